This design comes from an exercise in tuning for a short achievable clock period and few clock cycles on the open sky130 flow, not from production work. Only simulation tests tie the RTL to the original design; equivalence was not proved. The runs stand in the order in which they began. Some may have run side by side, so a run need not build on the results above it, and the first need not be the original design. Not every run is shown, and edits may drop behaviour that the tests do not exercise. Power figures rest on the tool's default switching activity, not on a simulated workload.

--- flow/design.v ---
module ALU #(parameter WIDTH = 32) (
    input logic [3:0] control,
    input logic signed [WIDTH - 1: 0] src_a, src_b,
    output logic zero,
    output logic signed [WIDTH - 1: 0] out
);
    always_comb begin
        case (control)
            4'b0000:out = src_a & src_b;             
            4'b0001:out = src_a | src_b;             
            4'b0011:out = src_a ^ src_b;             
            4'b0010:out = src_a + src_b;             
            4'b0110:out = src_a - src_b;             
            4'b1000:out = src_a << src_b[4:0];       
            4'b1001:out = src_a >> src_b[4:0];       
            4'b1011:out = src_a >>> src_b[4:0];      
            4'b1111:out = (src_a < src_b) ? 32'd1 : 32'd0;            
            4'b1110:out = ($unsigned(src_a) < $unsigned(src_b)) ? 32'd1 : 32'd0;  
            4'b1010:out = $unsigned(src_a) * $unsigned(src_b);        
            default: begin
                out = 32'd0;
            end
        endcase
    end
    assign zero = (out == 32'd0) ? 1'b1 : 1'b0;
endmodule
module PC #(parameter WIDTH = 32) (
    input logic clk, rst,en,
    input logic [WIDTH - 1: 0] in,
    output logic [WIDTH - 1: 0] out
);
    always_ff @(posedge clk ) begin
        if (rst) begin
            out <= 'd0;
        end else if (en) begin
            out <= in;
        end
    end
endmodule
module Registry #(parameter WIDTH = 32, DEPTH = 32) (
    input logic clk, write_en,
    input logic [$clog2(DEPTH) -1:0] rs1,
    input logic [$clog2(DEPTH) -1:0] rs2,
    input logic [$clog2(DEPTH) -1:0] rd,
    input logic [WIDTH - 1 : 0]  write_data,
    output logic [WIDTH - 1 : 0] data_1, data_2
);
    logic [WIDTH - 1 : 0] registry [1: DEPTH - 1];
    always_comb begin
        data_1 = (rs1 == 0) ? {WIDTH{1'b0}} : registry[rs1];
        data_2 = (rs2 == 0) ? {WIDTH{1'b0}} : registry[rs2];
    end
    always_ff @(posedge clk ) begin
        if (write_en && rd != 0) begin
            registry[rd] <= write_data;
        end
    end
endmodule
module Extender #(parameter WIDTH = 32) (
    input logic [2 : 0] selector,
    input logic [WIDTH - 1 : 7] in,
    output logic [WIDTH - 1 : 0] out
);
    always_comb begin
        case (selector)
            3'd0 : out = {{21{in[31]}}, in[30:20]};                                  
            3'd1 : out = {{21{in[31]}},in[30:25],in[11:7]};                          
            3'd2 : out = {{20{in[31]}},in[7],in[30:25],in[11:8],1'b0};               
            3'd3 : out = {in[31:12],12'b0};                                          
            3'd4 : out = {{12{in[31]}},in[19:12],in[20],in[30:21],1'b0};             
            default: begin
                out = 32'd0;
            end
        endcase
    end
endmodule
module LS_extender #(parameter WIDTH = 32) (
    input logic [2:0] selector,
    input logic [WIDTH - 1 : 0] load_in, store_in,
    output logic [WIDTH - 1 : 0] load_out, store_out
);
    always_comb begin
        case (selector)
            3'd0 :begin
                load_out  = load_in;
                store_out = store_in;
            end
            3'd1 :begin
                load_out  = {{16{load_in[15]}},load_in[15:0]};
                store_out = {load_in[31:16],store_in[15:0]};
            end
            3'd2 :begin
                load_out  = {{24{load_in[7]}},load_in[7:0]};
                store_out = {load_in[31:8],store_in[7:0]};
            end
            3'd3 :begin
                load_out  = {{16{1'b0}},load_in[15:0]};
                store_out = store_in;
            end
            3'd4 :begin
                load_out = {{24{1'b0}},load_in[7:0]};
                store_out = store_in;
            end
            default: begin
                load_out = load_in;
                store_out = store_in;
            end
        endcase
    end
endmodule
module Adder_PC #(parameter WIDTH = 32) (
    input logic [WIDTH - 1 : 0] in,
    output logic [WIDTH - 1 : 0] out
);
    always_comb begin
        out = in + 32'd4;
    end
endmodule
module Adder_Branch #(parameter WIDTH = 32) (
    input logic [WIDTH - 1 : 0] pc_in,
    input logic [WIDTH - 1 : 0] branch,
    output logic [WIDTH - 1 : 0] out
);
    always_comb begin
        out = pc_in + branch;
    end
endmodule
module Controller #(parameter WIDTH = 32) (
    input logic zero, last,
    input logic [1:0] state,
    input logic [WIDTH - 1 : 0] instr,
    output logic alu_src_2, alu_src_1, data_write_en, reg_write_en, multi_cy, pc_en, data_en,
    output logic [1:0] pc_src, result_src,
    output logic [2:0] ls_src, imm_src,
    output logic [3:0] alu_control
);
    localparam FETCH   = 2'd0;
    localparam EXEC    = 2'd1;
    localparam LOAD_W  = 2'd2;
    localparam STORE_W = 2'd3;
    logic [6:0] opcode;
    logic [2:0] funct3;
    logic       taken;
    assign opcode = instr[6:0];
    assign funct3 = instr[14:12];
    always_comb begin
        case (funct3)
            3'b000 : taken =  zero;                  
            3'b001 : taken = ~zero;                  
            3'b100 : taken = ~zero;                  
            3'b101 : taken =  zero;                  
            3'b110 : taken = ~zero;                  
            3'b111 : taken =  zero;                  
            default: taken = 1'b0;
        endcase
    end
    always_comb begin
        multi_cy      = 1'b0;
        data_en       = 1'b0;
        ls_src        = 3'd0;
        reg_write_en  = 1'b0;
        alu_src_1     = 1'b0;
        alu_src_2     = 1'b0;
        alu_control   = 4'b0010;
        data_write_en = 1'b0;
        result_src    = 2'b00;
        pc_src        = 2'b00;
        pc_en         = 1'b0;
        imm_src       = 3'd0;
        case (state)
            FETCH : begin
            end
            EXEC : begin
                pc_en = 1'b1;
                case (opcode)
                    7'b0110111 : begin                           
                        reg_write_en = 1'b1; result_src = 2'b11; imm_src = 3'd3;
                    end
                    7'b0010111 : begin                           
                        reg_write_en = 1'b1; alu_src_1 = 1'b1; alu_src_2 = 1'b1; imm_src = 3'd3;
                    end
                    7'b1101111 : begin                           
                        reg_write_en = 1'b1; result_src = 2'b10; pc_src = 2'b01; imm_src = 3'd4;
                    end
                    7'b1100111 : begin                           
                        reg_write_en = 1'b1; result_src = 2'b10; pc_src = 2'b10;
                        alu_src_2 = 1'b1; imm_src = 3'd0;
                    end
                    7'b1100011 : begin                           
                        imm_src = 3'd2;
                        case (funct3[2:1])
                            2'b00  : alu_control = 4'b0110;      
                            2'b10  : alu_control = 4'b1111;      
                            default: alu_control = 4'b1110;      
                        endcase
                        pc_src = taken ? 2'b01 : 2'b00;
                    end
                    7'b0000011 : begin                           
                        reg_write_en = 1'b1; result_src = 2'b01; alu_src_2 = 1'b1; imm_src = 3'd0;
                        data_en = 1'b1;
                        case (funct3)
                            3'b000 : ls_src = 3'd2;              
                            3'b001 : ls_src = 3'd1;              
                            3'b100 : ls_src = 3'd4;              
                            3'b101 : ls_src = 3'd3;              
                            default: ls_src = 3'd0;              
                        endcase
                    end
                    7'b0100011 : begin                           
                        data_write_en = 1'b1; result_src = 2'b01; alu_src_2 = 1'b1; imm_src = 3'd1;
                        data_en = 1'b1;
                        case (funct3)
                            3'b000 : ls_src = 3'd2;              
                            3'b001 : ls_src = 3'd1;              
                            default: ls_src = 3'd0;              
                        endcase
                    end
                    7'b0010011 : begin                           
                        reg_write_en = 1'b1; alu_src_2 = 1'b1; imm_src = 3'd0;
                        case (funct3)
                            3'b000 : alu_control = 4'b0010;      
                            3'b001 : alu_control = 4'b1000;      
                            3'b010 : alu_control = 4'b1111;      
                            3'b011 : alu_control = 4'b1110;      
                            3'b100 : alu_control = 4'b0011;      
                            3'b101 : alu_control = instr[30] ? 4'b1011 : 4'b1001;  
                            3'b110 : alu_control = 4'b0001;      
                            default: alu_control = 4'b0000;      
                        endcase
                    end
                    7'b0110011 : begin                           
                        reg_write_en = 1'b1;
                        case (funct3)
                            3'b000 : alu_control = instr[30] ? 4'b0110 : 4'b0010;  
                            3'b001 : alu_control = 4'b1000;      
                            3'b010 : alu_control = 4'b1111;      
                            3'b011 : alu_control = 4'b1110;      
                            3'b100 : alu_control = 4'b0011;      
                            3'b101 : alu_control = instr[30] ? 4'b1011 : 4'b1001;  
                            3'b110 : alu_control = 4'b0001;      
                            default: alu_control = 4'b0000;      
                        endcase
                    end
                    7'b0110000 : begin                           
                        reg_write_en = 1'b1; alu_control = 4'b1010;
                    end
                    7'b0000000 : begin                           
                        multi_cy = 1'b1; pc_en = 1'b0;
                    end
                    default : begin                              
                    end
                endcase
            end
            LOAD_W : begin
                reg_write_en = 1'b1; result_src = 2'b01; data_en = 1'b1;
            end
            default : begin
                data_write_en = 1'b1; result_src = 2'b01; data_en = 1'b1;
                pc_en = last;
            end
        endcase
    end
endmodule
module MI_dec #(parameter WIDTH = 32) (
    input logic clk, rst, en,
    input logic [WIDTH - 1 : 0] instr_in,
    output logic last,
    output logic [11:0] count,
    output logic [WIDTH - 1 : 0] instr_out,
    output logic [1:0] state
);
    localparam FETCH   = 2'd0;
    localparam EXEC    = 2'd1;
    localparam LOAD_W  = 2'd2;
    localparam STORE_W = 2'd3;
    assign last = (count == instr_out[31:20]);
    always_ff @(posedge clk) begin
        if (rst) begin
            state <= FETCH;
        end else begin
            case (state)
                FETCH : begin
                    instr_out <= instr_in;
                    count     <= 12'd0;
                    state     <= EXEC;
                end
                EXEC : begin
                    state <= (en) ? LOAD_W : FETCH;
                end
                LOAD_W : begin
                    state <= STORE_W;
                end
                default : begin
                    state <= (last) ? FETCH : LOAD_W;
                    count <= count + 12'd1;
                end
            endcase
        end
    end
endmodule
module Datapath #(parameter WIDTH = 32) (
    input logic clk, rst,
    input logic alu_src_2, alu_src_1,reg_write_en,pc_en,
    input logic [1:0] result_src, pc_src, state,
    input logic [2:0] ls_src, imm_src,
    input logic [3:0] alu_control,
    input logic [11:0] count,
    output logic zero,
    input logic [WIDTH - 1 : 7] instr,
    input logic [WIDTH - 1 : 0] data_in,
    output logic [WIDTH - 1: 0] pc_out, alu_out, write_data_mod
    );
    logic [WIDTH - 1 : 0] pc_target_out, branch_pc_out, adder_pc_out;
    logic [WIDTH - 1 : 0] reg_1_out, alu_mux_out_2, alu_mux_out_1, result_out, ext_out;
    logic [WIDTH - 1 : 0] reg_2_out, result_out_mod;
    logic [4:0] rs1, rs2, rd;
    logic memc;
    assign memc = state[1];
    assign rs1  = (state == 2'd3) ? instr[11:7] : instr[19:15];
    assign rs2  = (state == 2'd3) ? 5'd9        : instr[24:20];
    assign rd   = memc            ? 5'd9        : instr[11:7];
    assign alu_mux_out_1 = (alu_src_1)  ? pc_out   : reg_1_out;
    assign alu_mux_out_2 = memc ? {18'd0, count, 2'b00} :
                           (alu_src_2)  ? ext_out  : reg_2_out;
    always_comb begin
        case (pc_src)
            2'b00 : pc_target_out = adder_pc_out;
            2'b01 : pc_target_out = branch_pc_out;
            2'b10 : pc_target_out = {alu_out[WIDTH - 1 : 1], 1'b0};
            default:pc_target_out = adder_pc_out;
        endcase
    end
    always_comb begin
        case (result_src)
            2'b00 : result_out = alu_out;
            2'b01 : result_out = data_in;
            2'b10 : result_out = adder_pc_out;
            default:result_out = ext_out;
        endcase
    end
    PC              pc(.clk(clk), .rst(rst), .en(pc_en), .in(pc_target_out), .out(pc_out));
    Adder_PC        pcplus_4(.in(pc_out),    .out(adder_pc_out));
    Adder_Branch    pcbranch(.pc_in(pc_out), .branch(ext_out),
                            .out(branch_pc_out));
    Extender extender(.in(instr), .selector(imm_src), .out(ext_out));
    LS_extender ls_extender(.selector(ls_src), .load_in(result_out), .store_in(reg_2_out),
                            .load_out(result_out_mod), .store_out(write_data_mod));
    Registry registry (.clk(clk), .write_en(reg_write_en), .rs1(rs1),
                        .rs2(rs2), .rd(rd),
                       .write_data(result_out_mod), .data_1(reg_1_out), .data_2(reg_2_out));
    ALU alu (.control(alu_control), .src_a(alu_mux_out_1), .src_b(alu_mux_out_2), .zero(zero),
             .out(alu_out));
endmodule
module RISC #(parameter WIDTH = 32) (
    input logic clk, rst,
    input logic [WIDTH - 1 : 0] instr_in, data_in,
    output logic data_write_en,
    output logic [WIDTH - 1 : 0] instr_addr, data_addr, data_out
);
    logic multi_cy, last, zero, pc_en, data_en;
    logic alu_src_1, alu_src_2, reg_write_en;
    logic [1:0] pc_src, result_src, state;
    logic [2:0] ls_src, imm_src;
    logic [3:0] alu_control;
    logic [11:0] count;
    logic [WIDTH - 1 : 0] instr_mod, alu_out;
    Datapath Datapath_1 (.clk(clk), .rst(rst), .pc_en(pc_en), .instr(instr_mod[31:7]), .data_in(data_in),
     .pc_out(instr_addr), .alu_out(alu_out), .write_data_mod(data_out), .pc_src(pc_src),
     .alu_src_1(alu_src_1), .alu_src_2(alu_src_2), .result_src(result_src), .ls_src(ls_src) , .reg_write_en(reg_write_en),
     .imm_src(imm_src), .alu_control(alu_control), .zero(zero), .state(state), .count(count));
    Controller CPU (.zero(zero), .last(last), .state(state), .instr(instr_mod), .alu_src_1(alu_src_1), .alu_src_2(alu_src_2),
     .pc_src(pc_src), .pc_en(pc_en),
     .result_src(result_src), .ls_src(ls_src), .data_write_en(data_write_en), .reg_write_en(reg_write_en),
      .imm_src(imm_src), .alu_control(alu_control), .multi_cy(multi_cy), .data_en(data_en));
    assign data_addr = data_en ? alu_out : {WIDTH{1'b0}};
    MI_dec mi_decorder (.clk(clk) , .rst(rst), .en(multi_cy), .instr_in(instr_in), .instr_out(instr_mod),
     .last(last), .count(count), .state(state));
endmodule
--- flow/run.sh ---
#!/bin/bash
# synth_recipe.tcl (not shown) runs the flow's synth.tcl, then flattens the netlist and writes it again
# the make line also repeats each setting of config.mk as NAME=value (left out here)
make -C /OpenROAD-flow-scripts/flow DESIGN_CONFIG=/design/flow/config.mk WORK_HOME=/design/flow/orfs CLKGATE_MAP_FILE= SYNTH_SCRIPT=/design/flow/synth_recipe.tcl finish
--- flow/config.mk ---
export PLATFORM = sky130hd
export DESIGN_NAME = RISC
export DESIGN_NICKNAME = RISC
export VERILOG_FILES = /design/flow/design.v
export SDC_FILE = /design/flow/constraint.sdc
export NUM_CORES = 4
export LEC_CHECK = 0
export CAP_MARGIN = 20
export CORE_MARGIN = 2
export CORE_UTILIZATION = 35
export PLACE_DENSITY = 0.55
export SETUP_SLACK_MARGIN = 1.0
export SLEW_MARGIN = 20
--- flow/constraint.sdc ---
create_clock -name core_clock -period 20.0 [get_ports {clk}]
set_input_delay 4.0000 -clock core_clock [delete_from_list [all_inputs] [get_ports {clk}]]
set_output_delay 4.0000 -clock core_clock [all_outputs]
set_load 0.01 [all_outputs]
==> impl_results.md, run 1 <==
- Syn-to-layout area delta: 13.0%
- Mapped Avg Cell Area: between 10 and 15 µm²
- First-pass GRT wire length: around 570 mm
- Status: timing/DRC/antenna clean
- Die width: 485 µm
- Synth Area in Compound Gates: between 15 and 20%
- Post-Syn Area: 80,900 µm²
- Post-Route WL: 417 mm
- Period utilisation layout: between 90% and 100%
- Starting Density: 35.2%
- Total CTS buffers: about 110
- Fin Hold WS: 654 ps
- H-tree depth: 3
- Layout cells sized above 1: 12.8%
- Area of the core: ~230,000 µm²
- Largest net degree at the start of global routing: a little over 90
- Crit path kind: flip-flop to output pin
- Finish-stage setup viols: 0
- Dominant synthesized flop cell: edfxtp_1
- Req. time, crit path: around 16,000 ps
- Worst r2r src: mi_decorder.instr_out[22]
- Crit-path max cell delay: slightly above 700 ps
- Drt wl/cell: between 30 and 40 µm
- First DRT Iteration DRCs: between 10,000 and 15,000
- Post-synth ARST share: 0%
- Count of pins over their slew limit: 0
- Vias in the first global route: 70,025
- Die footprint: approximately 230,000 µm²
- Worst slew pin tran: approximately 1300 ps
- Die Ht: approximately 480 µm
- Max transition margin: approximately a tenth
- CP endpoint kind: output pin
- Fin Setup TNS: 0 ps
- CTS tree: yes
- Final Instance Area: roughly 90,000 µm²
- Clock Tree Buf Depth: 3
- CTS root buf: clkbuf_16
- Antenna violations before repair: 25
- Hold path start: Datapath_1.pc.out[21]
- Placer Congestion: approximately 1.1
- Syn Inst Count: just under 8,000
- Clock skew: around 89 ps
- Fill cells: between 20,000 and 25,000
- Crit path max-delay cell type: clkdlybuf4s50_1
- Synth unique cells: 110
- I/O Buffers: between 150 and 200
- All-Layer GR Usage: about 34%
- Synth Warn #: 10
- Data arrival time of the critical path: roughly 15,000 ps
- # rows: 176
- Placed cell area: about 87,000 µm²
- Tmin final: between 15,000 and 20,000 ps
- Pre-antenna DRT Iters: 9
- Setup crit start: mi_decorder.state[0]
- Largest family of logic cells by synthesized area: compound AO/OA/AOI/OAI gates
- Post-synthesis sequential area ratio: 39.3%
- Number of flops mapped to enable cells by yosys: between 1,000 and 1,500
- Grt total ovfl: 0
- Clock slew at reported path FFs: 60 ps
- Via count: around 73,000
- Post-Synth Simple-Gate Area: a little over an eighth
- Detailed Place HPWL: 292 mm
- FMAX: roughly 53 MHz
- Boundary Pins: roughly 160
- Yosys reg bits: between 1,000 and 1,500
- Clk Latency, worst-skew pair: 810 ps
- Final ANT Viol Nets: 0
- CP dominant cell by count: fa_1
- DRC viols: 0
- CP Launch Type: flip-flop
- Count of nets after finishing: 8,729
- HP Class: flip-flop to flip-flop
- Clk sinks: 1,070
- Final hold viol count: 0
- Synth Area in Adders: approximately 14%
- Post-Synth XOR/XNOR Area: approximately 1.9%
- Post-synthesis mux area share: under 10%
- Crit path max fanout: 27
- Vias/cell: ~6.6
- Unrepaired setup endpoints after global routing: no
- Maxcap violations: 0
==> routing by layer <==
metal | up-vias | GRT usage [%] | share of wire [%]
met4 | 20 | 25.0 | 9.2
met3 | 1425 | 11.0 | 14
met1 | 36662 | 43.6 | 36
met5 | - | 0.204 | 0.048
met2 | 6148 | 48.9 | 41
li1 | 29057 | - | -
==> metrics by stage <==
stage / util (%) / worst slack [ps] / std cells
4_1_cts: 39.6 / 953 / 11087
6_report: 39.8 / 966 / 11129
2_1_floorplan: - / 4510 / 7900
3_3_place_gp: 37.8 / 1210 / 10870
3_5_place_dp: 37.9 / 1230 / 10874
5_1_grt: 39.8 / 1010 / 11119
==> worst max-delay path, delay by kind of cell (launching register included) <==
| family | cells | cell delay (ps) |
|---|---|---|
| multiplexers | 3 | 1550 |
| flip-flops | 1 | 400 |
| buffers and inverters | 7 | 2430 |
| adder cells (fa/ha/maj) | 9 | 4380 |
| XOR/XNOR | 11 | 3200 |
| AO/OA/AOI/OAI | 5 | 1530 |
| AND/OR/NAND/NOR | 2 | 620 |
==> final timing paths <==
check,to,slack (ps),cells past startpoint
worst min-delay path,Datapath_1.pc.out[21],650,3
worst max-delay path,data_out[31],970,37
worst max register to register,Datapath_1.pc.out[31],3470,45
worst min register to register,Datapath_1.pc.out[21],650,3
==> registers in the layout (all words and copies together), names as in the netlist <==
name                          flops
mi_decorder.state                 2
Datapath_1.pc.out                32
mi_decorder.instr_out            32
mi_decorder.count                12
Datapath_1.registry.registry    992
==> final cells by class <==
type	instances	area (µm²)	area share, %
flip-flops and latches	1070	31800	34.8
clock inverters	81	906	0.991
repair buffers	546	4690	5.14
multi-input cells	5688	45200	49.4
diodes	15	37.5	0.0411
well taps	3026	3790	4.14
clock buffers	128	2880	3.15
inverters	575	2160	2.37
==> synth_stat cells (all sizes together), types with 34 or more instances <==
cell	n	area (µm²)
xnor2	109	955
o211ai	96	721
nor3	115	581
mux2	41	469
nor2	619	2330
a221oi	73	669
ha	259	3240
nand2	1107	4160
or2	60	375
and3	34	213
a21oi	421	2110
o21ai	323	1620
inv	567	2130
a2111oi	36	418
a21o	39	293
a22oi	66	495
or3	36	225
nand3	275	1380
nor2b	54	338
o22ai	80	500
a211oi	89	683
o221ai	64	604
o31ai	52	404
edfxtp	1036	31100
nand4	40	250
a221o	39	390
buf	288	1660
a31oi	84	526
a32oi	42	368
fa	411	8230
o21a	35	263
mux2i	359	3610
xor2	42	368
dfxtp	34	681
mux4	169	3810
clkbuf	284	1070
==> timing repair <==
item	4_1_cts	5_1_grt
gates resized for setup	5	27
cloned	0	5
endpoints found under the setup margin	4	5
pin swaps	2	5
buffers inserted	4	20
hold buffers	0	0
==> cells in the final DEF (no fill, tap or decap), types with 82 or more instances in the layout <==
cell type / netlist / routed
ha_1: 259 / 257
inv_1: 560 / 556
mux4_2: 169 / 169
nor2_1: 618 / 576
a31oi_1: 84 / 82
nor3_1: 114 / 110
clkdlybuf4s50_1: 0 / 162
o211ai_1: 96 / 96
fa_1: 411 / 411
xnor2_1: 109 / 108
edfxtp_1: 1036 / 1036
a21oi_1: 419 / 409
nand2_1: 1106 / 1101
o21ai_0: 311 / 289
mux2i_1: 356 / 352
clkbuf_16: 0 / 113
nand3_1: 275 / 274
buf_4: 40 / 366
==> kinds of logic after synthesis <==
family,count (synthesis)
AND/OR/NAND/NOR,2487
AO/OA/AOI/OAI,1797
buffers and inverters,1147
flip-flops,1070
adder cells (fa/ha/maj),670
multiplexers,569
XOR/XNOR,160
Testbench counts, summed over its fixed seeds: cycles 33,786.
Power of run 1 is not shown: the default activity estimate is doubtful for this run.
==> run 2: changes to the inputs <==
==> flow/design.v (replaced) <==
module ALU #(parameter WIDTH = 32) (
    input  logic [2:0] funct3,
    input  logic       alt,         
    input  logic [WIDTH - 1 : 0] src_a, src_b,
    output logic [WIDTH - 1 : 0] out
);
    logic [WIDTH - 1 : 0] sum, sh_r, sh_l;
    logic [2 * WIDTH - 1 : 0] sh_w;
    logic lt, ltu;
    assign sum  = alt ? (src_a - src_b) : (src_a + src_b);
    assign ltu  = src_a < src_b;
    assign lt   = (src_a[WIDTH - 1] ^ src_b[WIDTH - 1]) ? src_a[WIDTH - 1] : ltu;
    assign sh_l = src_a << src_b[4:0];
    assign sh_w = {{WIDTH{alt & src_a[WIDTH - 1]}}, src_a} >> src_b[4:0];
    assign sh_r = sh_w[WIDTH - 1 : 0];
    always_comb begin
        case (funct3)
            3'b000 : out = sum;
            3'b001 : out = sh_l;
            3'b010 : out = {31'd0, lt};
            3'b011 : out = {31'd0, ltu};
            3'b100 : out = src_a ^ src_b;
            3'b101 : out = sh_r;
            3'b110 : out = src_a | src_b;
            default: out = src_a & src_b;
        endcase
    end
endmodule
module Mul_sum (
    input  logic [31:0] p0,
    input  logic [23:0] p1,
    input  logic [15:0] p2,
    input  logic [7:0]  p3,
    output logic [31:0] out
);
    assign out = p0 + {p1, 8'd0} + {p2, 16'd0} + {p3, 24'd0};
endmodule
module Registry #(parameter WIDTH = 32) (
    input  logic clk,
    input  logic [31:0] we1_dec,             
    input  logic [WIDTH - 1 : 0] wd1,
    input  logic [31:0] we2_dec,             
    input  logic [WIDTH - 1 : 0] wd2,
    input  logic [4:0] ra1, ra2,
    output logic [WIDTH - 1 : 0] rd1, rd2
);
    logic [WIDTH - 1 : 0] rv [0:31];
    assign rv[0] = {WIDTH{1'b0}};
    genvar g;
    generate
        for (g = 1; g < 32; g = g + 1) begin : r
            logic [WIDTH - 1 : 0] q;
            always_ff @(posedge clk) begin
                if (we1_dec[g])
                    q <= wd1;
                else if (we2_dec[g])
                    q <= wd2;
            end
            assign rv[g] = q;
        end
    endgenerate
    assign rd1 = rv[ra1];
    assign rd2 = rv[ra2];
endmodule
module Extender #(parameter WIDTH = 32) (
    input  logic [WIDTH - 1 : 7] in,
    output logic [WIDTH - 1 : 0] imm_i, imm_s, imm_b, imm_u, imm_j
);
    assign imm_i = {{21{in[31]}}, in[30:20]};
    assign imm_s = {{21{in[31]}}, in[30:25], in[11:7]};
    assign imm_b = {{20{in[31]}}, in[7], in[30:25], in[11:8], 1'b0};
    assign imm_u = {in[31:12], 12'b0};
    assign imm_j = {{12{in[31]}}, in[19:12], in[20], in[30:21], 1'b0};
endmodule
module LS_extender #(parameter WIDTH = 32) (
    input  logic [2:0] selector,
    input  logic [WIDTH - 1 : 0] load_in, store_in,
    output logic [WIDTH - 1 : 0] load_out, store_out
);
    always_comb begin
        case (selector)
            3'b000 : load_out = {{24{load_in[7]}}, load_in[7:0]};     
            3'b001 : load_out = {{16{load_in[15]}}, load_in[15:0]};   
            3'b100 : load_out = {24'd0, load_in[7:0]};                
            3'b101 : load_out = {16'd0, load_in[15:0]};               
            default: load_out = load_in;                              
        endcase
    end
    assign store_out = selector[0] ? {load_in[31:16], store_in[15:0]}
                                   : {load_in[31:8],  store_in[7:0]};
endmodule
module Adder_PC #(parameter WIDTH = 32) (
    input  logic [WIDTH - 1 : 0] in,
    output logic [WIDTH - 1 : 0] out
);
    assign out = in + 32'd4;
endmodule
module Adder_Branch #(parameter WIDTH = 32) (
    input  logic [WIDTH - 1 : 0] pc_in,
    input  logic [WIDTH - 1 : 0] branch,
    output logic [WIDTH - 1 : 0] out
);
    assign out = pc_in + branch;
endmodule
module Controller #(parameter WIDTH = 32) (
    input  logic [WIDTH - 1 : 0] instr,
    output logic is_lui, is_auipc, is_jal, is_jalr, is_br, is_ld, is_st,
    output logic is_opi, is_op, is_mul, is_memc,
    output logic uses_rs1, uses_rs2, writes_rd, mem_op
);
    logic [6:0] opcode;
    assign opcode = instr[6:0];
    assign is_lui   = opcode == 7'b0110111;
    assign is_auipc = opcode == 7'b0010111;
    assign is_jal   = opcode == 7'b1101111;
    assign is_jalr  = opcode == 7'b1100111;
    assign is_br    = opcode == 7'b1100011;
    assign is_ld    = opcode == 7'b0000011;
    assign is_st    = opcode == 7'b0100011;
    assign is_opi   = opcode == 7'b0010011;
    assign is_op    = opcode == 7'b0110011;
    assign is_mul   = opcode == 7'b0110000;
    assign is_memc  = opcode == 7'b0000000;
    assign uses_rs1  = is_jalr | is_br | is_ld | is_st | is_opi | is_op | is_mul | is_memc;
    assign uses_rs2  = is_br | is_st | is_op | is_mul | is_memc;
    assign writes_rd = (is_lui | is_auipc | is_jal | is_jalr | is_opi | is_op) & (instr[11:7] != 5'd0);
    assign mem_op    = is_ld | is_st | is_mul | is_memc;
endmodule
module MI_dec #(parameter WIDTH = 32) (
    input  logic clk, rst,
    input  logic issue, is_ld, is_st, is_mul, is_memc,
    input  logic [2:0] funct3,
    input  logic [4:0] rd, rs1,
    input  logic [11:0] size,
    input  logic [WIDTH - 1 : 0] addr, reg_1, reg_2,
    input  logic [31:0] p0,
    input  logic [23:0] p1,
    input  logic [15:0] p2,
    input  logic [7:0]  p3,
    output logic busy_next,        
    output logic pend,             
    output logic [4:0] pend_rd,
    output logic x9_busy,          
    output logic [31:0] we2_dec,
    output logic [WIDTH - 1 : 0] wd2,
    input  logic [WIDTH - 1 : 0] data_in,
    output logic [WIDTH - 1 : 0] data_addr, data_out,
    output logic data_write_en
);
    localparam M_IDLE = 3'd0;
    localparam M_LD   = 3'd1;    
    localparam M_MUL  = 3'd2;    
    localparam M_RD   = 3'd3;    
    localparam M_WR   = 3'd4;    
    localparam M_CL   = 3'd5;    
    localparam M_CC   = 3'd6;    
    localparam M_CS   = 3'd7;    
    logic [2:0]  st;
    logic [2:0]  mf3;
    logic [4:0]  mrd;
    logic [WIDTH - 1 : 0] maddr, dout, sdata, word, lbase, sbase, off, offn;
    logic [11:0] cnt, msize;
    logic rs1_9, rd_9, dwe, last;
    logic [31:0] q0;
    logic [23:0] q1;
    logic [15:0] q2;
    logic [7:0]  q3;
    logic [WIDTH - 1 : 0] ld_val, merged, mul_val;
    assign data_addr     = maddr;
    assign data_out      = dout;
    assign data_write_en = dwe;
    assign last      = (cnt == msize);
    assign busy_next = (st == M_RD) | (st == M_CL) | (st == M_CC) | ((st == M_CS) & ~last);
    assign pend      = (st == M_LD) | (st == M_MUL);
    assign pend_rd   = mrd;
    assign x9_busy   = (st == M_CL) | (((st == M_CC) | (st == M_CS)) & ~last);
    LS_extender ls_ext (.selector(mf3), .load_in(data_in), .store_in(sdata),
                        .load_out(ld_val), .store_out(merged));
    Mul_sum mul_sum (.p0(q0), .p1(q1), .p2(q2), .p3(q3), .out(mul_val));
    logic we2;
    assign we2 = (st == M_LD) | (st == M_MUL) | (st == M_CL);
    assign wd2 = (st == M_MUL) ? mul_val : ld_val;
    always_comb begin
        we2_dec = 32'd0;
        for (int i = 1; i < 32; i++)
            we2_dec[i] = we2 & (mrd == i[4:0]);
    end
    always_ff @(posedge clk) begin
        if (rst) begin
            st  <= M_IDLE;
            dwe <= 1'b0;
        end else begin
            dwe <= 1'b0;
            if (issue) begin
                mf3 <= funct3;
                mrd <= rd;
                if (is_ld) begin
                    st    <= M_LD;
                    maddr <= addr;
                end else if (is_st) begin
                    maddr <= addr;
                    sdata <= reg_2;
                    dout  <= reg_2;
                    if (funct3[1]) begin         
                        st  <= M_WR;
                        dwe <= 1'b1;
                    end else begin               
                        st  <= M_RD;
                    end
                end else if (is_mul) begin
                    st <= M_MUL;
                    q0 <= p0;
                    q1 <= p1;
                    q2 <= p2;
                    q3 <= p3;
                end else begin                   
                    st    <= M_CL;
                    mf3   <= 3'b010;
                    mrd   <= 5'd9;
                    maddr <= reg_1;
                    lbase <= reg_1;
                    sbase <= reg_2;
                    off   <= 32'd0;
                    offn  <= 32'd4;
                    cnt   <= 12'd0;
                    msize <= size;
                    rs1_9 <= (rs1 == 5'd9);
                    rd_9  <= (rd == 5'd9);
                end
            end else begin
                case (st)
                    M_RD : begin
                        dout <= merged;
                        st   <= M_WR;
                        dwe  <= 1'b1;
                    end
                    M_CL : begin
                        word <= data_in;
                        dout <= data_in;
                        if (rd_9) begin
                            st <= M_CC;
                        end else begin
                            st    <= M_CS;
                            dwe   <= 1'b1;
                            maddr <= sbase + off;
                        end
                    end
                    M_CC : begin
                        st    <= M_CS;
                        dwe   <= 1'b1;
                        maddr <= word + off;
                    end
                    M_CS : begin
                        if (last) begin
                            st <= M_IDLE;
                        end else begin
                            st    <= M_CL;
                            cnt   <= cnt + 12'd1;
                            off   <= offn;
                            offn  <= offn + 32'd4;
                            maddr <= (rs1_9 ? word : lbase) + offn;
                        end
                    end
                    default : st <= M_IDLE;
                endcase
            end
        end
    end
endmodule
module Mul_part #(parameter WIDTH = 32) (
    input  logic [WIDTH - 1 : 0] a, b,
    output logic [31:0] p0,
    output logic [23:0] p1,
    output logic [15:0] p2,
    output logic [7:0]  p3
);
    assign p0 = a * {24'd0, b[7:0]};
    assign p1 = a[23:0] * {16'd0, b[15:8]};
    assign p2 = a[15:0] * {8'd0, b[23:16]};
    assign p3 = a[7:0] * b[31:24];
endmodule
module RISC #(parameter WIDTH = 32) (
    input logic clk, rst,
    input logic [WIDTH - 1 : 0] instr_in, data_in,
    output logic data_write_en,
    output logic [WIDTH - 1 : 0] instr_addr, data_addr, data_out
);
    logic [WIDTH - 1 : 0] pcf, pcf_4;       
    logic [WIDTH - 1 : 0] ir, pcx;          
    logic vx;                               
    logic [4:0] ra2x;                       
    assign instr_addr = pcf;
    Adder_PC pc_inc (.in(pcf), .out(pcf_4));
    logic is_lui, is_auipc, is_jal, is_jalr, is_br, is_ld, is_st;
    logic is_opi, is_op, is_mul, is_memc, uses_rs1, uses_rs2, writes_rd, mem_op;
    logic [2:0] f3;
    logic [4:0] rdx, rs1x;
    assign f3   = ir[14:12];
    assign rdx  = ir[11:7];
    assign rs1x = ir[19:15];
    Controller ctrl (.instr(ir), .is_lui(is_lui), .is_auipc(is_auipc), .is_jal(is_jal),
        .is_jalr(is_jalr), .is_br(is_br), .is_ld(is_ld), .is_st(is_st), .is_opi(is_opi),
        .is_op(is_op), .is_mul(is_mul), .is_memc(is_memc), .uses_rs1(uses_rs1),
        .uses_rs2(uses_rs2), .writes_rd(writes_rd), .mem_op(mem_op));
    logic [WIDTH - 1 : 0] imm_i, imm_s, imm_b, imm_u, imm_j;
    Extender ext (.in(ir[31:7]), .imm_i(imm_i), .imm_s(imm_s), .imm_b(imm_b),
                  .imm_u(imm_u), .imm_j(imm_j));
    logic [31:0] we1_dec, we2_dec;
    logic [WIDTH - 1 : 0] r1, r2, wd1, wd2;
    logic we1;
    Registry registry (.clk(clk), .we1_dec(we1_dec), .wd1(wd1), .we2_dec(we2_dec), .wd2(wd2),
                       .ra1(rs1x), .ra2(ra2x), .rd1(r1), .rd2(r2));
    logic [WIDTH - 1 : 0] alu_b, alu_out, agen, link, auipc, brt;
    logic alt, eq, lt, ltu, cond;
    assign alu_b = is_op ? r2 : imm_i;
    assign alt   = ir[30] & (is_op | (f3 == 3'b101));
    ALU alu (.funct3(f3), .alt(alt), .src_a(r1), .src_b(alu_b), .out(alu_out));
    assign agen  = r1 + (is_st ? imm_s : imm_i);       
    assign link  = pcx + 32'd4;
    assign auipc = pcx + imm_u;
    Adder_Branch br_add (.pc_in(pcx), .branch(is_jal ? imm_j : imm_b), .out(brt));
    assign eq  = (r1 == r2);
    assign ltu = r1 < r2;
    assign lt  = (r1[WIDTH - 1] ^ r2[WIDTH - 1]) ? r1[WIDTH - 1] : ltu;
    always_comb begin
        case (f3)
            3'b000 : cond =  eq;
            3'b001 : cond = ~eq;
            3'b100 : cond =  lt;
            3'b101 : cond = ~lt;
            3'b110 : cond =  ltu;
            3'b111 : cond = ~ltu;
            default: cond = 1'b0;
        endcase
    end
    always_comb begin
        if (is_lui)                 wd1 = imm_u;
        else if (is_auipc)          wd1 = auipc;
        else if (is_jal | is_jalr)  wd1 = link;
        else                        wd1 = alu_out;
    end
    logic [31:0] p0;
    logic [23:0] p1;
    logic [15:0] p2;
    logic [7:0]  p3;
    Mul_part mul_part (.a(r1), .b(r2), .p0(p0), .p1(p1), .p2(p2), .p3(p3));
    logic m_busy_next, m_pend, x9_busy, hazard, stall, issue, take;
    logic [4:0] m_pend_rd;
    logic rs1_nz, rs2_nz;
    assign rs1_nz = (rs1x != 5'd0);
    assign rs2_nz = (ra2x != 5'd0);
    assign hazard = (uses_rs1 & rs1_nz & ((m_pend & (rs1x == m_pend_rd)) | (x9_busy & (rs1x == 5'd9))))
                  | (uses_rs2 & rs2_nz & ((m_pend & (ra2x == m_pend_rd)) | (x9_busy & (ra2x == 5'd9))))
                  | (x9_busy & writes_rd & (rdx == 5'd9));
    assign stall  = vx & (hazard | (mem_op & m_busy_next));
    assign issue  = vx & ~stall & mem_op;
    assign take   = vx & ~stall & (is_jal | is_jalr | (is_br & cond));
    assign we1 = vx & ~stall & writes_rd;
    always_comb begin
        we1_dec = 32'd0;
        for (int i = 1; i < 32; i++)
            we1_dec[i] = we1 & (rdx == i[4:0]);
    end
    always_ff @(posedge clk) begin
        if (rst) begin
            pcf <= {WIDTH{1'b0}};
            vx  <= 1'b0;
        end else if (take) begin
            pcf <= is_jalr ? {agen[WIDTH - 1 : 1], 1'b0} : brt;
            vx  <= 1'b0;
        end else if (~stall) begin
            pcf  <= pcf_4;
            ir   <= instr_in;
            pcx  <= pcf;
            ra2x <= (instr_in[6:0] == 7'b0000000) ? instr_in[11:7] : instr_in[24:20];
            vx   <= 1'b1;
        end
    end
    MI_dec mem_unit (.clk(clk), .rst(rst), .issue(issue), .is_ld(is_ld), .is_st(is_st),
        .is_mul(is_mul), .is_memc(is_memc), .funct3(f3), .rd(rdx), .rs1(rs1x), .size(ir[31:20]),
        .addr(agen), .reg_1(r1), .reg_2(r2), .p0(p0), .p1(p1), .p2(p2), .p3(p3),
        .busy_next(m_busy_next), .pend(m_pend), .pend_rd(m_pend_rd), .x9_busy(x9_busy),
        .we2_dec(we2_dec), .wd2(wd2), .data_in(data_in), .data_addr(data_addr),
        .data_out(data_out), .data_write_en(data_write_en));
endmodule
--- a/flow/config.mk
+++ b/flow/config.mk
@@ -5,6 +5,7 @@
 export SDC_FILE = /design/flow/constraint.sdc
 export NUM_CORES = 4
 export LEC_CHECK = 0
+export ABC_CLOCK_PERIOD_IN_PS = 4000
 export CAP_MARGIN = 20
 export CORE_MARGIN = 2
 export CORE_UTILIZATION = 35
==> impl_results.md, run 2 <==
- Post-Syn Area: 107,000 µm² (+32%)
- Placer Congestion: 1.07 (+1.8%)
- Placed cell area: 114,000 µm² (+31%)
- Period utilisation layout: 56.8% (-38 points)
- Hold-fix buffers at CTS: 0 (unchanged)
- Largest family of logic cells by synthesized area: compound AO/OA/AOI/OAI gates
- # rows: 202 (+15%)
- Post-synthesis sequential area ratio: 40.3% (+1.0 points)
- Top post-synthesis cells by area: edfxtp_1 40%, fa_1 6.8%, ha_1 5.2%
- Mapped Avg Cell Area: 9.10 µm² (-11%)
- Data arrival time of the critical path: 11,920 ps (-3110 ps)
- Clock Tree Buf Depth: 4 (+1)
- Starting Density: 35.3% (+0.078 points)
- Met3 Usage GRT: 13.5% (+2.5 points)
- Syn-to-layout area delta: 12.7%
- I/O Buffers: 162 (unchanged)
- Pre-antenna DRT Iters: 9 (unchanged)
- Detailed Place HPWL: 460 mm (+58%)
- Sw Ratio: about two fifths
- Peak supply drop: ~0.086 mV
- Final core occ: 39.7% (about the same)
- Reg-to-reg endpoint: mem_unit.q0[31]
- Number of flops mapped to enable cells by yosys: 1,411 (+36%)
- Synth Warn #: 6 (-4)
- Setup bufs post-CTS: 0 (-4)
- Antenna violations before repair: 60 (+140%)
- Post-synthesis mux area share: 1.63% (-8.1 points)
- Largest net degree at the start of global routing: 77 (-17%)
- Synth Area in Compound Gates: 20.6% (+5.2 points)
- Die width: 557 µm (+15%)
- Clk network pwr share: between 20 and 30%
- Setup crit start: ra2x[4]
- First DRT Iteration DRCs: 19,425 (+60%)
- Logic pwr share: about two fifths
- Cell Int Power: between 7 and 8 mW
- Area of the core: 303,000 µm² (+32%)
- Fin Setup TNS: 0 ps (unchanged)
- Crit path max fanout: 40 (+48%)
- Finish-stage setup viols: 0 (unchanged)
- Dominant synthesized flop cell: edfxtp_1
- FF-to-FF setup slack: 8640 ps (+5170 ps)
- Max transition margin: 9.62% (-1.0 points)
- Clk sinks: 1,448 (+35%)
- CP Launch Type: flip-flop
- Count of pins over their slew limit: 0 (unchanged)
- Fill cells: 29,915 (+34%)
- HP Class: flip-flop to flip-flop
- Switching power: ~4.6 mW
- CTS tree: yes
- Status: timing/DRC/antenna clean
- Post-synth ARST share: 0% (unchanged)
- Die footprint: 310,000 µm² (+32%)
- Layout cells sized above 1: 9.76% (-3.0 points)
- Final Instance Area: 121,000 µm² (+32%)
- Leakage power: 45.8 nW
- Grt met1 use: 51.8% (+8.1 points)
- Clk Latency, worst-skew pair: 970 ps (+160 ps)
- Highest-count cells in the layout ignoring fill and taps: 1,445 x nand2_1, 1,411 x edfxtp_1, 1,021 x nor2_1
- H-tree depth: 4 (+1)
- Commonest non-fill, non-tap cell in the layout: nand2_1
- PD cells: roughly 96 nW/µm²
- Area leader, netlist: edfxtp_1
- Req. time, crit path: 20,550 ps (+4550 ps)
- Tmin final: 11,360 ps (-7670 ps)
- Syn Inst Count: 11,745 (+49%)
- Maxcap violations: 0 (unchanged)
- Clock slew at reported path FFs: 60 ps (about the same)
- Boundary Pins: 163 (unchanged)
- Crit path capture: mem_unit.q0[31]
- Vias in the first global route: 98,799 (+41%)
- Post_cts resized: 0 (-5)
- Via count: 106,305 (+45%)
- Crit path kind: flip-flop to flip-flop
- Worst Reg-to-Reg Cells: 27 (-40%)
- Final ANT Viol Nets: 0 (unchanged)
- Worst slew pin tran: 1350 ps (+18.3 ps)
- Vias/cell: 6.76 (+2.7%)
- Max reg flops: 992 (unchanged)
- Worst r2r src: ra2x[4]
- First-pass GRT wire length: 883 mm (+55%)
- Synth top area share: 39.6% (+1.2 points)
- FMAX: 88.0 MHz (+67%)
- Count leader, synth: nand2_1
- Drt wl/cell: 42.3 µm (+13%)
- Synth Area in Adders: 12.0% (-2.2 points)
- Count of nets after finishing: 12,444 (+43%)
- Post-Route WL: 665 mm (+59%)
- Post-Synth Simple-Gate Area: 16.9% (+3.4 points)
- Post-Synth XOR/XNOR Area: 2.75% (+0.87 points)
- Top post-synthesis cells by count: 1,465 x nand2_1, 1,411 x edfxtp_1, 1,088 x nor2_1, 826 x a21oi_1, 728 x a22oi_1
- Final hold viol count: 0 (unchanged)
- Sequential Power Share: 30.1%
- PnR Total Power: about 12 mW
- All-Layer GR Usage: 41.6% (+7.3 points)
- Total CTS buffers: 177 (+58%)
- Met2 Track Usage GR: 61.3% (+12 points)
- Fin Hold WS: 505 ps (-149 ps)
- Clock skew: 164 ps (+75.0 ps)
- CTS root buf: clkbuf_16
- Unrepaired setup endpoints after global routing: no
- Die Ht: 557 µm (+15%)
- Synth unique cells: 107 (-2.7%)
- Busiest grt layer: met2
- Grt total ovfl: 0 (unchanged)
- CP endpoint kind: flip-flop
- Yosys reg bits: 1,448 (+35%)
- Largest register by flop count: registry.r.q
- DRC viols: 0 (unchanged)
[run 2: changes by cell type after synthesis, moves of 359 or more]
cell,delta
clkbuf_1,+431
a21oi_1,+407
nor2_1,+470
nand2_1,+359
edfxtp_1,+375
o21ai_0,+416
a22oi_1,+662
[run 2: layer usage]
layer	share of wire, %	routed length [µm]
met1	37	246000
met2	42	277000
met3	13	85600
met4	8.4	56000
met5	0.084	560
[run 2: how the worst min path moves through the flow]
stage	startpoint	to	slack, ps	depth (start not counted)
after floorplan	mem_unit.sdata[0]	mem_unit.dout[0]	490	2
after global placement	pcf[0]	pcx[0]	470	0
after detailed placement	pcf[0]	pcx[0]	480	0
after CTS	pcf[24]	pcf[24]	510	2
after global routing	pcf[30]	pcx[30]	520	0
final	pcf[0]	pcx[0]	500	0
[run 2: layout make-up]
cell class / instances / area, µm² / area share (%)
Antenna cell: 32 / 80.1 / 0.0664
Multi-Input combinational cell: 8727 / 59100 / 49.0
Inverter: 616 / 2310 / 1.92
Sequential cell: 1448 / 43100 / 35.8
Tap cell: 3978 / 4980 / 4.13
Clock inverter: 112 / 1330 / 1.10
Timing Repair Buffer: 599 / 5030 / 4.18
Clock buffer: 207 / 4590 / 3.81
[run 2: logic make-up after synthesis]
logic type | after synthesis
other cells | 1
buf+inv | 1571
xor+xnor | 336
flops | 1448
simple gates | 3960
mux | 158
compound gates | 3462
fa+ha+maj | 809
[run 2: metrics by stage]
stage | setup slack [ps] | std cells
floorplan | 9540 | 11746
global placement | 9390 | 15360
detailed placement | 9230 | 15366
CTS | 9110 | 15685
global route | 8450 | 15695
finish | 8640 | 15719
[run 2: power groups by stage]
stage	combinational, mW	clock, mW	sequential (mW)
2_1_floorplan	2.91	0	3.56
3_3_place_gp	4.51	0	3.56
3_5_place_dp	4.55	0	3.56
4_1_cts	4.57	3.44	3.50
5_1_grt	5.05	3.55	3.50
6_report	4.70	3.43	3.50
[run 2: critical path, cell delays in order (launching register included)]
cell and delay (ps):
edfxtp_1 340, buf_4 470, nand2b_1 700, nor2_4 840, buf_4 570, a22oi_1 150, nand4_1 150, or3_1 770
inv_1 730, nor2_1 330, fa_1 440, fa_1 470, fa_1 490, inv_1 50, fa_1 490, inv_1 50
ha_1 350, a21oi_1 220, a21oi_1 100, a2111oi_0 700, o21bai_1 120, a21oi_1 300, o211ai_1 200, o41ai_1 590
o21ai_0 320, o41ai_1 500, o21ai_0 230, xnor2_1 160
Testbench counts for the RTL of run 2, summed over its fixed seeds: cycles 19,509.
==> run 3: changes to the inputs <==
==> flow/design.v (replaced) <==
module ALU #(parameter WIDTH = 32) (
    input  logic [2:0] funct3,
    input  logic       alt,         
    input  logic [WIDTH - 1 : 0] src_a, src_b,
    output logic [WIDTH - 1 : 0] out
);
    logic [WIDTH - 1 : 0] sum, sh_r, sh_l;
    logic [2 * WIDTH - 1 : 0] sh_w;
    logic lt, ltu;
    assign sum  = alt ? (src_a - src_b) : (src_a + src_b);
    assign ltu  = src_a < src_b;
    assign lt   = (src_a[WIDTH - 1] ^ src_b[WIDTH - 1]) ? src_a[WIDTH - 1] : ltu;
    assign sh_l = src_a << src_b[4:0];
    assign sh_w = {{WIDTH{alt & src_a[WIDTH - 1]}}, src_a} >> src_b[4:0];
    assign sh_r = sh_w[WIDTH - 1 : 0];
    always_comb begin
        case (funct3)
            3'b000 : out = sum;
            3'b001 : out = sh_l;
            3'b010 : out = {31'd0, lt};
            3'b011 : out = {31'd0, ltu};
            3'b100 : out = src_a ^ src_b;
            3'b101 : out = sh_r;
            3'b110 : out = src_a | src_b;
            default: out = src_a & src_b;
        endcase
    end
endmodule
module Mul_sum #(parameter WIDTH = 32) (
    input  logic [WIDTH - 1 : 0] i0, i1, i2, i3,
    output logic [WIDTH - 1 : 0] out
);
    logic [31:0] tc0_0;
    logic [31:0] tc1_0;
    logic [31:0] ts0_0;
    logic [31:0] ts1_0;
    logic [31:0] c_tc0_0;
    logic [31:0] c_tc1_0;
    assign ts0_0 = i0 ^ i1 ^ i2;
    assign c_tc0_0 = ((i0 & i1) | (i0 & i2) | (i1 & i2));
    assign tc0_0 = {c_tc0_0[30:0], 1'b0};
    assign ts1_0 = ts0_0 ^ tc0_0 ^ i3;
    assign c_tc1_0 = ((ts0_0 & tc0_0) | (ts0_0 & i3) | (tc0_0 & i3));
    assign tc1_0 = {c_tc1_0[30:0], 1'b0};
    assign out = ts1_0 + tc1_0;
endmodule
module Registry #(parameter WIDTH = 32) (
    input  logic clk,
    input  logic [31:0] we1_dec,             
    input  logic [WIDTH - 1 : 0] wd1,
    input  logic [31:0] we2_dec,             
    input  logic [WIDTH - 1 : 0] wd2,
    input  logic [31:0] sel1, sel2,          
    output logic [WIDTH - 1 : 0] rd1, rd2
);
    logic [WIDTH - 1 : 0] rv [0:31];
    assign rv[0] = {WIDTH{1'b0}};
    genvar g;
    generate
        for (g = 1; g < 32; g = g + 1) begin : r
            logic [WIDTH - 1 : 0] q;
            always_ff @(posedge clk) begin
                if (we1_dec[g])
                    q <= wd1;
                else if (we2_dec[g])
                    q <= wd2;
            end
            assign rv[g] = q;
        end
    endgenerate
    always_comb begin
        rd1 = {WIDTH{1'b0}};
        rd2 = {WIDTH{1'b0}};
        for (int i = 1; i < 32; i++) begin
            rd1 = rd1 | ({WIDTH{sel1[i]}} & rv[i]);
            rd2 = rd2 | ({WIDTH{sel2[i]}} & rv[i]);
        end
    end
endmodule
module Extender #(parameter WIDTH = 32) (
    input  logic [WIDTH - 1 : 7] in,
    output logic [WIDTH - 1 : 0] imm_i, imm_s, imm_b, imm_u, imm_j
);
    assign imm_i = {{21{in[31]}}, in[30:20]};
    assign imm_s = {{21{in[31]}}, in[30:25], in[11:7]};
    assign imm_b = {{20{in[31]}}, in[7], in[30:25], in[11:8], 1'b0};
    assign imm_u = {in[31:12], 12'b0};
    assign imm_j = {{12{in[31]}}, in[19:12], in[20], in[30:21], 1'b0};
endmodule
module LS_extender #(parameter WIDTH = 32) (
    input  logic [2:0] selector,
    input  logic [WIDTH - 1 : 0] load_in, store_in,
    output logic [WIDTH - 1 : 0] load_out, store_out
);
    always_comb begin
        case (selector)
            3'b000 : load_out = {{24{load_in[7]}}, load_in[7:0]};     
            3'b001 : load_out = {{16{load_in[15]}}, load_in[15:0]};   
            3'b100 : load_out = {24'd0, load_in[7:0]};                
            3'b101 : load_out = {16'd0, load_in[15:0]};               
            default: load_out = load_in;                              
        endcase
    end
    assign store_out = selector[0] ? {load_in[31:16], store_in[15:0]}
                                   : {load_in[31:8],  store_in[7:0]};
endmodule
module Adder_PC #(parameter WIDTH = 32) (
    input  logic [WIDTH - 1 : 0] in,
    output logic [WIDTH - 1 : 0] out
);
    assign out = in + 32'd4;
endmodule
module Adder_Branch #(parameter WIDTH = 32) (
    input  logic [WIDTH - 1 : 0] pc_in,
    input  logic [WIDTH - 1 : 0] branch,
    output logic [WIDTH - 1 : 0] out
);
    assign out = pc_in + branch;
endmodule
module Controller #(parameter WIDTH = 32) (
    input  logic [WIDTH - 1 : 0] instr,
    output logic is_lui, is_auipc, is_jal, is_jalr, is_br, is_ld, is_st,
    output logic is_opi, is_op, is_mul, is_memc,
    output logic uses_rs1, uses_rs2, writes_rd, mem_op
);
    logic [6:0] opcode;
    assign opcode = instr[6:0];
    assign is_lui   = opcode == 7'b0110111;
    assign is_auipc = opcode == 7'b0010111;
    assign is_jal   = opcode == 7'b1101111;
    assign is_jalr  = opcode == 7'b1100111;
    assign is_br    = opcode == 7'b1100011;
    assign is_ld    = opcode == 7'b0000011;
    assign is_st    = opcode == 7'b0100011;
    assign is_opi   = opcode == 7'b0010011;
    assign is_op    = opcode == 7'b0110011;
    assign is_mul   = opcode == 7'b0110000;
    assign is_memc  = opcode == 7'b0000000;
    assign uses_rs1  = is_jalr | is_br | is_ld | is_st | is_opi | is_op | is_mul | is_memc;
    assign uses_rs2  = is_br | is_st | is_op | is_mul | is_memc;
    assign writes_rd = (is_lui | is_auipc | is_jal | is_jalr | is_opi | is_op) & (instr[11:7] != 5'd0);
    assign mem_op    = is_ld | is_st | is_mul | is_memc;
endmodule
module MI_dec #(parameter WIDTH = 32) (
    input  logic clk, rst,
    input  logic issue, is_ld, is_st, is_mul, is_memc,
    input  logic [2:0] funct3,
    input  logic [4:0] rd, rs1,
    input  logic [11:0] size,
    input  logic [WIDTH - 1 : 0] addr, reg_1, reg_2,
    output logic busy_next,        
    output logic now_wr,           
    output logic mul1,             
    output logic [4:0] pend_rd,
    output logic x9_later,         
    output logic [31:0] we2_dec,
    output logic [WIDTH - 1 : 0] wd2,
    input  logic [WIDTH - 1 : 0] data_in,
    output logic [WIDTH - 1 : 0] data_addr, data_out,
    output logic data_write_en
);
    localparam M_IDLE = 4'd0;
    localparam M_LD   = 4'd1;    
    localparam M_MUL1 = 4'd2;    
    localparam M_MUL2 = 4'd3;    
    localparam M_RD   = 4'd4;    
    localparam M_WR   = 4'd5;    
    localparam M_CL   = 4'd6;    
    localparam M_CC   = 4'd7;    
    localparam M_CS   = 4'd8;    
    logic [3:0]  st;
    logic [2:0]  mf3;
    logic [4:0]  mrd;
    logic [WIDTH - 1 : 0] maddr, dout, sdata, word, lbase, sbase, off, offn;
    logic [WIDTH - 1 : 0] ma, mb, o0, o1, o2, o3, q0, q1, q2, q3;
    logic [11:0] cnt, msize;
    logic rs1_9, rd_9, dwe, last;
    logic [WIDTH - 1 : 0] ld_val, merged, mul_val;
    assign data_addr     = maddr;
    assign data_out      = dout;
    assign data_write_en = dwe;
    assign last      = (cnt == msize);
    assign busy_next = (st == M_MUL1) | (st == M_RD) | (st == M_CL) | (st == M_CC)
                     | ((st == M_CS) & ~last);
    assign now_wr    = (st == M_LD) | (st == M_MUL2) | (st == M_CL);
    assign mul1      = (st == M_MUL1);
    assign pend_rd   = mrd;
    assign x9_later  = ((st == M_CL) | (st == M_CC) | (st == M_CS)) & ~last;
    LS_extender ls_ext (.selector(mf3), .load_in(data_in), .store_in(sdata),
                        .load_out(ld_val), .store_out(merged));
    Mul_part mul_part (.a(ma), .b(mb), .o0(o0), .o1(o1), .o2(o2), .o3(o3));
    Mul_sum mul_sum (.i0(q0), .i1(q1), .i2(q2), .i3(q3), .out(mul_val));
    logic we2;
    assign we2 = now_wr;
    assign wd2 = (st == M_MUL2) ? mul_val : ld_val;
    always_comb begin
        we2_dec = 32'd0;
        for (int i = 1; i < 32; i++)
            we2_dec[i] = we2 & (mrd == i[4:0]);
    end
    always_ff @(posedge clk) begin
        if (rst) begin
            st  <= M_IDLE;
            dwe <= 1'b0;
        end else if (issue) begin
            if (is_ld)
                st <= M_LD;
            else if (is_st)
                st <= funct3[1] ? M_WR : M_RD;
            else if (is_mul)
                st <= M_MUL1;
            else
                st <= M_CL;
            dwe <= is_st & funct3[1];
        end else begin
            case (st)
                M_MUL1 : st <= M_MUL2;
                M_RD   : st <= M_WR;
                M_CL   : st <= rd_9 ? M_CC : M_CS;
                M_CC   : st <= M_CS;
                M_CS   : st <= last ? M_IDLE : M_CL;
                default: st <= M_IDLE;
            endcase
            dwe <= (st == M_RD) | ((st == M_CL) & ~rd_9) | (st == M_CC);
        end
    end
    always_ff @(posedge clk) begin
        if (issue) begin
            mf3   <= is_memc ? 3'b010 : funct3;
            mrd   <= is_memc ? 5'd9 : rd;
            maddr <= is_memc ? reg_1 : addr;
            sdata <= reg_2;
            dout  <= reg_2;
            ma    <= reg_1;
            mb    <= reg_2;
            lbase <= reg_1;
            sbase <= reg_2;
            off   <= 32'd0;
            offn  <= 32'd4;
            cnt   <= 12'd0;
            msize <= size;
            rs1_9 <= (rs1 == 5'd9);
            rd_9  <= (rd == 5'd9);
        end else begin
            case (st)
                M_MUL1 : begin
                    q0 <= o0;
                    q1 <= o1;
                    q2 <= o2;
                    q3 <= o3;
                end
                M_RD : dout <= merged;
                M_CL : begin
                    word <= data_in;
                    dout <= data_in;
                    maddr <= sbase + off;
                end
                M_CC : maddr <= word + off;
                M_CS : begin
                    cnt   <= cnt + 12'd1;
                    off   <= offn;
                    offn  <= offn + 32'd4;
                    maddr <= (rs1_9 ? word : lbase) + offn;
                end
                default : ;
            endcase
        end
    end
endmodule
module Mul_part #(parameter WIDTH = 32) (
    input  logic [WIDTH - 1 : 0] a, b,
    output logic [WIDTH - 1 : 0] o0, o1, o2, o3
);
    logic [WIDTH - 1 : 0] pp [0:WIDTH - 1];
    genvar g;
    generate
        for (g = 0; g < WIDTH; g = g + 1) begin : row
            assign pp[g] = (a << g) & {WIDTH{b[g]}};
        end
    endgenerate
    logic [31:0] c0_0;
    logic [31:0] c0_1;
    logic [31:0] c0_2;
    logic [31:0] c0_3;
    logic [31:0] c0_4;
    logic [31:0] c0_5;
    logic [31:0] c0_6;
    logic [31:0] c0_7;
    logic [31:0] c0_8;
    logic [31:0] c0_9;
    logic [31:0] c1_0;
    logic [31:0] c1_1;
    logic [31:0] c1_2;
    logic [31:0] c1_3;
    logic [31:0] c1_4;
    logic [31:0] c1_5;
    logic [31:0] c1_6;
    logic [31:0] c2_0;
    logic [31:0] c2_1;
    logic [31:0] c2_2;
    logic [31:0] c2_3;
    logic [31:0] c2_4;
    logic [31:0] c3_0;
    logic [31:0] c3_1;
    logic [31:0] c3_2;
    logic [31:0] c4_0;
    logic [31:0] c4_1;
    logic [31:0] c5_0;
    logic [31:0] s0_0;
    logic [31:0] s0_1;
    logic [31:0] s0_2;
    logic [31:0] s0_3;
    logic [31:0] s0_4;
    logic [31:0] s0_5;
    logic [31:0] s0_6;
    logic [31:0] s0_7;
    logic [31:0] s0_8;
    logic [31:0] s0_9;
    logic [31:0] s1_0;
    logic [31:0] s1_1;
    logic [31:0] s1_2;
    logic [31:0] s1_3;
    logic [31:0] s1_4;
    logic [31:0] s1_5;
    logic [31:0] s1_6;
    logic [31:0] s2_0;
    logic [31:0] s2_1;
    logic [31:0] s2_2;
    logic [31:0] s2_3;
    logic [31:0] s2_4;
    logic [31:0] s3_0;
    logic [31:0] s3_1;
    logic [31:0] s3_2;
    logic [31:0] s4_0;
    logic [31:0] s4_1;
    logic [31:0] s5_0;
    logic [31:0] c_c0_0;
    logic [31:0] c_c0_1;
    logic [31:0] c_c0_2;
    logic [31:0] c_c0_3;
    logic [31:0] c_c0_4;
    logic [31:0] c_c0_5;
    logic [31:0] c_c0_6;
    logic [31:0] c_c0_7;
    logic [31:0] c_c0_8;
    logic [31:0] c_c0_9;
    logic [31:0] c_c1_0;
    logic [31:0] c_c1_1;
    logic [31:0] c_c1_2;
    logic [31:0] c_c1_3;
    logic [31:0] c_c1_4;
    logic [31:0] c_c1_5;
    logic [31:0] c_c1_6;
    logic [31:0] c_c2_0;
    logic [31:0] c_c2_1;
    logic [31:0] c_c2_2;
    logic [31:0] c_c2_3;
    logic [31:0] c_c2_4;
    logic [31:0] c_c3_0;
    logic [31:0] c_c3_1;
    logic [31:0] c_c3_2;
    logic [31:0] c_c4_0;
    logic [31:0] c_c4_1;
    logic [31:0] c_c5_0;
    assign s0_0 = pp[0] ^ pp[1] ^ pp[2];
    assign c_c0_0 = ((pp[0] & pp[1]) | (pp[0] & pp[2]) | (pp[1] & pp[2]));
    assign c0_0 = {c_c0_0[30:0], 1'b0};
    assign s0_1 = pp[3] ^ pp[4] ^ pp[5];
    assign c_c0_1 = ((pp[3] & pp[4]) | (pp[3] & pp[5]) | (pp[4] & pp[5]));
    assign c0_1 = {c_c0_1[30:0], 1'b0};
    assign s0_2 = pp[6] ^ pp[7] ^ pp[8];
    assign c_c0_2 = ((pp[6] & pp[7]) | (pp[6] & pp[8]) | (pp[7] & pp[8]));
    assign c0_2 = {c_c0_2[30:0], 1'b0};
    assign s0_3 = pp[9] ^ pp[10] ^ pp[11];
    assign c_c0_3 = ((pp[9] & pp[10]) | (pp[9] & pp[11]) | (pp[10] & pp[11]));
    assign c0_3 = {c_c0_3[30:0], 1'b0};
    assign s0_4 = pp[12] ^ pp[13] ^ pp[14];
    assign c_c0_4 = ((pp[12] & pp[13]) | (pp[12] & pp[14]) | (pp[13] & pp[14]));
    assign c0_4 = {c_c0_4[30:0], 1'b0};
    assign s0_5 = pp[15] ^ pp[16] ^ pp[17];
    assign c_c0_5 = ((pp[15] & pp[16]) | (pp[15] & pp[17]) | (pp[16] & pp[17]));
    assign c0_5 = {c_c0_5[30:0], 1'b0};
    assign s0_6 = pp[18] ^ pp[19] ^ pp[20];
    assign c_c0_6 = ((pp[18] & pp[19]) | (pp[18] & pp[20]) | (pp[19] & pp[20]));
    assign c0_6 = {c_c0_6[30:0], 1'b0};
    assign s0_7 = pp[21] ^ pp[22] ^ pp[23];
    assign c_c0_7 = ((pp[21] & pp[22]) | (pp[21] & pp[23]) | (pp[22] & pp[23]));
    assign c0_7 = {c_c0_7[30:0], 1'b0};
    assign s0_8 = pp[24] ^ pp[25] ^ pp[26];
    assign c_c0_8 = ((pp[24] & pp[25]) | (pp[24] & pp[26]) | (pp[25] & pp[26]));
    assign c0_8 = {c_c0_8[30:0], 1'b0};
    assign s0_9 = pp[27] ^ pp[28] ^ pp[29];
    assign c_c0_9 = ((pp[27] & pp[28]) | (pp[27] & pp[29]) | (pp[28] & pp[29]));
    assign c0_9 = {c_c0_9[30:0], 1'b0};
    assign s1_0 = s0_0 ^ c0_0 ^ s0_1;
    assign c_c1_0 = ((s0_0 & c0_0) | (s0_0 & s0_1) | (c0_0 & s0_1));
    assign c1_0 = {c_c1_0[30:0], 1'b0};
    assign s1_1 = c0_1 ^ s0_2 ^ c0_2;
    assign c_c1_1 = ((c0_1 & s0_2) | (c0_1 & c0_2) | (s0_2 & c0_2));
    assign c1_1 = {c_c1_1[30:0], 1'b0};
    assign s1_2 = s0_3 ^ c0_3 ^ s0_4;
    assign c_c1_2 = ((s0_3 & c0_3) | (s0_3 & s0_4) | (c0_3 & s0_4));
    assign c1_2 = {c_c1_2[30:0], 1'b0};
    assign s1_3 = c0_4 ^ s0_5 ^ c0_5;
    assign c_c1_3 = ((c0_4 & s0_5) | (c0_4 & c0_5) | (s0_5 & c0_5));
    assign c1_3 = {c_c1_3[30:0], 1'b0};
    assign s1_4 = s0_6 ^ c0_6 ^ s0_7;
    assign c_c1_4 = ((s0_6 & c0_6) | (s0_6 & s0_7) | (c0_6 & s0_7));
    assign c1_4 = {c_c1_4[30:0], 1'b0};
    assign s1_5 = c0_7 ^ s0_8 ^ c0_8;
    assign c_c1_5 = ((c0_7 & s0_8) | (c0_7 & c0_8) | (s0_8 & c0_8));
    assign c1_5 = {c_c1_5[30:0], 1'b0};
    assign s1_6 = s0_9 ^ c0_9 ^ pp[30];
    assign c_c1_6 = ((s0_9 & c0_9) | (s0_9 & pp[30]) | (c0_9 & pp[30]));
    assign c1_6 = {c_c1_6[30:0], 1'b0};
    assign s2_0 = s1_0 ^ c1_0 ^ s1_1;
    assign c_c2_0 = ((s1_0 & c1_0) | (s1_0 & s1_1) | (c1_0 & s1_1));
    assign c2_0 = {c_c2_0[30:0], 1'b0};
    assign s2_1 = c1_1 ^ s1_2 ^ c1_2;
    assign c_c2_1 = ((c1_1 & s1_2) | (c1_1 & c1_2) | (s1_2 & c1_2));
    assign c2_1 = {c_c2_1[30:0], 1'b0};
    assign s2_2 = s1_3 ^ c1_3 ^ s1_4;
    assign c_c2_2 = ((s1_3 & c1_3) | (s1_3 & s1_4) | (c1_3 & s1_4));
    assign c2_2 = {c_c2_2[30:0], 1'b0};
    assign s2_3 = c1_4 ^ s1_5 ^ c1_5;
    assign c_c2_3 = ((c1_4 & s1_5) | (c1_4 & c1_5) | (s1_5 & c1_5));
    assign c2_3 = {c_c2_3[30:0], 1'b0};
    assign s2_4 = s1_6 ^ c1_6 ^ pp[31];
    assign c_c2_4 = ((s1_6 & c1_6) | (s1_6 & pp[31]) | (c1_6 & pp[31]));
    assign c2_4 = {c_c2_4[30:0], 1'b0};
    assign s3_0 = s2_0 ^ c2_0 ^ s2_1;
    assign c_c3_0 = ((s2_0 & c2_0) | (s2_0 & s2_1) | (c2_0 & s2_1));
    assign c3_0 = {c_c3_0[30:0], 1'b0};
    assign s3_1 = c2_1 ^ s2_2 ^ c2_2;
    assign c_c3_1 = ((c2_1 & s2_2) | (c2_1 & c2_2) | (s2_2 & c2_2));
    assign c3_1 = {c_c3_1[30:0], 1'b0};
    assign s3_2 = s2_3 ^ c2_3 ^ s2_4;
    assign c_c3_2 = ((s2_3 & c2_3) | (s2_3 & s2_4) | (c2_3 & s2_4));
    assign c3_2 = {c_c3_2[30:0], 1'b0};
    assign s4_0 = s3_0 ^ c3_0 ^ s3_1;
    assign c_c4_0 = ((s3_0 & c3_0) | (s3_0 & s3_1) | (c3_0 & s3_1));
    assign c4_0 = {c_c4_0[30:0], 1'b0};
    assign s4_1 = c3_1 ^ s3_2 ^ c3_2;
    assign c_c4_1 = ((c3_1 & s3_2) | (c3_1 & c3_2) | (s3_2 & c3_2));
    assign c4_1 = {c_c4_1[30:0], 1'b0};
    assign s5_0 = s4_0 ^ c4_0 ^ s4_1;
    assign c_c5_0 = ((s4_0 & c4_0) | (s4_0 & s4_1) | (c4_0 & s4_1));
    assign c5_0 = {c_c5_0[30:0], 1'b0};
    assign o0 = s5_0;
    assign o1 = c5_0;
    assign o2 = c4_1;
    assign o3 = c2_4;
endmodule
module RISC #(parameter WIDTH = 32) (
    input logic clk, rst,
    input logic [WIDTH - 1 : 0] instr_in, data_in,
    output logic data_write_en,
    output logic [WIDTH - 1 : 0] instr_addr, data_addr, data_out
);
    logic [WIDTH - 1 : 0] pcf, pcf_4;
    logic [WIDTH - 1 : 0] ird, pcd;         
    logic vd;                               
    logic [4:0] ra2d;                       
    logic [31:0] sel1, sel2;                
    logic [4:0] ra2f;
    assign instr_addr = pcf;
    Adder_PC pc_inc (.in(pcf), .out(pcf_4));
    logic is_lui, is_auipc, is_jal, is_jalr, is_br, is_ld, is_st;
    logic is_opi, is_op, is_mul, is_memc, uses_rs1, uses_rs2, writes_rd, mem_op;
    logic [2:0] f3;
    logic [4:0] rdd, rs1d;
    assign f3   = ird[14:12];
    assign rdd  = ird[11:7];
    assign rs1d = ird[19:15];
    Controller ctrl (.instr(ird), .is_lui(is_lui), .is_auipc(is_auipc), .is_jal(is_jal),
        .is_jalr(is_jalr), .is_br(is_br), .is_ld(is_ld), .is_st(is_st), .is_opi(is_opi),
        .is_op(is_op), .is_mul(is_mul), .is_memc(is_memc), .uses_rs1(uses_rs1),
        .uses_rs2(uses_rs2), .writes_rd(writes_rd), .mem_op(mem_op));
    logic [WIDTH - 1 : 0] imm_i, imm_s, imm_b, imm_u, imm_j;
    Extender ext (.in(ird[31:7]), .imm_i(imm_i), .imm_s(imm_s), .imm_b(imm_b),
                  .imm_u(imm_u), .imm_j(imm_j));
    logic [31:0] we1_dec, we2_dec;
    logic [WIDTH - 1 : 0] rf1, rf2, wd1, wd2;
    Registry registry (.clk(clk), .we1_dec(we1_dec), .wd1(wd1), .we2_dec(we2_dec), .wd2(wd2),
                       .sel1(sel1), .sel2(sel2), .rd1(rf1), .rd2(rf2));
    logic vx, x_wr, x_ldmul, x_memc;
    logic [4:0] x_rd;
    logic m_now, m_mul1, m_x9_later, m_busy_next;
    logic [4:0] m_rd;
    logic s1_nz, s2_nz, s1_x, s2_x, s1_m, s2_m, s1_wait, s2_wait;
    assign s1_nz = uses_rs1 & (rs1d != 5'd0);
    assign s2_nz = uses_rs2 & (ra2d != 5'd0);
    assign s1_x  = s1_nz & vx & x_wr & (x_rd == rs1d);
    assign s2_x  = s2_nz & vx & x_wr & (x_rd == ra2d);
    assign s1_m  = s1_nz & m_now & (m_rd == rs1d);
    assign s2_m  = s2_nz & m_now & (m_rd == ra2d);
    localparam QD = 2;
    logic q_v [0:QD-1];
    logic q_ld [0:QD-1];
    logic q_st [0:QD-1];
    logic q_mul [0:QD-1];
    logic q_memc [0:QD-1];
    logic [2:0] q_f3 [0:QD-1];
    logic [4:0] q_rd [0:QD-1];
    logic [4:0] q_rs1 [0:QD-1];
    logic [11:0] q_size [0:QD-1];
    logic [WIDTH - 1 : 0] q_addr [0:QD-1];
    logic [WIDTH - 1 : 0] q_a [0:QD-1];
    logic [WIDTH - 1 : 0] q_d [0:QD-1];
    logic q_hit1, q_hit2, q_hitd, q_x9;
    always_comb begin
        q_hit1 = 1'b0;
        q_hit2 = 1'b0;
        q_hitd = 1'b0;
        q_x9   = 1'b0;
        for (int k = 0; k < QD; k++) begin
            q_hit1 = q_hit1 | (q_v[k] & (q_ld[k] | q_mul[k]) & (q_rd[k] == rs1d));
            q_hit2 = q_hit2 | (q_v[k] & (q_ld[k] | q_mul[k]) & (q_rd[k] == ra2d));
            q_hitd = q_hitd | (q_v[k] & (q_ld[k] | q_mul[k]) & (q_rd[k] == rdd));
            q_x9   = q_x9   | (q_v[k] & q_memc[k]);
        end
    end
    assign s1_wait = s1_nz & ((vx & x_ldmul & (x_rd == rs1d)) | ((vx & x_memc) | q_x9 | m_x9_later) & (rs1d == 5'd9)
                            | (m_mul1 & (m_rd == rs1d)) | q_hit1);
    assign s2_wait = s2_nz & ((vx & x_ldmul & (x_rd == ra2d)) | ((vx & x_memc) | q_x9 | m_x9_later) & (ra2d == 5'd9)
                            | (m_mul1 & (m_rd == ra2d)) | q_hit2);
    logic [WIDTH - 1 : 0] x_res, a_d, b_d;
    assign a_d = s1_x ? x_res : (s1_m ? wd2 : rf1);
    assign b_d = s2_x ? x_res : (s2_m ? wd2 : rf2);
    logic waw, hazard, hold_x, stall_d, go_d, take_d, x_redirect;
    assign waw = writes_rd & ((vx & x_ldmul & (x_rd == rdd)) | q_hitd
                              | (((vx & x_memc) | q_x9 | m_x9_later) & (rdd == 5'd9)));
    assign hazard = s1_wait | s2_wait | waw;
    assign stall_d = vd & hazard;
    logic [WIDTH - 1 : 0] brt_b, brt_j, target_d;
    logic pred_d;
    Adder_Branch br_add (.pc_in(pcd), .branch(imm_b), .out(brt_b));
    Adder_Branch jal_add (.pc_in(pcd), .branch(imm_j), .out(brt_j));
    assign target_d = is_jal ? brt_j : brt_b;
    localparam BHN = 64;
    logic [1:0] bh_cnt [0:BHN-1];
    logic       bh_v   [0:BHN-1];
    logic [5:0] bh_idx, x_bidx;
    assign bh_idx = pcd[7:2];
    assign pred_d = is_br & (bh_v[bh_idx] ? bh_cnt[bh_idx][1] : imm_b[WIDTH - 1]);
    assign go_d   = vd & ~stall_d & ~hold_x & ~x_redirect;
    assign take_d = go_d & (is_jal | pred_d);
    logic [WIDTH - 1 : 0] opa_d, opb_d;
    always_comb begin
        if (is_lui)
            opa_d = {WIDTH{1'b0}};
        else if (is_auipc)
            opa_d = pcd;
        else
            opa_d = a_d;
        if (is_op | is_mul | is_br)
            opb_d = b_d;
        else if (is_st)
            opb_d = imm_s;
        else if (is_lui | is_auipc)
            opb_d = imm_u;
        else if (is_memc)
            opb_d = {WIDTH{1'b0}};
        else
            opb_d = imm_i;
    end
    logic [WIDTH - 1 : 0] opa, opb, sdat, link, alu_out;
    logic [2:0] x_f3, x_mf3;
    logic x_alt, x_link, x_ld, x_st, x_mul;
    logic [4:0] x_rs1;
    logic [11:0] x_size;
    logic [31:0] x_rd_dec;
    logic issue;
    ALU alu (.funct3(x_f3), .alt(x_alt), .src_a(opa), .src_b(opb), .out(alu_out));
    logic [WIDTH - 1 : 0] x_bpc, x_target;
    logic [2:0] x_bf3;
    logic x_br, x_jalr, x_pred, eq, lt, ltu, cond;
    assign eq  = (opa == opb);
    assign ltu = opa < opb;
    assign lt  = (opa[WIDTH - 1] ^ opb[WIDTH - 1]) ? opa[WIDTH - 1] : ltu;
    always_comb begin
        case (x_bf3)
            3'b000 : cond =  eq;
            3'b001 : cond = ~eq;
            3'b100 : cond =  lt;
            3'b101 : cond = ~lt;
            3'b110 : cond =  ltu;
            3'b111 : cond = ~ltu;
            default: cond = 1'b0;
        endcase
    end
    assign x_redirect = vx & (x_jalr | (x_br & (cond ^ x_pred)));
    assign x_target   = x_jalr ? {alu_out[WIDTH - 1 : 1], 1'b0} : x_bpc;
    always_ff @(posedge clk) begin
        if (rst) begin
            for (int k = 0; k < BHN; k++)
                bh_v[k] <= 1'b0;
        end else if (vx & x_br) begin
            bh_v[x_bidx] <= 1'b1;
        end
    end
    always_ff @(posedge clk) begin
        if (vx & x_br) begin
            if (~bh_v[x_bidx])
                bh_cnt[x_bidx] <= cond ? 2'b10 : 2'b01;
            else if (cond & (bh_cnt[x_bidx] != 2'b11))
                bh_cnt[x_bidx] <= bh_cnt[x_bidx] + 2'b01;
            else if (~cond & (bh_cnt[x_bidx] != 2'b00))
                bh_cnt[x_bidx] <= bh_cnt[x_bidx] - 2'b01;
        end
    end
    assign x_res = x_link ? link : alu_out;
    logic x_mem, m_free, from_q, from_x, enq;
    logic [2:0] q_cnt, q_left;
    assign x_mem  = vx & (x_ld | x_st | x_mul | x_memc);
    assign m_free = ~m_busy_next;
    assign from_q = m_free & q_v[0];
    assign from_x = m_free & ~q_v[0] & x_mem;
    always_comb begin
        q_cnt = 3'd0;
        for (int k = 0; k < QD; k++)
            q_cnt = q_cnt + {2'b00, q_v[k]};
    end
    assign q_left = q_cnt - {2'b00, from_q};
    assign enq    = x_mem & ~from_x & (q_left < QD);
    assign hold_x = x_mem & ~from_x & ~enq;
    assign issue  = from_q | from_x;
    logic i_ld, i_st, i_mul, i_memc;
    logic [2:0] i_f3;
    logic [4:0] i_rd, i_rs1;
    logic [11:0] i_size;
    logic [WIDTH - 1 : 0] i_addr, i_a, i_d;
    assign i_ld   = q_v[0] ? q_ld[0]   : x_ld;
    assign i_st   = q_v[0] ? q_st[0]   : x_st;
    assign i_mul  = q_v[0] ? q_mul[0]  : x_mul;
    assign i_memc = q_v[0] ? q_memc[0] : x_memc;
    assign i_f3   = q_v[0] ? q_f3[0]   : x_mf3;
    assign i_rd   = q_v[0] ? q_rd[0]   : x_rd;
    assign i_rs1  = q_v[0] ? q_rs1[0]  : x_rs1;
    assign i_size = q_v[0] ? q_size[0] : x_size;
    assign i_addr = q_v[0] ? q_addr[0] : alu_out;
    assign i_a    = q_v[0] ? q_a[0]    : opa;
    assign i_d    = q_v[0] ? q_d[0]    : sdat;
    always_ff @(posedge clk) begin
        if (rst) begin
            for (int k = 0; k < QD; k++)
                q_v[k] <= 1'b0;
        end else begin
            for (int k = 0; k < QD; k++) begin
                if (from_q)
                    q_v[k] <= (k + 1 < QD) ? q_v[k + 1] : 1'b0;
                if (enq && (q_left == k))
                    q_v[k] <= 1'b1;
            end
        end
    end
    always_ff @(posedge clk) begin
        for (int k = 0; k < QD; k++) begin
            if (enq && (q_left == k)) begin
                q_ld[k]   <= x_ld;
                q_st[k]   <= x_st;
                q_mul[k]  <= x_mul;
                q_memc[k] <= x_memc;
                q_f3[k]   <= x_mf3;
                q_rd[k]   <= x_rd;
                q_rs1[k]  <= x_rs1;
                q_size[k] <= x_size;
                q_addr[k] <= alu_out;
                q_a[k]    <= opa;
                q_d[k]    <= sdat;
            end else if (from_q && (k + 1 < QD)) begin
                q_ld[k]   <= q_ld[k + 1];
                q_st[k]   <= q_st[k + 1];
                q_mul[k]  <= q_mul[k + 1];
                q_memc[k] <= q_memc[k + 1];
                q_f3[k]   <= q_f3[k + 1];
                q_rd[k]   <= q_rd[k + 1];
                q_rs1[k]  <= q_rs1[k + 1];
                q_size[k] <= q_size[k + 1];
                q_addr[k] <= q_addr[k + 1];
                q_a[k]    <= q_a[k + 1];
                q_d[k]    <= q_d[k + 1];
            end
        end
    end
    assign we1_dec = (vx & x_wr) ? x_rd_dec : 32'd0;
    assign wd1     = x_res;
    assign ra2f = (instr_in[6:0] == 7'b0000000) ? instr_in[11:7] : instr_in[24:20];
    always_ff @(posedge clk) begin
        if (rst) begin
            pcf <= {WIDTH{1'b0}};
            vd  <= 1'b0;
            vx  <= 1'b0;
        end else if (x_redirect) begin
            pcf <= x_target;
            vd  <= 1'b0;
            vx  <= 1'b0;
        end else if (~hold_x) begin
            if (take_d) begin
                pcf <= target_d;
                vd  <= 1'b0;
            end else if (~stall_d) begin
                pcf <= pcf_4;
                vd  <= 1'b1;
            end
            vx <= go_d;
        end
    end
    always_ff @(posedge clk) begin
        if (~hold_x & ~stall_d) begin
            ird  <= instr_in;
            pcd  <= pcf;
            ra2d <= ra2f;
            for (int i = 0; i < 32; i++) begin
                sel1[i] <= (instr_in[19:15] == i[4:0]);
                sel2[i] <= (ra2f == i[4:0]);
            end
        end
    end
    always_ff @(posedge clk) begin
        if (~hold_x) begin
            opa     <= opa_d;
            opb     <= opb_d;
            sdat    <= b_d;
            link    <= pcd + 32'd4;
            x_f3    <= (is_op | is_opi) ? f3 : 3'b000;
            x_alt   <= ird[30] & (is_op | (is_opi & (f3 == 3'b101)));
            x_link  <= is_jal | is_jalr;
            x_br    <= is_br;
            x_jalr  <= is_jalr;
            x_pred  <= pred_d;
            x_bidx  <= bh_idx;
            x_bf3   <= f3;
            x_bpc   <= pred_d ? pcd + 32'd4 : brt_b;
            x_wr    <= writes_rd;
            x_ldmul <= is_ld | is_mul;
            x_ld    <= is_ld;
            x_st    <= is_st;
            x_mul   <= is_mul;
            x_memc  <= is_memc;
            x_rd    <= rdd;
            x_rs1   <= rs1d;
            x_mf3   <= f3;
            x_size  <= ird[31:20];
            for (int i = 0; i < 32; i++)
                x_rd_dec[i] <= (rdd == i[4:0]) & (i != 0);
        end
    end
    MI_dec mem_unit (.clk(clk), .rst(rst), .issue(issue), .is_ld(i_ld), .is_st(i_st),
        .is_mul(i_mul), .is_memc(i_memc), .funct3(i_f3), .rd(i_rd), .rs1(i_rs1), .size(i_size),
        .addr(i_addr), .reg_1(i_a), .reg_2(i_d),
        .busy_next(m_busy_next), .now_wr(m_now), .mul1(m_mul1), .x9_later(m_x9_later),
        .pend_rd(m_rd),
        .we2_dec(we2_dec), .wd2(wd2), .data_in(data_in), .data_addr(data_addr),
        .data_out(data_out), .data_write_en(data_write_en));
endmodule
==> flow/flow/run.sh (new file) <==
#!/bin/bash
# Own layout flow: the standard layout (standard synthesis, floorplan,
# placement, CTS, routing), with ORFS's timing repair aiming at a setup
# margin below the design's clock period. The clock period and the
# constraints are the design's; only the repair target differs.
set -euo pipefail
MARGIN=${REPAIR_MARGIN:-14}
bash standard.sh SETUP_SLACK_MARGIN=$MARGIN finish > standard_flow.log 2>&1
==> flow/standard.sh (new file) <==
#!/bin/bash
# synth_recipe.tcl (not shown) runs the flow's synth.tcl, then flattens the netlist and writes it again
# the make line also repeats each setting of config.mk as NAME=value (left out here)
make -C /OpenROAD-flow-scripts/flow DESIGN_CONFIG=/design/flow/config.mk WORK_HOME=/design/flow/orfs CLKGATE_MAP_FILE= SYNTH_SCRIPT=/design/flow/synth_recipe.tcl "${@:-finish}"
--- a/flow/config.mk
+++ b/flow/config.mk
@@ -10,5 +10,4 @@
 export CORE_MARGIN = 2
 export CORE_UTILIZATION = 35
 export PLACE_DENSITY = 0.55
-export SETUP_SLACK_MARGIN = 1.0
 export SLEW_MARGIN = 20
removed: flow/run.sh
==> impl_results.md, run 3 <==
- Crit path max fanout: 1 (-98%)
- Syn Inst Count: 12,795 (+8.9%)
- Starting Density: 35.2% (-0.083 points)
- Via count: 115,729 (+8.9%)
- Dominant synthesized flop cell: edfxtp_1
- CP Depth: 1 (-96%)
- Count leader, synth: edfxtp_1
- Clk sinks: 2,175 (+50%)
- Boundary Pins: 163 (unchanged)
- Crit path kind: flip-flop to output pin
- Die footprint: 383,000 µm² (+23%)
- Busiest grt layer: met2
- Unrepaired setup endpoints after global routing: yes
- Met2 Track Usage GR: 45.6% (-16 points)
- Synth top area share: 45.1% (+5.5 points)
- I/O Buffers: 162 (unchanged)
- Sw Ratio: 30.7% (-8.9 points)
- Period utilisation layout: 29.8% (-27 points)
- Buffer and inverter count on the worst path: 1 (-4)
- PnR Total Power: 11.8 mW (+1.9%)
- DRC viols: 0 (unchanged)
- HP Class: flip-flop to flip-flop
- # rows: 225 (+11%)
- Max reg flops: 992 (unchanged)
- Pre-antenna DRT Iters: 10 (+1)
- Drt wl/cell: 36.3 µm (-14%)
- Area leader, netlist: edfxtp_1
- Fill cells: 36,509 (+22%)
- Top post-synthesis cells by count: 1,986 x edfxtp_1, 1,774 x nand2_1, 1,084 x o21ai_0, 990 x clkbuf_1, 902 x nor2_1
- Top post-synthesis cells by area: edfxtp_1 45%, fa_1 6.4%, nand2_1 5.0%
- Sequential Power Share: 43.5% (+13 points)
- Largest net degree at the start of global routing: 87 (+13%)
- Maxcap violations: 0 (unchanged)
- Die Ht: 619 µm (+11%)
- All-Layer GR Usage: 32.7% (-9.0 points)
- Synth unique cells: 90 (-16%)
- Grt met1 use: 42.1% (-9.6 points)
- Top flop regs: registry.r.q x992, bh_cnt x128
- Peak supply drop: 0.0842 mV (-1.6%)
- Clk Latency, worst-skew pair: 1040 ps (+70 ps)
- PD cells: 79.5 nW/µm² (-18%)
- Placer Congestion: 0.988 (-7.7%)
- Met3 Usage GRT: 12.7% (-0.83 points)
- Total CTS buffers: 244 (+38%)
- CP Launch Type: flip-flop
- Req. time, crit path: 16,000 ps (-4550 ps)
- Number of flops mapped to enable cells by yosys: 1,986 (+41%)
- Grt total ovfl: 0 (unchanged)
- Detailed Place HPWL: 411 mm (-11%)
- Leakage power: 54.4 nW (+19%)
- CP endpoint kind: output pin
- Antenna violations before repair: 41 (-32%)
- FMAX: 168 MHz (+91%)
- Area of the core: 376,000 µm² (+24%)
- Commonest non-fill, non-tap cell in the layout: edfxtp_1
- Crit path max-delay cell type: clkdlybuf4s50_1
- Yosys reg bits: 2,175 (+50%)
- Final ANT Viol Nets: 0 (unchanged)
- Hold Path Depth: 2 (+2)
- Status: timing/DRC/antenna clean
- Largest register by flop count: registry.r.q
- CP Cell Sequence: clkdlybuf4s50_1
- H-tree depth: 4 (unchanged)
- Logic pwr share: 17.5% (-23 points)
- Post-synthesis sequential area ratio: 48.0% (+7.7 points)
- Final hold viol count: 0 (unchanged)
- Post-Route WL: 645 mm (-2.9%)
- Fin Setup TNS: 0 ps (unchanged)
- Worst Reg-to-Reg Cells: 16 (-41%)
- Count of pins over their slew limit: 0 (unchanged)
- Mapped Avg Cell Area: 10.3 µm² (+13%)
- Cell Int Power: 8.21 mW (+17%)
- Highest-count cells in the layout ignoring fill and taps: 1,986 x edfxtp_1, 1,768 x nand2_1, 1,047 x o21ai_0
- Synth Warn #: 20 (+14)
- First DRT Iteration DRCs: 22,003 (+13%)
- Clock skew: 173 ps (+9.24 ps)
- Worst slew pin tran: 1390 ps (+34.1 ps)
- Worst r2r src: opb[1]
- Data arrival time of the critical path: 1960 ps (-9960 ps)
- Switching power: 3.63 mW (-21%)
- Finish-stage setup viols: 0 (unchanged)
- CTS tree: yes
- Die width: 619 µm (+11%)
- Tmin final: 5960 ps (-5400 ps)
- Layout cells sized above 1: 10.5% (+0.73 points)
- Post-synth ARST share: 0% (unchanged)
- CP delay by family, top: buffers and inverters
- Hold path start: mem_unit.off[27]
- Vias in the first global route: 107,239 (+8.5%)
- Crit-path max cell delay: 590 ps (-250 ps)
- Hold-fix buffers at CTS: 0 (unchanged)
- Vias/cell: 6.50 (-3.9%)
- Post-Syn Area: 132,000 µm² (+24%)
- Setup crit start: mem_unit.maddr[24]
- Max transition margin: 7.54% (-2.1 points)
- Count of nets after finishing: 13,390 (+7.6%)
- CTS root buf: clkbuf_16
- Clock slew at reported path FFs: 60 ps (about the same)
- Clock Tree Buf Depth: 4 (unchanged)
- Syn-to-layout area delta: 12.6% (about the same)
- Clk network pwr share: 39.0% (+9.5 points)
- First-pass GRT wire length: 877 mm (-0.72%)
run 3: changes by cell type after synthesis, sizes merged, moves of 136 or more:
cell,change
edfxtp,+575
and2,+372
nand2,+309
a22oi,-307
clkbuf,+274
a22o,+255
a221oi,+245
nor2,-189
and3,-157
mux4,+154
dfxtp,+152
buf,-136
run 3: metrics by stage:
step                cell area (µm²)  hold WS (ps)  setup WS, ps  util [%]  cells
floorplan                    132000           424         14150         -  12795
global placement             140000           449         12660      37.3  17302
detailed placement           140000           456         12670      37.4  17309
CTS                          149000           465         13760      39.5  17769
global route                 149000           482         13990      39.6  17783
finish                       149000           467         14040      39.6  17804
run 3: worst paths after layout:
path	endpoint	slack, ps
worst max register to register	registry.r[20].q[29]	14140
worst min register to register	mem_unit.off[27]	470
worst max-delay path	data_addr[24]	14040
worst min-delay path	mem_unit.off[27]	470
run 3: power by group through the flow:
stage / Sequential [mW] / Combinational, mW / Clock, mW
final: 5.15 / 2.07 / 4.62
after global routing: 5.15 / 2.14 / 4.80
after CTS: 5.14 / 1.96 / 4.63
after detailed placement: 5.24 / 1.94 / 0
after global placement: 5.24 / 1.93 / 0
after floorplan: 5.18 / 1.04 / 0
run 3: area by class of cell:
type | instances | area [µm²] | area share (%)
clock buffer | 318 | 6600 | 4.43
timing repair buffer | 626 | 5330 | 3.58
inverter | 557 | 2110 | 1.42
clock inverter | 135 | 1360 | 0.913
multi-input combinational | 8976 | 63700 | 42.8
tap | 4994 | 6250 | 4.20
sequential | 2175 | 63500 | 42.6
antenna | 23 | 57.6 | 0.0387
run 3: per-layer routing:
metal  share of wire (%)  wire (µm)
met4                 7.9      50800
met3                  15      97600
met5               0.097        626
met2                  40     259000
met1                  37     237000
run 3: timing repair:
| action | CTS | global route |
|---|---|---|
| gates cloned | 5 | 2 |
| endpoints found under the setup margin | 246 | 395 |
| pin swaps | 2 | 3 |
| gates resized for setup | 69 | 18 |
| setup buffers | 2 | 6 |
run 3: kinds of logic (layout without fill, tap and decap cells):
kind of cell	after synthesis	in the layout	synth area share, %
mux	423	423	4.81
compound gates	3486	3489	17.2
xor+xnor	329	329	2.18
buf+inv	1650	1636	4.75
fa+ha+maj	744	744	9.43
other cells	0	23	0
simple gates	3988	3991	13.6
flops	2175	2175	48.0
Testbench counts for the RTL of run 3, summed over its fixed seeds: cycles 19,780.

## port drivers added, routing unchanged
How much do the figures lean on ideal ports? The routed layouts below were timed once more, with nothing changed but the port constraints.
Step 1 sets driving cells, clkbuf_16 on the clock port and buf_2 on the other inputs (assumed; they add their load-dependent delay and slew).
Step 2 moves the port delays by t, midway between the first and last clock arrival at a register: inputs arrive t later, outputs are due t later. That takes back most of the time a late clock gives input paths.
Three values: ideal, step 1, step 2; two values: the first two.
run | t (ns) | slack for setup (ns) | worst setup path at the end | latest minus earliest clock arrival (ns)
run 1 | 0.853 | 0.966 / 0.878 / 1.731 | register to output | 0.088 / 0.088
run 2 | 1.009 | 8.636 / 8.636 / 8.636 | register to register | 0.164 / 0.163
run 3 | 1.055 | 14.039 / 13.936 / 13.151 | input to register | 0.178 / 0.179
After both steps setup and hold are still met in every run listed. For run 3, which loses most, drivers alone change the setup slack by -0.103 ns; drivers and shift together by -0.888 ns.
